This is an optimization exercise on Yosys and OpenROAD, whose aim is small area, not a production implementation.
In this exercise RTL edits were held to simulation tests only and were not proved equivalent to the original.
Runs are listed by start time; runs that overlapped did not see each other's results, and the first one shown may already differ from the original design.
Not every run is shown, and edits may drop behaviour that the tests do not exercise.
Power is estimated from default activity; no workload was simulated.

### flow/design.v
module tlb
(
    input  wire                      clk,
    input  wire [               18:0] s0_vppn    ,
    input  wire                       s0_va_bit12,
    input  wire [                9:0] s0_asid    ,
    output wire                       s0_found   ,
    output wire [$clog2(16)-1:0] s0_index   ,  
    output wire [               19:0] s0_ppn     ,
    output wire [                5:0] s0_ps      ,
    output wire [                1:0] s0_plv     ,
    output wire [                1:0] s0_mat     ,
    output wire                       s0_d       ,
    output wire                       s0_v       ,
    input  wire [               18:0] s1_vppn    ,
    input  wire                       s1_va_bit12,
    input  wire [                9:0] s1_asid    ,
    output wire                       s1_found   ,
    output wire [$clog2(16)-1:0] s1_index   ,
    output wire [               19:0] s1_ppn     ,
    output wire [                5:0] s1_ps      ,
    output wire [                1:0] s1_plv     ,
    output wire [                1:0] s1_mat     ,
    output wire                       s1_d       ,
    output wire                       s1_v       ,
    input  wire                      invtlb_valid,
    input  wire [               4:0] invtlb_op   ,
    input  wire                       we     ,
    input  wire [$clog2(16)-1:0] w_index,
    input  wire                       w_e    ,
    input  wire [               18:0] w_vppn ,
    input  wire [                5:0] w_ps   ,
    input  wire [                9:0] w_asid ,
    input  wire                       w_g    ,
    input  wire [               19:0] w_ppn0 ,
    input  wire [                1:0] w_plv0 ,
    input  wire [                1:0] w_mat0 ,
    input  wire                       w_d0   ,
    input  wire                       w_v0   ,
    input  wire [               19:0] w_ppn1 ,
    input  wire [                1:0] w_plv1 ,
    input  wire [                1:0] w_mat1 ,
    input  wire                       w_d1   ,
    input  wire                       w_v1   ,
    input  wire [$clog2(16)-1:0] r_index,
    output wire                       r_e    ,
    output wire [               18:0] r_vppn ,
    output wire [                5:0] r_ps   ,
    output wire [                9:0] r_asid ,
    output wire                       r_g    ,
    output wire [               19:0] r_ppn0 ,
    output wire [                1:0] r_plv0 ,
    output wire [                1:0] r_mat0 ,
    output wire                       r_d0   ,
    output wire                       r_v0   ,
    output wire [               19:0] r_ppn1 ,
    output wire [                1:0] r_plv1 ,
    output wire [                1:0] r_mat1 ,
    output wire                       r_d1   ,
    output wire                       r_v1
);
reg  [16-1:0] tlb_e                     ;
reg  [16-1:0] tlb_ps2MB                 ;  
reg  [        5:0] tlb_ps       [16-1:0];
reg  [       18:0] tlb_vppn     [16-1:0];
reg  [        9:0] tlb_asid     [16-1:0];
reg                tlb_g        [16-1:0];
reg  [       19:0] tlb_ppn0     [16-1:0];
reg  [        1:0] tlb_plv0     [16-1:0];
reg  [        1:0] tlb_mat0     [16-1:0];
reg                tlb_d0       [16-1:0];
reg                tlb_v0       [16-1:0];
reg  [       19:0] tlb_ppn1     [16-1:0];
reg  [        1:0] tlb_plv1     [16-1:0];
reg  [        1:0] tlb_mat1     [16-1:0];
reg                tlb_d1       [16-1:0];
reg                tlb_v1       [16-1:0];
wire [       15:0] match0                    ;
wire [       15:0] match1                    ;
assign match0[ 0] = (s0_vppn[18:9]==tlb_vppn[ 0][18:9])
                 && (tlb_ps2MB[ 0] || s0_vppn[8:0]==tlb_vppn[ 0][8:0])
                 && ((s0_asid==tlb_asid[ 0]) || tlb_g[ 0])
                 && tlb_e[0];
assign match0[ 1] = (s0_vppn[18:9]==tlb_vppn[ 1][18:9])
                 && (tlb_ps2MB[ 1] || s0_vppn[8:0]==tlb_vppn[ 1][8:0])
                 && ((s0_asid==tlb_asid[ 1]) || tlb_g[ 1])
                 && tlb_e[1];
assign match0[ 2] = (s0_vppn[18:9]==tlb_vppn[ 2][18:9])
                 && (tlb_ps2MB[ 2] || s0_vppn[8:0]==tlb_vppn[ 2][8:0])
                 && ((s0_asid==tlb_asid[ 2]) || tlb_g[ 2])
                 && tlb_e[2];
assign match0[ 3] = (s0_vppn[18:9]==tlb_vppn[ 3][18:9])
                 && (tlb_ps2MB[ 3] || s0_vppn[8:0]==tlb_vppn[ 3][8:0])
                 && ((s0_asid==tlb_asid[ 3]) || tlb_g[ 3])
                 && tlb_e[3];
assign match0[ 4] = (s0_vppn[18:9]==tlb_vppn[ 4][18:9])
                 && (tlb_ps2MB[ 4] || s0_vppn[8:0]==tlb_vppn[ 4][8:0])
                 && ((s0_asid==tlb_asid[ 4]) || tlb_g[ 4])
                 && tlb_e[4];
assign match0[ 5] = (s0_vppn[18:9]==tlb_vppn[ 5][18:9])
                 && (tlb_ps2MB[ 5] || s0_vppn[8:0]==tlb_vppn[ 5][8:0])
                 && ((s0_asid==tlb_asid[ 5]) || tlb_g[ 5])
                 && tlb_e[5];
assign match0[ 6] = (s0_vppn[18:9]==tlb_vppn[ 6][18:9])
                 && (tlb_ps2MB[ 6] || s0_vppn[8:0]==tlb_vppn[ 6][8:0])
                 && ((s0_asid==tlb_asid[ 6]) || tlb_g[ 6])
                 && tlb_e[6];
assign match0[ 7] = (s0_vppn[18:9]==tlb_vppn[ 7][18:9])
                 && (tlb_ps2MB[ 7] || s0_vppn[8:0]==tlb_vppn[ 7][8:0])
                 && ((s0_asid==tlb_asid[ 7]) || tlb_g[ 7])
                 && tlb_e[7];
assign match0[ 8] = (s0_vppn[18:9]==tlb_vppn[ 8][18:9])
                 && (tlb_ps2MB[ 8] || s0_vppn[8:0]==tlb_vppn[ 8][8:0])
                 && ((s0_asid==tlb_asid[ 8]) || tlb_g[ 8])
                 && tlb_e[8];
assign match0[ 9] = (s0_vppn[18:9]==tlb_vppn[ 9][18:9])
                 && (tlb_ps2MB[ 9] || s0_vppn[8:0]==tlb_vppn[ 9][8:0])
                 && ((s0_asid==tlb_asid[ 9]) || tlb_g[ 9])
                 && tlb_e[9];
assign match0[10] = (s0_vppn[18:9]==tlb_vppn[10][18:9])
                 && (tlb_ps2MB[10] || s0_vppn[8:0]==tlb_vppn[10][8:0])
                 && ((s0_asid==tlb_asid[10]) || tlb_g[10])
                 && tlb_e[10];
assign match0[11] = (s0_vppn[18:9]==tlb_vppn[11][18:9])
                 && (tlb_ps2MB[11] || s0_vppn[8:0]==tlb_vppn[11][8:0])
                 && ((s0_asid==tlb_asid[11]) || tlb_g[11])
                 && tlb_e[11];
assign match0[12] = (s0_vppn[18:9]==tlb_vppn[12][18:9])
                 && (tlb_ps2MB[12] || s0_vppn[8:0]==tlb_vppn[12][8:0])
                 && ((s0_asid==tlb_asid[12]) || tlb_g[12])
                 && tlb_e[12];
assign match0[13] = (s0_vppn[18:9]==tlb_vppn[13][18:9])
                 && (tlb_ps2MB[13] || s0_vppn[8:0]==tlb_vppn[13][8:0])
                 && ((s0_asid==tlb_asid[13]) || tlb_g[13])
                 && tlb_e[13];
assign match0[14] = (s0_vppn[18:9]==tlb_vppn[14][18:9])
                 && (tlb_ps2MB[14] || s0_vppn[8:0]==tlb_vppn[14][8:0])
                 && ((s0_asid==tlb_asid[14]) || tlb_g[14])
                 && tlb_e[14];
assign match0[15] = (s0_vppn[18:9]==tlb_vppn[15][18:9])
                 && (tlb_ps2MB[15] || s0_vppn[8:0]==tlb_vppn[15][8:0])
                 && ((s0_asid==tlb_asid[15]) || tlb_g[15])
                 && tlb_e[15];
assign match1[ 0] = (s1_vppn[18:9]==tlb_vppn[ 0][18:9])
                 && (tlb_ps2MB[ 0] || s1_vppn[8:0]==tlb_vppn[ 0][8:0])
                 && ((s1_asid==tlb_asid[ 0]) || tlb_g[ 0])
                 && tlb_e[0];
assign match1[ 1] = (s1_vppn[18:9]==tlb_vppn[ 1][18:9])
                 && (tlb_ps2MB[ 1] || s1_vppn[8:0]==tlb_vppn[ 1][8:0])
                 && ((s1_asid==tlb_asid[ 1]) || tlb_g[ 1])
                 && tlb_e[1];
assign match1[ 2] = (s1_vppn[18:9]==tlb_vppn[ 2][18:9])
                 && (tlb_ps2MB[ 2] || s1_vppn[8:0]==tlb_vppn[ 2][8:0])
                 && ((s1_asid==tlb_asid[ 2]) || tlb_g[ 2])
                 && tlb_e[2];
assign match1[ 3] = (s1_vppn[18:9]==tlb_vppn[ 3][18:9])
                 && (tlb_ps2MB[ 3] || s1_vppn[8:0]==tlb_vppn[ 3][8:0])
                 && ((s1_asid==tlb_asid[ 3]) || tlb_g[ 3])
                 && tlb_e[3];
assign match1[ 4] = (s1_vppn[18:9]==tlb_vppn[ 4][18:9])
                 && (tlb_ps2MB[ 4] || s1_vppn[8:0]==tlb_vppn[ 4][8:0])
                 && ((s1_asid==tlb_asid[ 4]) || tlb_g[ 4])
                 && tlb_e[4];
assign match1[ 5] = (s1_vppn[18:9]==tlb_vppn[ 5][18:9])
                 && (tlb_ps2MB[ 5] || s1_vppn[8:0]==tlb_vppn[ 5][8:0])
                 && ((s1_asid==tlb_asid[ 5]) || tlb_g[ 5])
                 && tlb_e[5];
assign match1[ 6] = (s1_vppn[18:9]==tlb_vppn[ 6][18:9])
                 && (tlb_ps2MB[ 6] || s1_vppn[8:0]==tlb_vppn[ 6][8:0])
                 && ((s1_asid==tlb_asid[ 6]) || tlb_g[ 6])
                 && tlb_e[6];
assign match1[ 7] = (s1_vppn[18:9]==tlb_vppn[ 7][18:9])
                 && (tlb_ps2MB[ 7] || s1_vppn[8:0]==tlb_vppn[ 7][8:0])
                 && ((s1_asid==tlb_asid[ 7]) || tlb_g[ 7])
                 && tlb_e[7];
assign match1[ 8] = (s1_vppn[18:9]==tlb_vppn[ 8][18:9])
                 && (tlb_ps2MB[ 8] || s1_vppn[8:0]==tlb_vppn[ 8][8:0])
                 && ((s1_asid==tlb_asid[ 8]) || tlb_g[ 8])
                 && tlb_e[8];
assign match1[ 9] = (s1_vppn[18:9]==tlb_vppn[ 9][18:9])
                 && (tlb_ps2MB[ 9] || s1_vppn[8:0]==tlb_vppn[ 9][8:0])
                 && ((s1_asid==tlb_asid[ 9]) || tlb_g[ 9])
                 && tlb_e[9];
assign match1[10] = (s1_vppn[18:9]==tlb_vppn[10][18:9])
                 && (tlb_ps2MB[10] || s1_vppn[8:0]==tlb_vppn[10][8:0])
                 && ((s1_asid==tlb_asid[10]) || tlb_g[10])
                 && tlb_e[10];
assign match1[11] = (s1_vppn[18:9]==tlb_vppn[11][18:9])
                 && (tlb_ps2MB[11] || s1_vppn[8:0]==tlb_vppn[11][8:0])
                 && ((s1_asid==tlb_asid[11]) || tlb_g[11])
                 && tlb_e[11];
assign match1[12] = (s1_vppn[18:9]==tlb_vppn[12][18:9])
                 && (tlb_ps2MB[12] || s1_vppn[8:0]==tlb_vppn[12][8:0])
                 && ((s1_asid==tlb_asid[12]) || tlb_g[12])
                 && tlb_e[12];
assign match1[13] = (s1_vppn[18:9]==tlb_vppn[13][18:9])
                 && (tlb_ps2MB[13] || s1_vppn[8:0]==tlb_vppn[13][8:0])
                 && ((s1_asid==tlb_asid[13]) || tlb_g[13])
                 && tlb_e[13];
assign match1[14] = (s1_vppn[18:9]==tlb_vppn[14][18:9])
                 && (tlb_ps2MB[14] || s1_vppn[8:0]==tlb_vppn[14][8:0])
                 && ((s1_asid==tlb_asid[14]) || tlb_g[14])
                 && tlb_e[14];
assign match1[15] = (s1_vppn[18:9]==tlb_vppn[15][18:9])
                 && (tlb_ps2MB[15] || s1_vppn[8:0]==tlb_vppn[15][8:0])
                 && ((s1_asid==tlb_asid[15]) || tlb_g[15])
                 && tlb_e[15];
assign s0_found     = match0[ 0] | match0[ 1] | match0[ 2] | match0[ 3]
                    | match0[ 4] | match0[ 5] | match0[ 6] | match0[ 7]
                    | match0[ 8] | match0[ 9] | match0[10] | match0[11]
                    | match0[12] | match0[13] | match0[14] | match0[15];
assign s0_index     = s0_found ? (match0[ 0] ? 4'h0 : (match0[ 1] ? 4'h1 : (
                                  match0[ 2] ? 4'h2 : (match0[ 3] ? 4'h3 : (
                                  match0[ 4] ? 4'h4 : (match0[ 5] ? 4'h5 : (
                                  match0[ 6] ? 4'h6 : (match0[ 7] ? 4'h7 : (
                                  match0[ 8] ? 4'h8 : (match0[ 9] ? 4'h9 : (
                                  match0[10] ? 4'ha : (match0[11] ? 4'hb : (
                                  match0[12] ? 4'hc : (match0[13] ? 4'hd : (
                                  match0[14] ? 4'he : (match0[15] ? 4'hf : 4'hx
                                  )))))))))))))))) : 4'hx;
wire even_or_odd0 = tlb_ps2MB[s0_index] ? s0_vppn[8] : s0_va_bit12;
assign s0_ppn		= s0_found ? (even_or_odd0 ? tlb_ppn1[s0_index] : tlb_ppn0[s0_index])
 :
								 20'hxxx;
assign s0_ps        =   tlb_ps[s0_index]  ;
assign s0_plv       =   even_or_odd0 ? tlb_plv1[s0_index] : tlb_plv0[s0_index];
assign s0_mat       =   even_or_odd0 ? tlb_mat1[s0_index] : tlb_mat0[s0_index];
assign s0_d         =   even_or_odd0 ? tlb_d1[s0_index] : tlb_d0[s0_index];
assign s0_v         =   even_or_odd0 ? tlb_v1[s0_index] : tlb_v0[s0_index];
assign s1_found     = match1[ 0] | match1[ 1] | match1[ 2] | match1[ 3]
                    | match1[ 4] | match1[ 5] | match1[ 6] | match1[ 7]
                    | match1[ 8] | match1[ 9] | match1[10] | match1[11]
                    | match1[12] | match1[13] | match1[14] | match1[15];
assign s1_index     = s1_found ? (match1[ 0] ? 4'h0 : (match1[ 1] ? 4'h1 : (
                                  match1[ 2] ? 4'h2 : (match1[ 3] ? 4'h3 : (
                                  match1[ 4] ? 4'h4 : (match1[ 5] ? 4'h5 : (
                                  match1[ 6] ? 4'h6 : (match1[ 7] ? 4'h7 : (
                                  match1[ 8] ? 4'h8 : (match1[ 9] ? 4'h9 : (
                                  match1[10] ? 4'ha : (match1[11] ? 4'hb : (
                                  match1[12] ? 4'hc : (match1[13] ? 4'hd : (
                                  match1[14] ? 4'he : (match1[15] ? 4'hf : 4'hx
                                  )))))))))))))))) : 4'hx;
wire even_or_odd1 = tlb_ps2MB[s1_index] ? s1_vppn[8] : s1_va_bit12;
assign s1_ppn		= s1_found ? (even_or_odd1 ? tlb_ppn1[s1_index] : tlb_ppn0[s1_index])
 :
								 20'hxxx;
assign s1_ps        =   tlb_ps[s1_index]  ;
assign s1_plv       =   even_or_odd1 ? tlb_plv1[s1_index] : tlb_plv0[s1_index];
assign s1_mat       =   even_or_odd1 ? tlb_mat1[s1_index] : tlb_mat0[s1_index];
assign s1_d         =   even_or_odd1 ? tlb_d1[s1_index] : tlb_d0[s1_index];
assign s1_v         =   even_or_odd1 ? tlb_v1[s1_index] : tlb_v0[s1_index];
integer i;
always @(posedge clk) begin
    if(invtlb_valid) begin
        if(invtlb_op == 5'b00000||invtlb_op == 5'b00001) begin
            for(i = 0; i < 16; i = i+1) begin
                tlb_e[i] <= 1'b0;
            end
        end
        else if(invtlb_op == 5'b00010) begin
            for(i = 0; i < 16; i = i+1) begin
                if(tlb_g[i] == 1'b1) begin
                    tlb_e[i] <= 1'b0;
                end
            end
        end
        else if(invtlb_op == 5'b00011) begin
            for(i = 0; i < 16; i = i+1) begin
                if(tlb_g[i]==1'b0) begin
                    tlb_e[i] <= 1'b0;
                end
            end
        end
        else if(invtlb_op == 5'b00100) begin
            for(i = 0; i < 16; i = i+1) begin
                if(tlb_g[i]==1'b0 && tlb_asid[i]==s1_asid) begin
                    tlb_e[i] <= 1'b0;
                end
            end
        end
        else if(invtlb_op == 5'b00101) begin
            for(i = 0; i < 16; i = i+1) begin
                if(tlb_g[i]==1'b0 && tlb_asid[i]==s1_asid && tlb_vppn[i][18:9]==s1_vppn[18:9] && (tlb_ps2MB[i] || s1_vppn[8:0] == tlb_vppn[i][8:0])) begin
                    tlb_e[i] <= 1'b0;
                end
            end
        end
        else if(invtlb_op == 5'b00110) begin
            for(i = 0; i < 16; i = i+1) begin
                if((tlb_g[i]==1'b1 || tlb_asid[i]==s1_asid) && tlb_vppn[i][18:9]==s1_vppn[18:9] && (tlb_ps2MB[i] || s1_vppn[8:0] == tlb_vppn[i][8:0])) begin
                    tlb_e[i] <= 1'b0;
                end
            end
        end
    end
    if(we) begin
        tlb_e[w_index]       <= w_e                    ;
        tlb_ps[w_index]      <= w_ps                   ;
        tlb_ps2MB[w_index]   <= (w_ps == 6'h15) ? 1 : 0; 
        tlb_vppn[w_index]    <= w_vppn                 ;
        tlb_asid[w_index]    <= w_asid                 ;
        tlb_g[w_index]       <= w_g                    ;
        tlb_ppn0[w_index]    <= w_ppn0                 ;
        tlb_plv0[w_index]    <= w_plv0                 ;
        tlb_mat0[w_index]    <= w_mat0                 ;
        tlb_d0[w_index]      <= w_d0                   ;
        tlb_v0[w_index]      <= w_v0                   ;
        tlb_ppn1[w_index]    <= w_ppn1                 ;
        tlb_plv1[w_index]    <= w_plv1                 ;
        tlb_mat1[w_index]    <= w_mat1                 ;
        tlb_d1[w_index]      <= w_d1                   ;
        tlb_v1[w_index]      <= w_v1                   ;
    end
end
assign r_e      = tlb_e[r_index]   ;
assign r_vppn   = tlb_vppn[r_index];
assign r_ps     = tlb_ps[r_index]  ;
assign r_asid   = tlb_asid[r_index];
assign r_g      = tlb_g[r_index]   ;
assign r_ppn0   = tlb_ppn0[r_index];
assign r_plv0   = tlb_plv0[r_index];
assign r_mat0   = tlb_mat0[r_index];
assign r_d0     = tlb_d0[r_index]  ;
assign r_v0     = tlb_v0[r_index]  ;
assign r_ppn1   = tlb_ppn1[r_index];
assign r_plv1   = tlb_plv1[r_index];
assign r_mat1   = tlb_mat1[r_index];
assign r_d1     = tlb_d1[r_index]  ;
assign r_v1     = tlb_v1[r_index]  ;
endmodule
### flow/run.sh
#!/bin/bash
# synth_recipe.tcl (not shown) runs the flow's synth.tcl, then flattens the netlist and writes it again
# the make line also repeats each setting of config.mk as NAME=value (left out here)
make -C /OpenROAD-flow-scripts/flow DESIGN_CONFIG=/design/flow/config.mk WORK_HOME=/design/flow/orfs CLKGATE_MAP_FILE= SYNTH_SCRIPT=/design/flow/synth_recipe.tcl finish
### flow/config.mk
export PLATFORM = sky130hd
export DESIGN_NAME = tlb
export DESIGN_NICKNAME = tlb
export VERILOG_FILES = /design/flow/design.v
export SDC_FILE = /design/flow/constraint.sdc
export NUM_CORES = 4
export LEC_CHECK = 0
export CAP_MARGIN = 20
export CORE_MARGIN = 2
export CORE_UTILIZATION = 40
export SETUP_SLACK_MARGIN = 0.3
export SLEW_MARGIN = 20
### flow/constraint.sdc
create_clock -name core_clock -period 10.0 [get_ports {clk}]
set_input_delay 2.0000 -clock core_clock [delete_from_list [all_inputs] [get_ports {clk}]]
set_output_delay 2.0000 -clock core_clock [all_outputs]
set_load 0.01 [all_outputs]
==> run_results.csv, run 1 <==
group,metric,value,unit
run_status,outcome,"timing/DRC/antenna clean",
worst_setup_path,cp_top_family,"buffers and inverters",
yosys,netlist-cell-type-count,78,
route,vias,62400,
floorplanning,placeableCoreArea,212000,sq um
pwr,p_leak,36.7,nW
worst_setup_path,crit_arrival,7.73,ns
worst_setup_path,crit_path_end,"s1_ppn[7]",
worst_setup_path,crit_fanout,35,
yosys,ys.warnings.count,1,
route,drc,0,
global_routing,antenna_found_initial,34,
clocking,clock_latency,0.85,ns
worst_setup_path,path_buf_inv,7,
final_layout,fillers,18600,
route,dr.pass1.iters,6,
yosys,synth_top_cell_by_area,"edfxtp_1",
route,routedWlPerCell,34.1,microns
global_routing,grt_pass1_wl,465000,microns
sta,fin_hold_ws,0.537,ns
worst_setup_path,worstSetupPathType,"in -> out",
min_path,hp-class,"reg -> reg",
worst_setup_path,crit_slowest_cell,"nor4_1",
run,maxCapViolations,0,
yosys,synth-seq-cells,1440,
yosys,synth_edf_count,1424,
sta,max_freq,103,MHz
sta,relSlewSlack,21.3,%
sta,hold_violations,0,
sta,finalCriticalPeriod,9.73,ns
yosys,netlist_instances,6385,
place,portBuffers,327,
worst_setup_path,max_stage_delay,0.63,ns
clocking,clockBufferDepth,3,
yosys,synth_area_leaders,"edfxtp_1, mux4_2, mux2i_1",
global_routing,grtUsageTotal,30.1,%
yosys,syn-mean-instance-area,13.3,sq um
yosys,yosys-top-cells-count,"edfxtp_1, mux2i_1, xor2_1",
route,avgViaCountPerCell,6.36,
worst_setup_path,reg2reg_depth,9,
pwr,peakVddDrop,188,uV
worst_setup_path,crit_start,"s1_vppn[14]",
clocking,path_clk_slew,0.06,ns
place,pre_cts_slack,-0.369,ns
yosys,yosysSeqAreaShare,50.6,%
yosys,synth_most_common_cell,"edfxtp_1",
route,routed_wl,334000,microns
yosys,syn-num-nets,6554,
final_layout,area_growth_syn_to_layout,18.3,%
sta,setup_ws,0.268,ns
sta,period_share,97.3,%
route,drt_iter0_markers,8336,
floorplanning,die_area,216000,sq um
route,final_antenna_net_count,0,
worst_setup_path,worst_ep_required_time,8.00,ns
sta,finClkSkew,0.0325,ns
yosys,synthArstFlopShare,0,%
clocking,cts_root_buffer,"clkbuf_16",
worst_setup_path,worst-r2r-setup-slack,6.73,ns
worst_setup_path,cp-start-kind,"primary input",
place,post-place-cells,9470,
worst_setup_path,path_cells,"dlygate4sd2_1 > buf_4 > xor2_1 > nor4_1 > nand4_1 > nor4b_4 > buf_4 > a21oi_4 > o41a_1 > a41oi_4 > buf_12 > buf_12 > buf_12 > mux2i_1 > o22ai_1 > a211oi_1 > mux2i_1 > clkdlybuf4s50_1",
worst_setup_path,end_kind,"output pin",
pwr,power,14.7,mW
sta,final-max-slew-violation-count,0,
floorplanning,io_pins,328,
worst_setup_path,path_common_cell,"buf_12",
worst_setup_path,path_depth,18,
sta,rsz0062_at_grt,"yes",
place,globalplace.congestion,1.03,
final_layout,finalNetCount,7003,
clocking,numCtsBuffers,165,
worst_setup_path,r2r_end,"tlb_e[15]",
global_routing,grt_pass1_vias,60900,
yosys,synth_top_area_share,50.2,%
sta,setup_violations,0,
final_layout,drive_above_1_share,19.8,%
yosys,synth_ff_type,"edfxtp_1",
floorplanning,num_rows,169,
global_routing,grt_max_degree,90,
clocking,htreeDepth,4,
floorplanning,die_x,465,microns
worst_setup_path,r2r_start,"tlb_asid[15][4]",
sta,tightest_slew,1.17,ns
global_routing,gr-total-overflow,0,
clocking,clkSinkCount,1440,
clocking,cts_tree,"done",
final_layout,instances_no_fill,9815,
pwr,powerDensity,146,nW/um^2
floorplanning,die_h,465,microns
place,hpwl,220000,microns
yosys,netlist_area,85100,sq um
floorplanning,start_util,40.2,%
-- worst register-to-register path: stages, from the launching register on --
cell and delay [ns]:
edfxtp_1 0.46, xor2_1 0.18, nor4_1 0.60, a41oi_1 0.51, nor3_1 0.58, a21oi_1 0.17
a21oi_1 0.16, o21ai_0 0.16, o211ai_1 0.18, o21ai_0 0.11
-- kinds of logic (layout without fill, tap and decap cells) --
group	count (synthesis)	count (layout)	share of synthesized area [%]
AOI/OAI and AO/OA	759	759	5.70
xor gates and xnor gates	930	930	9.57
DFF	1440	1440	50.6
adders and majority gates	4	4	0.0588
muxes	1471	1471	24.0
and+or+nand+nor	1263	1263	7.25
buffers and inverters	518	1107	2.76
other	0	20	0
-- flip-flops by register name, summed over array words and instances (netlist names), 32 cells and up --
| name | count |
|---|---|
| tlb_ppn1 | 320 |
| tlb_mat0 | 32 |
| tlb_ps | 96 |
| tlb_plv1 | 32 |
| tlb_plv0 | 32 |
| tlb_mat1 | 32 |
| tlb_asid | 160 |
| tlb_ppn0 | 320 |
| tlb_vppn | 304 |
-- cell usage in the layout, fill, tap and decap left out, types with 28 or more instances in the layout --
cell | Yosys | routed
edfxtp_1 | 1424 | 1424
mux2_2 | 101 | 101
nand4_1 | 86 | 86
clkbuf_16 | 0 | 166
nand3_1 | 50 | 49
a21oi_1 | 73 | 72
mux2i_1 | 923 | 910
xor2_1 | 590 | 590
a211oi_1 | 117 | 116
clkinv_1 | 1 | 37
nor3_1 | 101 | 93
o21ai_0 | 306 | 301
buf_12 | 0 | 86
mux4_2 | 445 | 445
o22ai_1 | 66 | 66
xnor2_1 | 340 | 339
nor4_1 | 150 | 130
nor2_1 | 123 | 108
and3_1 | 95 | 95
buf_4 | 20 | 350
nand2_1 | 551 | 546
a41oi_1 | 53 | 29
clkbuf_1 | 229 | 28
clkdlybuf4s50_1 | 0 | 306
-- how the worst min path moves through the flow --
stage / from / endpoint / slack, ns / depth (start not counted)
6_report: tlb_e[6] / tlb_e[6] / 0.54 / 2
5_1_grt: tlb_e[6] / tlb_e[6] / 0.55 / 2
4_1_cts: tlb_e[6] / tlb_e[6] / 0.52 / 2
3_5_place_dp: tlb_e[6] / tlb_e[6] / 0.51 / 2
3_3_place_gp: tlb_e[6] / tlb_e[6] / 0.49 / 2
2_1_floorplan: tlb_e[4] / tlb_e[4] / 0.46 / 2
-- through the flow --
stage | cell area, sq um | TNS, ns | utilization, %
finish | 101000 | 0 | 47.5
global placement | 94300 | -1.44 | 44.5
detailed placement | 94300 | -1.05 | 44.5
CTS | 100000 | 0 | 47.2
floorplan | 85100 | 0 | -
global route | 101000 | 0 | 47.5
-- what timing repair did --
action                                  in CTS  in global routing
endpoints found under the setup margin      49                 49
endpoints found under the hold margin        0                  0
buffers inserted                             6                 10
hold buffers                                 0                  0
resized for setup                           50                 66
cloned                                       0                  1
pin swaps                                    5                 10
-- per-layer routing --
layer  vias to the layer above  share of wire [%]  track usage, %
li1                      25700                  -               -
met1                     32300                 41            41.9
met2                      3782                 44            45.1
met3                       644                 10            6.54
met4                        18                4.6            13.3
met5                         -              0.034               0
-- report_power, final --
part	total (mW)	leakage (nW)	switching (mW)	internal, mW
combinational	1.51	21.0	0.860	0.651
clock	6.29	2.70	2.67	3.61
sequential	6.91	13.0	0.134	6.78
-- area by class of cell --
type                    count  area, sq um  area share, %
clock buffers             193         4230           4.21
diodes                     20         50.0         0.0497
flip-flops and latches   1440        43100           42.8
inverters                  25          104          0.103
clock inverters           114         1340           1.33
repair buffers            775         7850           7.80
multi-input cells        4427        40500           40.2
well taps                2821         3530           3.51
==> inputs of run 2 (changes only) <==
==> flow/design.v (replaced) <==
module tlb
(
    input  wire                      clk,
    input  wire [               18:0] s0_vppn    ,
    input  wire                       s0_va_bit12,
    input  wire [                9:0] s0_asid    ,
    output wire                       s0_found   ,
    output wire [$clog2(16)-1:0] s0_index   ,
    output wire [               19:0] s0_ppn     ,
    output wire [                5:0] s0_ps      ,
    output wire [                1:0] s0_plv     ,
    output wire [                1:0] s0_mat     ,
    output wire                       s0_d       ,
    output wire                       s0_v       ,
    input  wire [               18:0] s1_vppn    ,
    input  wire                       s1_va_bit12,
    input  wire [                9:0] s1_asid    ,
    output wire                       s1_found   ,
    output wire [$clog2(16)-1:0] s1_index   ,
    output wire [               19:0] s1_ppn     ,
    output wire [                5:0] s1_ps      ,
    output wire [                1:0] s1_plv     ,
    output wire [                1:0] s1_mat     ,
    output wire                       s1_d       ,
    output wire                       s1_v       ,
    input  wire                      invtlb_valid,
    input  wire [               4:0] invtlb_op   ,
    input  wire                       we     ,
    input  wire [$clog2(16)-1:0] w_index,
    input  wire                       w_e    ,
    input  wire [               18:0] w_vppn ,
    input  wire [                5:0] w_ps   ,
    input  wire [                9:0] w_asid ,
    input  wire                       w_g    ,
    input  wire [               19:0] w_ppn0 ,
    input  wire [                1:0] w_plv0 ,
    input  wire [                1:0] w_mat0 ,
    input  wire                       w_d0   ,
    input  wire                       w_v0   ,
    input  wire [               19:0] w_ppn1 ,
    input  wire [                1:0] w_plv1 ,
    input  wire [                1:0] w_mat1 ,
    input  wire                       w_d1   ,
    input  wire                       w_v1   ,
    input  wire [$clog2(16)-1:0] r_index,
    output wire                       r_e    ,
    output wire [               18:0] r_vppn ,
    output wire [                5:0] r_ps   ,
    output wire [                9:0] r_asid ,
    output wire                       r_g    ,
    output wire [               19:0] r_ppn0 ,
    output wire [                1:0] r_plv0 ,
    output wire [                1:0] r_mat0 ,
    output wire                       r_d0   ,
    output wire                       r_v0   ,
    output wire [               19:0] r_ppn1 ,
    output wire [                1:0] r_plv1 ,
    output wire [                1:0] r_mat1 ,
    output wire                       r_d1   ,
    output wire                       r_v1
);
localparam PD = 26;
localparam W  = 19 + 6 + 10 + 1 + 2*PD;  
reg  [15:0]  tlb_e;
reg  [W-1:0] ent [0:15];
wire [W-1:0] w_word = {w_vppn, w_ps, w_asid, w_g,
                       w_ppn0, w_plv0, w_mat0, w_d0, w_v0,
                       w_ppn1, w_plv1, w_mat1, w_d1, w_v1};
wire [18:0] e_vppn [0:15];
wire [ 5:0] e_ps   [0:15];
wire [ 9:0] e_asid [0:15];
wire [15:0] e_g;
wire [15:0] e_huge;
wire [PD-1:0] e_pd0 [0:15];
wire [PD-1:0] e_pd1 [0:15];
genvar gi;
generate
for (gi = 0; gi < 16; gi = gi + 1) begin : fld
    assign e_vppn[gi] = ent[gi][W-1 -: 19];
    assign e_ps[gi]   = ent[gi][W-20 -: 6];
    assign e_asid[gi] = ent[gi][W-26 -: 10];
    assign e_g[gi]    = ent[gi][2*PD];
    assign e_pd0[gi]  = ent[gi][2*PD-1 -: PD];
    assign e_pd1[gi]  = ent[gi][PD-1:0];
    assign e_huge[gi] = (e_ps[gi] == 6'd21);
end
endgenerate
wire [15:0] va0, va1, as0, as1;
generate
for (gi = 0; gi < 16; gi = gi + 1) begin : cmp
    assign va0[gi] = (s0_vppn[18:9] == e_vppn[gi][18:9])
                  && (e_huge[gi] || s0_vppn[8:0] == e_vppn[gi][8:0]);
    assign va1[gi] = (s1_vppn[18:9] == e_vppn[gi][18:9])
                  && (e_huge[gi] || s1_vppn[8:0] == e_vppn[gi][8:0]);
    assign as0[gi] = (s0_asid == e_asid[gi]);
    assign as1[gi] = (s1_asid == e_asid[gi]);
end
endgenerate
wire [15:0] m0 = tlb_e & va0 & (e_g | as0);
wire [15:0] m1 = tlb_e & va1 & (e_g | as1);
wire [15:0] f0 = m0 & ~(m0 - 16'd1) ;
wire [15:0] f1 = m1 & ~(m1 - 16'd1) ;
assign s0_found = |m0;
assign s1_found = |m1;
reg [3:0]    s0_idx_r, s1_idx_r;
reg [5:0]    s0_ps_r, s1_ps_r;
reg [PD-1:0] s0_pd0, s0_pd1, s1_pd0, s1_pd1;
integer k;
always @(*) begin
    s0_idx_r = 4'd0; s1_idx_r = 4'd0;
    s0_ps_r = 6'd0; s1_ps_r = 6'd0;
    s0_pd0 = {PD{1'b0}}; s0_pd1 = {PD{1'b0}};
    s1_pd0 = {PD{1'b0}}; s1_pd1 = {PD{1'b0}};
    for (k = 0; k < 16; k = k + 1) begin
        s0_idx_r = s0_idx_r | ({4{f0[k]}} & k[3:0]);
        s1_idx_r = s1_idx_r | ({4{f1[k]}} & k[3:0]);
        s0_ps_r  = s0_ps_r  | ({6{f0[k]}} & e_ps[k]);
        s1_ps_r  = s1_ps_r  | ({6{f1[k]}} & e_ps[k]);
        s0_pd0   = s0_pd0   | ({PD{f0[k]}} & e_pd0[k]);
        s0_pd1   = s0_pd1   | ({PD{f0[k]}} & e_pd1[k]);
        s1_pd0   = s1_pd0   | ({PD{f1[k]}} & e_pd0[k]);
        s1_pd1   = s1_pd1   | ({PD{f1[k]}} & e_pd1[k]);
    end
end
wire odd0 = (s0_ps_r == 6'd21) ? s0_vppn[8] : s0_va_bit12;
wire odd1 = (s1_ps_r == 6'd21) ? s1_vppn[8] : s1_va_bit12;
wire [PD-1:0] s0_pd = odd0 ? s0_pd1 : s0_pd0;
wire [PD-1:0] s1_pd = odd1 ? s1_pd1 : s1_pd0;
assign s0_index = s0_idx_r;
assign s0_ps    = s0_ps_r;
assign {s0_ppn, s0_plv, s0_mat, s0_d, s0_v} = s0_pd;
assign s1_index = s1_idx_r;
assign s1_ps    = s1_ps_r;
assign {s1_ppn, s1_plv, s1_mat, s1_d, s1_v} = s1_pd;
wire [W-1:0] r_word = ent[r_index];
wire r_e_r = tlb_e[r_index];
assign r_e = r_e_r;
assign {r_vppn, r_ps, r_asid, r_g,
        r_ppn0, r_plv0, r_mat0, r_d0, r_v0,
        r_ppn1, r_plv1, r_mat1, r_d1, r_v1} = r_word;
wire [15:0] inv_sel =
      (invtlb_op == 5'd0 || invtlb_op == 5'd1) ? 16'hffff
    : (invtlb_op == 5'd2) ? e_g
    : (invtlb_op == 5'd3) ? ~e_g
    : (invtlb_op == 5'd4) ? (~e_g & as1)
    : (invtlb_op == 5'd5) ? (~e_g & as1 & va1)
    : (invtlb_op == 5'd6) ? ((e_g | as1) & va1)
    : 16'h0000;
wire [15:0] w_oh = 16'd1 << w_index;
integer j;
always @(posedge clk) begin
    for (j = 0; j < 16; j = j + 1) begin
        if (we && w_oh[j]) begin
            tlb_e[j] <= w_e;
            ent[j]   <= w_word;
        end else if (invtlb_valid && inv_sel[j]) begin
            tlb_e[j] <= 1'b0;
        end
    end
end
endmodule
==> run 2 against run 1 <==
Effect of this change: synthesized cell count decreased by 3.9%; via count increased by 8.9%; critical endpoint is now s0_ppn[7]; first-iteration DRC count increased by 75%; hold slack improved by 0.29 ns; utilization increased by 0.22 points; sequential share of layout area increased by 4.9 points; final cell count decreased by 7.0%; total power decreased by 4.4%; global-route usage increased by 11 points; largest cell class unchanged; non-clock buffer count decreased by 59; sequential cell count decreased by 16; maximum frequency increased by 1.3%.
==> run_results.csv, run 2 <==
group,metric,value,unit
yosys,synth_edf_count,1424,
sta,finalSetupTns,0,ns
final_layout,fin_area,89700,sq um
global_routing,grt_pass1_vias,64900,
yosys,syn-mean-instance-area,12.3,sq um
yosys,syn-num-nets,6298,
worst_setup_path,worst_ep_required_time,8.00,ns
yosys,yosys.area_share.simple,9.81,%
clocking,cts_tree,"done",
final_layout,finalNetCount,6656,
route,dr.pass1.iters,14,
sta,tightest_slew,1.29,ns
yosys,netlist_instances,6133,
final_layout,area_growth_syn_to_layout,18.5,%
worst_setup_path,worstSetupPathType,"in -> out",
floorplanning,num_rows,159,
yosys,ys.warnings.count,2,
place,place_area,84300,sq um
floorplanning,placeableCoreArea,188000,sq um
floorplanning,die_area,193000,sq um
floorplanning,io_pins,328,
yosys,synth_top_family_by_area,"compound AO/OA/AOI/OAI gates",
sta,finalCriticalPeriod,9.61,ns
worst_setup_path,crit_fanout,23,
final_layout,final_common_cell,"edfxtp_1",
route,avgViaCountPerCell,7.45,
sta,final-max-slew-violation-count,0,
yosys,synth_top_area_share,56.5,%
sta,relSlewSlack,14.2,%
run,maxCapViolations,0,
clocking,clkSinkCount,1424,
yosys,synth_top_cell_by_area,"edfxtp_1",
worst_setup_path,reg2reg_depth,9,
route,routedWlPerCell,44.5,microns
sta,hold_violations,0,
yosys,synthXorXnorAreaFrac,10.7,%
run_status,outcome,"timing/DRC/antenna clean",
pwr,powerDensity,157,nW/um^2
route,vias,68000,
final_layout,regMostFlops,"ent",
yosys,synth_area_leaders,"edfxtp_1, a22oi_1, xor2_1",
global_routing,grt_max_degree,91,
yosys,synthArstFlopShare,0,%
global_routing,gr-total-overflow,0,
min_path,hold_start,"ent[1][52]",
sta,setup_violations,0,
place,portBuffers,327,
min_path,whs_path_depth,3,
sta,rsz0062_at_grt,"yes",
clocking,clock_latency,0.83,ns
floorplanning,die_x,439,microns
yosys,yosysSeqAreaShare,56.5,%
clocking,clockBufferDepth,3,
sta,max_freq,104,MHz
clocking,htreeDepth,4,
pwr,power,14.1,mW
place,hpwl,244000,microns
final_layout,drive_above_1_share,12.0,%
worst_setup_path,worst-r2r-setup-slack,6.45,ns
worst_setup_path,crit_start,"s0_vppn[6]",
worst_setup_path,crit_arrival,7.61,ns
final_layout,largest_register_ffs,1408,
clocking,numCtsBuffers,159,
pwr,p_leak,28.5,nW
yosys,synthAdderAreaFrac,0,%
yosys,synth_compound_area_share,18.5,%
yosys,synth_most_common_cell,"edfxtp_1",
clocking,path_clk_slew,0.06,ns
global_routing,antenna_found_initial,32,
final_layout,post-route-util,47.7,%
route,drc,0,
floorplanning,die_h,439,microns
clocking,cts_root_buffer,"clkbuf_16",
yosys,yosys-top-cells-count,"edfxtp_1, a22oi_1, xor2_1",
worst_setup_path,end_kind,"output pin",
route,routed_wl,407000,microns
final_layout,fillers,16700,
place,globalplace.congestion,1.03,
sta,finClkSkew,0.0291,ns
worst_setup_path,cp-start-kind,"primary input",
yosys,netlist-cell-type-count,93,
final_layout,top_regs,"ent: 1408 flops, tlb_e: 16 flops",
yosys,synth_ff_type,"edfxtp_1",
route,final_antenna_net_count,0,
global_routing,grt_pass1_wl,546000,microns
global_routing,grtUsageTotal,40.9,%
pwr,peakVddDrop,139,uV
route,drt_iter0_markers,14600,
sta,period_share,96.1,%
yosys,synthMuxAreaShare,1.15,%
yosys,netlist_area,75700,sq um
floorplanning,start_util,40.3,%
yosys,synth-seq-cells,1424,
worst_setup_path,r2r_start,"ent[2][68]",
min_path,hp-class,"reg -> reg",
final_layout,layout_common_cells,"edfxtp_1, a22oi_1, xor2_1",
==> run 2: path summary, 6_finish.rpt <==
| check | end |
|---|---|
| max | s0_ppn[7] |
| min | tlb_e[1] |
| max reg2reg | tlb_e[2] |
| min reg2reg | tlb_e[1] |
==> run 2: final cells by class <==
class / count / area, sq um / area share [%]
Timing Repair Buffer: 716 / 7420 / 8.27
Sequential cell: 1424 / 42800 / 47.7
Clock buffer: 182 / 4130 / 4.60
Inverter: 32 / 120 / 0.134
Antenna cell: 24 / 60.1 / 0.0669
Clock inverter: 100 / 1070 / 1.19
Multi-Input combinational cell: 4158 / 31000 / 34.6
Tap cell: 2495 / 3120 / 3.48
==> run 2: routing by layer <==
layer  track usage [%]  routed length (microns)
met1              51.0                   141000
met2              59.0                   169000
met3              13.4                    58800
met4              30.3                    37900
met5            0.0744                      114
==> run 2: kinds of logic (layout without fill, tap and decap cells) <==
family,Yosys count,in the layout
compound gates,1810,1810
flops,1424,1424
simple gates,1356,1356
xor+xnor,928,928
buf+inv,551,1030
mux,64,64
other cells,0,24
==> run 2: critical path, stage by stage <==
cell and delay, ns:
clkdlybuf4s50_1 0.59, buf_4 0.30, xor2_1 0.17, nor3_1 0.08, a31oi_1 0.74, nor3_1 0.11
buf_4 0.21, or4_1 0.41, buf_4 0.24, or3_1 0.43, o32a_1 0.40, a311oi_1 0.29
nand4b_1 0.21, mux2i_4 0.25, buf_12 0.26, mux2_1 0.37, clkdlybuf4s50_1 0.49
==> run 2: what timing repair did <==
item,4_1_cts,5_1_grt
setup endpoints to repair,40,52
buffers inserted,0,5
cloned,0,0
gates resized for setup,2,26
pin swaps,0,4
hold buffers,0,0
==> run 2: metrics by stage <==
step,cells,worst slack (ns),hold WS (ns)
finish,9131,0.391,0.828
global route,9118,0.304,0.848
CTS,9102,0.312,0.824
detailed placement,8820,0.229,0.808
global placement,8820,0.305,0.799
floorplan,6133,0.675,0.724
==> run 2: power breakdown <==
group / total (mW) / switching [mW] / internal [mW]
logic: 1.21 / 0.766 / 0.442
registers: 6.85 / 0.141 / 6.71
clock network: 6.01 / 2.59 / 3.41
==> inputs of run 3 (changes only) <==
--- a/flow/design.v
+++ b/flow/design.v
@@ -60,81 +60,74 @@
     output wire                       r_v1
 );
 localparam PD = 26;
-localparam W  = 19 + 6 + 10 + 1 + 2*PD;  
-reg  [15:0]  tlb_e;
-reg  [W-1:0] ent [0:15];
+localparam W  = 88;
+reg  [15:0]     tlb_e;
+reg  [16*W-1:0] ent;
 wire [W-1:0] w_word = {w_vppn, w_ps, w_asid, w_g,
                        w_ppn0, w_plv0, w_mat0, w_d0, w_v0,
                        w_ppn1, w_plv1, w_mat1, w_d1, w_v1};
-wire [18:0] e_vppn [0:15];
-wire [ 5:0] e_ps   [0:15];
-wire [ 9:0] e_asid [0:15];
-wire [15:0] e_g;
-wire [15:0] e_huge;
-wire [PD-1:0] e_pd0 [0:15];
-wire [PD-1:0] e_pd1 [0:15];
-genvar gi;
-generate
-for (gi = 0; gi < 16; gi = gi + 1) begin : fld
-    assign e_vppn[gi] = ent[gi][W-1 -: 19];
-    assign e_ps[gi]   = ent[gi][W-20 -: 6];
-    assign e_asid[gi] = ent[gi][W-26 -: 10];
-    assign e_g[gi]    = ent[gi][2*PD];
-    assign e_pd0[gi]  = ent[gi][2*PD-1 -: PD];
-    assign e_pd1[gi]  = ent[gi][PD-1:0];
-    assign e_huge[gi] = (e_ps[gi] == 6'd21);
-end
-endgenerate
-wire [15:0] va0, va1, as0, as1;
+wire [15:0] e_g, e_huge, va0, va1, as0, as1, m0, m1;
+genvar gi, gb;
 generate
 for (gi = 0; gi < 16; gi = gi + 1) begin : cmp
-    assign va0[gi] = (s0_vppn[18:9] == e_vppn[gi][18:9])
-                  && (e_huge[gi] || s0_vppn[8:0] == e_vppn[gi][8:0]);
-    assign va1[gi] = (s1_vppn[18:9] == e_vppn[gi][18:9])
-                  && (e_huge[gi] || s1_vppn[8:0] == e_vppn[gi][8:0]);
-    assign as0[gi] = (s0_asid == e_asid[gi]);
-    assign as1[gi] = (s1_asid == e_asid[gi]);
-end
-endgenerate
-wire [15:0] m0 = tlb_e & va0 & (e_g | as0);
-wire [15:0] m1 = tlb_e & va1 & (e_g | as1);
-wire [15:0] f0 = m0 & ~(m0 - 16'd1) ;
-wire [15:0] f1 = m1 & ~(m1 - 16'd1) ;
-assign s0_found = |m0;
-assign s1_found = |m1;
-reg [3:0]    s0_idx_r, s1_idx_r;
-reg [5:0]    s0_ps_r, s1_ps_r;
-reg [PD-1:0] s0_pd0, s0_pd1, s1_pd0, s1_pd1;
-integer k;
-always @(*) begin
-    s0_idx_r = 4'd0; s1_idx_r = 4'd0;
-    s0_ps_r = 6'd0; s1_ps_r = 6'd0;
-    s0_pd0 = {PD{1'b0}}; s0_pd1 = {PD{1'b0}};
-    s1_pd0 = {PD{1'b0}}; s1_pd1 = {PD{1'b0}};
-    for (k = 0; k < 16; k = k + 1) begin
-        s0_idx_r = s0_idx_r | ({4{f0[k]}} & k[3:0]);
-        s1_idx_r = s1_idx_r | ({4{f1[k]}} & k[3:0]);
-        s0_ps_r  = s0_ps_r  | ({6{f0[k]}} & e_ps[k]);
-        s1_ps_r  = s1_ps_r  | ({6{f1[k]}} & e_ps[k]);
-        s0_pd0   = s0_pd0   | ({PD{f0[k]}} & e_pd0[k]);
-        s0_pd1   = s0_pd1   | ({PD{f0[k]}} & e_pd1[k]);
-        s1_pd0   = s1_pd0   | ({PD{f1[k]}} & e_pd0[k]);
-        s1_pd1   = s1_pd1   | ({PD{f1[k]}} & e_pd1[k]);
-    end
-end
-wire odd0 = (s0_ps_r == 6'd21) ? s0_vppn[8] : s0_va_bit12;
-wire odd1 = (s1_ps_r == 6'd21) ? s1_vppn[8] : s1_va_bit12;
-wire [PD-1:0] s0_pd = odd0 ? s0_pd1 : s0_pd0;
-wire [PD-1:0] s1_pd = odd1 ? s1_pd1 : s1_pd0;
-assign s0_index = s0_idx_r;
-assign s0_ps    = s0_ps_r;
+    wire [W-1:0] q = ent[gi*W +: W];
+    assign e_g[gi]    = q[2*PD];
+    assign e_huge[gi] = (q[68:63] == 6'd21);
+    tlb_cmp c0 (.sv(s0_vppn), .sa(s0_asid), .ev(q[87:69]), .ea(q[62:53]),
+                .huge(e_huge[gi]), .g(e_g[gi]), .e(tlb_e[gi]),
+                .match(m0[gi]), .va(va0[gi]), .as(as0[gi]));
+    tlb_cmp c1 (.sv(s1_vppn), .sa(s1_asid), .ev(q[87:69]), .ea(q[62:53]),
+                .huge(e_huge[gi]), .g(e_g[gi]), .e(tlb_e[gi]),
+                .match(m1[gi]), .va(va1[gi]), .as(as1[gi]));
+end
+endgenerate
+wire [15:0] f0, f1, g00, g01, g10, g11;
+wire [31:0] sel0, sel1;  
+genvar gk;
+generate
+for (gk = 0; gk < 16; gk = gk + 1) begin : il
+    assign sel0[2*gk] = g00[gk]; assign sel0[2*gk+1] = g01[gk];
+    assign sel1[2*gk] = g10[gk]; assign sel1[2*gk+1] = g11[gk];
+end
+endgenerate
+tlb_prio p0 (.m(m0), .huge(e_huge), .v8(s0_vppn[8]), .b12(s0_va_bit12),
+             .f(f0), .g0(g00), .g1(g01), .found(s0_found), .index(s0_index));
+tlb_prio p1 (.m(m1), .huge(e_huge), .v8(s1_vppn[8]), .b12(s1_va_bit12),
+             .f(f1), .g0(g10), .g1(g11), .found(s1_found), .index(s1_index));
+wire [PD-1:0] s0_pd, s1_pd;
+generate
+for (gb = 0; gb < PD; gb = gb + 1) begin : spd
+    wire [31:0] col;
+    for (gi = 0; gi < 16; gi = gi + 1) begin : c
+        assign col[2*gi]   = ent[gi*W + PD + gb];  
+        assign col[2*gi+1] = ent[gi*W + gb];       
+    end
+    tlb_mux32 u0 (.s(sel0), .d(col), .y(s0_pd[gb]));
+    tlb_mux32 u1 (.s(sel1), .d(col), .y(s1_pd[gb]));
+end
+for (gb = 0; gb < 6; gb = gb + 1) begin : sps
+    wire [15:0] col;
+    for (gi = 0; gi < 16; gi = gi + 1) begin : c
+        assign col[gi] = ent[gi*W + 63 + gb];
+    end
+    tlb_mux16 u0 (.s(f0), .d(col), .y(s0_ps[gb]));
+    tlb_mux16 u1 (.s(f1), .d(col), .y(s1_ps[gb]));
+end
+endgenerate
 assign {s0_ppn, s0_plv, s0_mat, s0_d, s0_v} = s0_pd;
-assign s1_index = s1_idx_r;
-assign s1_ps    = s1_ps_r;
 assign {s1_ppn, s1_plv, s1_mat, s1_d, s1_v} = s1_pd;
-wire [W-1:0] r_word = ent[r_index];
-wire r_e_r = tlb_e[r_index];
-assign r_e = r_e_r;
+wire [15:0] r_oh = 16'd1 << r_index;
+wire [W-1:0] r_word;
+generate
+for (gb = 0; gb < W; gb = gb + 1) begin : rd
+    wire [15:0] col;
+    for (gi = 0; gi < 16; gi = gi + 1) begin : c
+        assign col[gi] = ent[gi*W + gb];
+    end
+    tlb_mux16 u (.s(r_oh), .d(col), .y(r_word[gb]));
+end
+endgenerate
+tlb_mux16 u_re (.s(r_oh), .d(tlb_e), .y(r_e));
 assign {r_vppn, r_ps, r_asid, r_g,
         r_ppn0, r_plv0, r_mat0, r_d0, r_v0,
         r_ppn1, r_plv1, r_mat1, r_d1, r_v1} = r_word;
@@ -146,16 +139,112 @@
     : (invtlb_op == 5'd5) ? (~e_g & as1 & va1)
     : (invtlb_op == 5'd6) ? ((e_g | as1) & va1)
     : 16'h0000;
-wire [15:0] w_oh = 16'd1 << w_index;
 integer j;
 always @(posedge clk) begin
     for (j = 0; j < 16; j = j + 1) begin
-        if (we && w_oh[j]) begin
-            tlb_e[j] <= w_e;
-            ent[j]   <= w_word;
+        if (we && w_index == j) begin
+            tlb_e[j]       <= w_e;
+            ent[j*W +: W]  <= w_word;
         end else if (invtlb_valid && inv_sel[j]) begin
             tlb_e[j] <= 1'b0;
         end
     end
 end
 endmodule
+module tlb_cmp (
+    input  wire [18:0] sv,
+    input  wire [ 9:0] sa,
+    input  wire [18:0] ev,
+    input  wire [ 9:0] ea,
+    input  wire        huge,
+    input  wire        g,
+    input  wire        e,
+    output wire        match,
+    output wire        va,
+    output wire        as
+);
+    assign va    = (sv[18:9] == ev[18:9]) && (huge || sv[8:0] == ev[8:0]);
+    assign as    = (sa == ea);
+    assign match = e && va && (g || as);
+endmodule
+module tlb_prio (
+    input  wire [15:0] m,
+    input  wire [15:0] huge,
+    input  wire        v8,
+    input  wire        b12,
+    output wire [15:0] f,
+    output wire [15:0] g0,
+    output wire [15:0] g1,
+    output wire        found,
+    output reg  [ 3:0] index
+);
+    assign f = m & ~(m - 16'd1);
+    wire [15:0] odd = (huge & {16{v8}}) | (~huge & {16{b12}});
+    assign g1 = f & odd;
+    assign g0 = f & ~odd;
+    assign found = |m;
+    integer k;
+    always @(*) begin
+        index = 4'd0;
+        for (k = 0; k < 16; k = k + 1)
+            index = index | ({4{f[k]}} & k[3:0]);
+    end
+endmodule
+module tlb_mux16 (
+    input  wire [15:0] s,
+    input  wire [15:0] d,
+    output wire        y
+);
+    wire [5:0] n;
+    genvar i;
+    generate
+    for (i = 0; i < 5; i = i + 1) begin : a
+        tlb_aoi222 u (.a1(s[3*i]), .a2(d[3*i]), .b1(s[3*i+1]), .b2(d[3*i+1]),
+                      .c1(s[3*i+2]), .c2(d[3*i+2]), .y(n[i]));
+    end
+    endgenerate
+    tlb_nand2 u5 (.a(s[15]), .b(d[15]), .y(n[5]));
+    wire p0, p1;
+    tlb_nand3 u6 (.a(n[0]), .b(n[1]), .c(n[2]), .y(p0));
+    tlb_nand3 u7 (.a(n[3]), .b(n[4]), .c(n[5]), .y(p1));
+    tlb_or2   u8 (.a(p0), .b(p1), .y(y));
+endmodule
+module tlb_mux32 (
+    input  wire [31:0] s,
+    input  wire [31:0] d,
+    output wire        y
+);
+    wire [11:0] n;
+    genvar i;
+    generate
+    for (i = 0; i < 10; i = i + 1) begin : a
+        tlb_aoi222 u (.a1(s[3*i]), .a2(d[3*i]), .b1(s[3*i+1]), .b2(d[3*i+1]),
+                      .c1(s[3*i+2]), .c2(d[3*i+2]), .y(n[i]));
+    end
+    endgenerate
+    tlb_nand2 u10 (.a(s[30]), .b(d[30]), .y(n[10]));
+    tlb_nand2 u11 (.a(s[31]), .b(d[31]), .y(n[11]));
+    wire p0, p1, p2;
+    tlb_nand4 u12 (.a(n[0]), .b(n[1]), .c(n[2]),  .d(n[3]),  .y(p0));
+    tlb_nand4 u13 (.a(n[4]), .b(n[5]), .c(n[6]),  .d(n[7]),  .y(p1));
+    tlb_nand4 u14 (.a(n[8]), .b(n[9]), .c(n[10]), .d(n[11]), .y(p2));
+    tlb_or3   u15 (.a(p0), .b(p1), .c(p2), .y(y));
+endmodule
+module tlb_aoi222 (input wire a1, a2, b1, b2, c1, c2, output wire y);
+    assign y = ~((a1 & a2) | (b1 & b2) | (c1 & c2));
+endmodule
+module tlb_nand2 (input wire a, b, output wire y);
+    assign y = ~(a & b);
+endmodule
+module tlb_nand3 (input wire a, b, c, output wire y);
+    assign y = ~(a & b & c);
+endmodule
+module tlb_nand4 (input wire a, b, c, d, output wire y);
+    assign y = ~(a & b & c & d);
+endmodule
+module tlb_or2 (input wire a, b, output wire y);
+    assign y = a | b;
+endmodule
+module tlb_or3 (input wire a, b, c, output wire y);
+    assign y = a | b | c;
+endmodule
--- a/flow/config.mk
+++ b/flow/config.mk
@@ -10,3 +10,5 @@
 export CORE_UTILIZATION = 40
 export SETUP_SLACK_MARGIN = 0.3
 export SLEW_MARGIN = 20
+export SYNTH_HIERARCHICAL = 1
+export SYNTH_MINIMUM_KEEP_SIZE = 0
==> run 3 against run 2 <==
Effect of this change: largest power group unchanged; clock skew grew 0.015 ns; clock power shrank 1%; first-iteration DRC count grew 11%; synthesized cell count shrank 18%; sequential share of layout area grew 2.0 points; setup slack lost 0.14 ns; combinational power shrank 11%; utilization grew 0.68 points; die area shrank 5.5%; design area shrank 3.9%; count of clock-buffer cells in the layout grew 11.
==> run_results.csv, run 3 <==
group,metric,value,unit
worst_setup_path,path_depth,13,
pwr,power,13.8,mW
floorplanning,io_pins,328,
yosys,netlist_instances,5018,
final_layout,final_common_cell,"edfxtp_1",
route,avgViaCountPerCell,7.31,
floorplanning,placeableCoreArea,178000,sq um
route,routedWlPerCell,38.3,microns
final_layout,drive_above_1_share,13.4,%
yosys,syn-mean-instance-area,14.2,sq um
worst_setup_path,crit_fanout,26,
floorplanning,start_util,40.1,%
sta,setup_violations,0,
worst_setup_path,worst_ep_required_time,8.00,ns
floorplanning,die_area,182000,sq um
global_routing,antenna_found_initial,16,
place,hpwl,202000,microns
sta,relSlewSlack,12.5,%
pwr,peakVddDrop,202,uV
floorplanning,num_rows,155,
run_status,outcome,"timing/DRC/antenna clean",
pwr,powerDensity,160,nW/um^2
worst_setup_path,cp_top_family,"simple AND/OR/NAND/NOR gates",
route,drt_iter0_markers,16200,
final_layout,instances_no_fill,8260,
worst_setup_path,worstSetupPathType,"in -> out",
worst_setup_path,crit_arrival,7.75,ns
min_path,hp-class,"reg -> reg",
route,vias,60400,
global_routing,gr-total-overflow,0,
worst_setup_path,reg2reg_depth,8,
sta,rsz0062_at_grt,"no",
clocking,numCtsBuffers,160,
global_routing,grtUsageTotal,33.4,%
sta,final-max-slew-violation-count,0,
clocking,cts_tree,"done",
clocking,clock_latency,0.83,ns
worst_setup_path,cp-start-kind,"primary input",
sta,tightest_slew,1.31,ns
clocking,clkSinkCount,1424,
yosys,netlist_area,71500,sq um
clocking,cts_root_buffer,"clkbuf_16",
floorplanning,die_h,427,microns
route,final_antenna_net_count,0,
clocking,htreeDepth,4,
global_routing,grt_pass1_vias,57400,
worst_setup_path,max_stage_delay,0.73,ns
worst_setup_path,path_buf_inv,3,
clocking,path_clk_slew,0.06,ns
sta,finalCriticalPeriod,9.75,ns
route,drc,0,
route,routed_wl,316000,microns
route,dr.pass1.iters,19,
place,portBuffers,327,
sta,finalSetupTns,0,ns
global_routing,grt_max_degree,91,
pwr,p_leak,28.0,nW
global_routing,grt_pass1_wl,433000,microns
worst_setup_path,path_common_cell,"clkdlybuf4s50_1",
final_layout,layout_common_cells,"edfxtp_1, a222oi_1, xor2_1",
worst_setup_path,path_cells,"clkdlybuf4s50_1 > xor2_1 > nor4_1 > a41oi_1 > a2111oi_2 > buf_4 > nor3_1 > and2_1 > and3_2 > a222oi_1 > nand4_1 > or3_1 > clkdlybuf4s50_1",
sta,period_share,97.5,%
final_layout,largest_register_ffs,1408,
run,maxCapViolations,0,
sta,max_freq,103,MHz
final_layout,top_regs,"ent: 1408 flops, tlb_e: 16 flops",
sta,hold_violations,0,
min_path,whs_path_depth,3,
worst_setup_path,end_kind,"output pin",
sta,finClkSkew,0.0444,ns
place,globalplace.congestion,1.03,
clocking,clockBufferDepth,3,
yosys,syn-num-nets,5183,
final_layout,finalNetCount,5925,
yosys,ys.warnings.count,8,
floorplanning,die_x,427,microns
final_layout,area_growth_syn_to_layout,20.6,%
place,post-place-cells,7947,
final_layout,regMostFlops,"ent",
worst_setup_path,crit_slowest_cell,"nor4_1",
==> run 3: power by group <==
group / leakage [nW] / internal, mW / switching, mW
logic: 12.6 / 0.407 / 0.674
clock network: 2.52 / 3.35 / 2.58
registers: 12.9 / 6.70 / 0.104
==> run 3: timing repair <==
item                       in CTS  in global routing
setup buffers                   0                  5
resized for setup               0                  7
hold buffers                    0                  0
setup endpoints to repair       0                 23
==> run 3: final timing paths <==
| check | startpoint | end | slack (ns) |
|---|---|---|---|
| hold reg to reg | ent[404] | tlb_e[4] | 0.91 |
| setup reg to reg | ent[1036] | tlb_e[11] | 6.74 |
| setup / recovery | s0_vppn[7] | s0_ppn[12] | 0.25 |
| hold / removal | ent[404] | tlb_e[4] | 0.91 |
==> run 3: metal layers <==
layer  wire [microns]  global-route usage (%)  vias to the layer above  share of wire (%)
li1                 -                       -                    23700                  -
met2           138000                    50.4                     5726                 44
met4            25800                    22.8                        6                8.2
met5               43                       0                        -              0.014
met1           108000                    40.9                    29600                 34
met3            44300                    10.5                     1317                 14
==> run 3: layout make-up <==
class                   count  area (sq um)
diodes                     17          42.5
clock buffers             193          4190
clock inverters            97          1030
fillers                 15500         91800
inverters                 127           477
multi-input cells        3438         28800
flip-flops and latches   1424         42800
well taps                2355          2950
repair buffers            609          5910
==> run 3: worst reg2reg max path, stage by stage (launching register included) <==
cell,delay (ns)
edfxtp_1,0.44
nand4bb_1,0.26
nor3b_2,0.98
a41oi_1,0.42
nor2_1,0.36
inv_1,0.07
a21oi_1,0.14
a221o_1,0.17
a311o_1,0.17
==> run 3: stage by stage <==
stage	cell area (sq um)	hold WS (ns)	utilization, %	setup slack (ns)
CTS	86000	0.906	48.3	0.415
floorplan	71500	0.817	-	0.577
detailed placement	80700	0.887	45.3	0.450
global route	86200	0.971	48.4	0.317
global placement	80600	0.873	45.3	0.430
finish	86200	0.913	48.4	0.252
==> inputs of run 4 (changes only) <==
--- a/flow/design.v
+++ b/flow/design.v
@@ -66,21 +66,25 @@
 wire [W-1:0] w_word = {w_vppn, w_ps, w_asid, w_g,
                        w_ppn0, w_plv0, w_mat0, w_d0, w_v0,
                        w_ppn1, w_plv1, w_mat1, w_d1, w_v1};
-wire [15:0] e_g, e_huge, va0, va1, as0, as1, m0, m1;
+wire [15:0] e_g, e_huge, m0, m1, lo_ok1, hi_ne1, as_ne1;
 genvar gi, gb;
 generate
 for (gi = 0; gi < 16; gi = gi + 1) begin : cmp
     wire [W-1:0] q = ent[gi*W +: W];
+    wire huge_n = ~(q[68:63] == 6'd21);
+    wire g_n    = ~q[2*PD];
     assign e_g[gi]    = q[2*PD];
-    assign e_huge[gi] = (q[68:63] == 6'd21);
+    assign e_huge[gi] = ~huge_n;
     tlb_cmp c0 (.sv(s0_vppn), .sa(s0_asid), .ev(q[87:69]), .ea(q[62:53]),
-                .huge(e_huge[gi]), .g(e_g[gi]), .e(tlb_e[gi]),
-                .match(m0[gi]), .va(va0[gi]), .as(as0[gi]));
+                .huge_n(huge_n), .g_n(g_n), .e(tlb_e[gi]),
+                .match(m0[gi]), .lo_ok(), .hi_ne(), .as_ne());
     tlb_cmp c1 (.sv(s1_vppn), .sa(s1_asid), .ev(q[87:69]), .ea(q[62:53]),
-                .huge(e_huge[gi]), .g(e_g[gi]), .e(tlb_e[gi]),
-                .match(m1[gi]), .va(va1[gi]), .as(as1[gi]));
-end
-endgenerate
+                .huge_n(huge_n), .g_n(g_n), .e(tlb_e[gi]),
+                .match(m1[gi]), .lo_ok(lo_ok1[gi]), .hi_ne(hi_ne1[gi]), .as_ne(as_ne1[gi]));
+end
+endgenerate
+wire [15:0] va1 = lo_ok1 & ~hi_ne1;
+wire [15:0] as1 = ~as_ne1;
 wire [15:0] f0, f1, g00, g01, g10, g11;
 wire [31:0] sel0, sel1;  
 genvar gk;
@@ -156,16 +160,43 @@
     input  wire [ 9:0] sa,
     input  wire [18:0] ev,
     input  wire [ 9:0] ea,
-    input  wire        huge,
-    input  wire        g,
+    input  wire        huge_n,
+    input  wire        g_n,
     input  wire        e,
     output wire        match,
-    output wire        va,
-    output wire        as
-);
-    assign va    = (sv[18:9] == ev[18:9]) && (huge || sv[8:0] == ev[8:0]);
-    assign as    = (sa == ea);
-    assign match = e && va && (g || as);
+    output wire        lo_ok,    
+    output wire        hi_ne,    
+    output wire        as_ne     
+);
+    wire [18:0] qv;
+    wire [ 9:0] qa;
+    genvar i;
+    generate
+    for (i = 0; i < 19; i = i + 1) begin : xv
+        tlb_xnor2 u (.a(sv[i]), .b(ev[i]), .y(qv[i]));
+    end
+    for (i = 0; i < 10; i = i + 1) begin : xa
+        tlb_xnor2 u (.a(sa[i]), .b(ea[i]), .y(qa[i]));
+    end
+    endgenerate
+    wire h1, h2, h3, l1, l2, l3, a1, a2, a3, lo_ne, z;
+    tlb_nand4 uh1 (.a(qv[18]), .b(qv[17]), .c(qv[16]), .d(qv[15]), .y(h1));
+    tlb_nand4 uh2 (.a(qv[14]), .b(qv[13]), .c(qv[12]), .d(qv[11]), .y(h2));
+    tlb_nand2 uh3 (.a(qv[10]), .b(qv[9]), .y(h3));
+    tlb_nand3 ul1 (.a(qv[8]), .b(qv[7]), .c(qv[6]), .y(l1));
+    tlb_nand3 ul2 (.a(qv[5]), .b(qv[4]), .c(qv[3]), .y(l2));
+    tlb_nand3 ul3 (.a(qv[2]), .b(qv[1]), .c(qv[0]), .y(l3));
+    tlb_nand4 ua1 (.a(qa[9]), .b(qa[8]), .c(qa[7]), .d(qa[6]), .y(a1));
+    tlb_nand4 ua2 (.a(qa[5]), .b(qa[4]), .c(qa[3]), .d(qa[2]), .y(a2));
+    tlb_nand2 ua3 (.a(qa[1]), .b(qa[0]), .y(a3));
+    tlb_or3   uhn (.a(h1), .b(h2), .c(h3), .y(hi_ne));
+    tlb_or3   uln (.a(l1), .b(l2), .c(l3), .y(lo_ne));
+    tlb_or3   uan (.a(a1), .b(a2), .c(a3), .y(as_ne));
+    wire as_ok;
+    tlb_nand2 ulo (.a(lo_ne), .b(huge_n), .y(lo_ok));
+    tlb_nand2 uao (.a(as_ne), .b(g_n), .y(as_ok));
+    tlb_nand3 uz  (.a(e), .b(lo_ok), .c(as_ok), .y(z));
+    tlb_nor2  um  (.a(z), .b(hi_ne), .y(match));
 endmodule
 module tlb_prio (
     input  wire [15:0] m,
@@ -242,6 +273,12 @@
 module tlb_nand4 (input wire a, b, c, d, output wire y);
     assign y = ~(a & b & c & d);
 endmodule
+module tlb_xnor2 (input wire a, b, output wire y);
+    assign y = ~(a ^ b);
+endmodule
+module tlb_nor2 (input wire a, b, output wire y);
+    assign y = ~(a | b);
+endmodule
 module tlb_or2 (input wire a, b, output wire y);
     assign y = a | b;
 endmodule
==> flow/flow/run.sh (new file) <==
#!/bin/bash
set -euo pipefail
export POST_SYNTH_TCL=$PWD/flow/downsize.tcl
bash standard.sh \
  BUFFER_PORTS_ARGS="-buffer_cell sky130_fd_sc_hd__buf_1" \
  CTS_ARGS="-sink_clustering_enable -repair_clock_nets -dont_use_dummy_load -buf_list sky130_fd_sc_hd__clkbuf_8" \
  finish > standard.log 2>&1
==> flow/flow/downsize.tcl (new file) <==
# Set every combinational cell from synthesis to the smallest drive of its
# own type; timing repair later sizes up only what the paths need.
set db [ord::get_db]
set block [ord::get_db_block]
set dont_use {}
if { [info exists ::env(DONT_USE_CELLS)] } { set dont_use $::env(DONT_USE_CELLS) }
set n 0
foreach inst [$block getInsts] {
  set mname [[$inst getMaster] getName]
  if { ![regexp {^(sky130_fd_sc_hd__)(.*)_([0-9]+)$} $mname -> pre base drv] } { continue }
  if { [regexp {^(df|edf|sdf|sedf|dl|tap|fill|decap|conb|lpflow|probe)} $base] } { continue }
  foreach d {0 1 2} {
    if { $d >= $drv } { break }
    set cand "${pre}${base}_$d"
    if { [lsearch -exact $dont_use $cand] >= 0 } { continue }
    set cm [$db findMaster $cand]
    if { $cm != "NULL" } {
      $inst swapMaster $cm
      incr n
      break
    }
  }
}
puts "downsize: $n instances set to a smaller drive"
==> flow/standard.sh (new file) <==
#!/bin/bash
# synth_recipe.tcl (not shown) runs the flow's synth.tcl, then flattens the netlist and writes it again
# the make line also repeats each setting of config.mk as NAME=value (left out here)
make -C /OpenROAD-flow-scripts/flow DESIGN_CONFIG=/design/flow/config.mk WORK_HOME=/design/flow/orfs CLKGATE_MAP_FILE= SYNTH_SCRIPT=/design/flow/synth_recipe.tcl "${@:-finish}"
--- a/flow/config.mk
+++ b/flow/config.mk
@@ -7,8 +7,8 @@
 export LEC_CHECK = 0
 export CAP_MARGIN = 20
 export CORE_MARGIN = 2
-export CORE_UTILIZATION = 40
-export SETUP_SLACK_MARGIN = 0.3
+export CORE_UTILIZATION = 45
+export SETUP_SLACK_MARGIN = 0.1
 export SLEW_MARGIN = 20
 export SYNTH_HIERARCHICAL = 1
 export SYNTH_MINIMUM_KEEP_SIZE = 0
removed: flow/run.sh
==> run 4 against run 3 <==
Effect of this change: utilization rose by 2.8 points; combinational power fell by about 10%; wire length fell by 0.62%; hold slack got worse by 0.23 ns; largest power group unchanged; maximum frequency rose by 4.4%; via count fell by 0.21%; synthesized cell count rose by 1.1%.
==> run_results.csv, run 4 <==
group,metric,value,unit
yosys,synthArstFlopShare,0,%
route,wl_met1,111000,microns
final_layout,drive_above_1_share,9.33,%
route,vias,60300,
final_layout,layout_common_cells,"edfxtp_1, a222oi_1, xnor2_1",
global_routing,grt_pass1_vias,57600,
yosys,netlist_area,70300,sq um
global_routing,antenna_found_initial,34,
route,route.met3.wl,48600,microns
route,routedWlPerCell,39.8,microns
final_layout,top_regs,"ent: 1408 flops, tlb_e: 16 flops",
final_layout,finalNetCount,5988,
sta,period_share,93.4,%
global_routing,gr-total-overflow,0,
worst_setup_path,worst_ep_required_time,8.00,ns
yosys,netlist_instances,5075,
worst_setup_path,worst-r2r-setup-slack,7.26,ns
sta,rsz0062_at_grt,"no",
final_layout,largest_register_ffs,1408,
sta,max_freq,107,MHz
floorplanning,start_util,45.2,%
sta,setup_violations,0,
sta,final-max-slew-violation-count,0,
final_layout,fillers,13400,
place,hpwl,196000,microns
pwr,peakVddDrop,116,uV
final_layout,regMostFlops,"ent",
yosys,synth_top_area_share,60.6,%
yosys,synth_ff_type,"edfxtp_1",
sta,finClkSkew,0.0793,ns
route,routed_wl,314000,microns
worst_setup_path,cp-start-kind,"primary input",
clocking,clockBufferDepth,3,
clocking,htreeDepth,4,
place,globalplace.congestion,1.01,
global_routing,grt_pass1_wl,427000,microns
pwr,power,12.0,mW
final_layout,area_growth_syn_to_layout,13.3,%
clocking,cts_root_buffer,"clkbuf_8",
global_routing,grt_max_degree,90,
yosys,synth_area_leaders,"edfxtp_1, a222oi_1, xnor2_1",
place,portBuffers,327,
worst_setup_path,crit_start,"s1_asid[2]",
floorplanning,die_area,159000,sq um
yosys,syn-num-nets,5240,
route,drt_iter0_markers,15900,
yosys,syn-mean-instance-area,13.9,sq um
sta,finalCriticalPeriod,9.34,ns
run_status,outcome,"timing/DRC/antenna clean",
route,dr.pass1.iters,17,
place,place_area,76300,sq um
worst_setup_path,reg2reg_depth,7,
yosys,synth_edf_count,1424,
final_layout,final_common_cell,"edfxtp_1",
clocking,cts_tree,"done",
yosys,ys.warnings.count,8,
worst_setup_path,crit_arrival,7.34,ns
final_layout,post-route-util,51.2,%
global_routing,grtUsageTotal,38.0,%
worst_setup_path,crit_path_end,"s1_mat[0]",
worst_setup_path,worstSetupPathType,"in -> out",
yosys,synth-seq-cells,1424,
worst_setup_path,path_cells,"buf_1 > xnor2_1 > nand4_1 > or3_1 > nand2_1 > nand3_1 > nor2_1 > or4_1 > nor2_1 > nand3_1 > inv_1 > and2_2 > a222oi_1 > nand4_1 > or3_1 > buf_1",
clocking,clkSinkCount,1424,
worst_setup_path,r2r_end,"tlb_e[15]",
yosys,ys_chip_area,70500,sq um
route,drc,0,
yosys,yosysSeqAreaShare,60.6,%
sta,hold_violations,0,
yosys,netlist-cell-type-count,46,
clocking,cts_resized,0,
floorplanning,die_h,399,microns
run,maxCapViolations,0,
sta,finalSetupTns,0,ns
worst_setup_path,end_kind,"output pin",
clocking,post-cts-setup-buffer-count,0,
floorplanning,io_pins,328,
yosys,synth_top_cell_by_area,"edfxtp_1",
route,wl_met2,134000,microns
floorplanning,num_rows,145,
clocking,path_clk_slew,0.06,ns
yosys,yosys-top-cells-count,"edfxtp_1, a222oi_1, xnor2_1",
worst_setup_path,crit_fanout,26,
place,post-place-cells,7643,
worst_setup_path,crit_slowest_cell,"buf_1",
clocking,hold_buffers,0,
pwr,p_leak,24.1,nW
clocking,clock_latency,0.99,ns
yosys,synth_most_common_cell,"edfxtp_1",
final_layout,fin_area,79700,sq um
worst_setup_path,r2r_start,"ent[1386]",
clocking,numCtsBuffers,233,
worst_setup_path,max_stage_delay,0.72,ns
route,avgViaCountPerCell,7.62,
floorplanning,placeableCoreArea,156000,sq um
route,highest_layer,"met5",
floorplanning,die_x,399,microns
pwr,powerDensity,150,nW/um^2
route,final_antenna_net_count,0,
min_path,hp-class,"reg -> reg",
final_layout,instances_no_fill,7906,
sta,relSlewSlack,15.1,%
sta,tightest_slew,1.27,ns
## run 4: cell count changes in the layout (fill, tap and decap cells not counted), sizes merged, moves of 98 or more
cell / previous run / this run
clkdlybuf4s50: 325 / 0
xor2: 800 / 0
or3: 52 / 151
xnor2: 128 / 930
nand4: 192 / 290
nor4: 165 / 15
nand2: 221 / 352
buf: 282 / 531
## run 4: power by group
part	total, mW	switching, mW	internal [mW]	leakage (nW)
logic	0.972	0.641	0.332	9.52
registers	6.81	0.105	6.71	12.9
clock network	4.19	2.16	2.03	1.68
total	12.0	2.91	9.07	24.1
## run 4: cell families (layout without fill, tap and decap cells)
| kind of cell | count (synthesis) | in the layout | synth area share [%] |
|---|---|---|---|
| AO/OA/AOI/OAI | 1115 | 1115 | 15.4 |
| other | 0 | 27 | 0 |
| AND/OR/NAND/NOR | 1501 | 1501 | 11.5 |
| multiplexers | 32 | 32 | 0.454 |
| XOR/XNOR | 930 | 930 | 11.5 |
| buffers and inverters | 73 | 819 | 0.450 |
| flip-flops | 1424 | 1424 | 60.6 |
## run 4: area by class of cell
type / count / area (sq um) / area share (%)
Sequential cell: 1424 / 42800 / 53.7
Multi-Input combinational cell: 3578 / 27900 / 35.0
Clock buffer: 233 / 3210 / 4.02
Antenna cell: 27 / 67.6 / 0.0848
Inverter: 53 / 199 / 0.250
Timing Repair Buffer: 533 / 2990 / 3.75
Tap cell: 2058 / 2570 / 3.23
## run 4: per-stage QoR
stage	hold slack, ns	setup slack (ns)
finish	0.680	0.664
global route	0.703	0.589
CTS	0.661	0.961
detailed placement	0.664	1.00
global placement	0.667	1.08
floorplan	0.625	0.542
## run 4: routing by layer
metal / track usage, % / up-vias
met4: 21.2 / 26
met5: 0.817 / -
li1: - / 23700
met3: 13.1 / 1234
met2: 55.9 / 5819
met1: 48.9 / 29500
## run 4: worst min path at each step
| stage | depth (start not counted) | slack (ns) | from | endpoint |
|---|---|---|---|---|
| after floorplan | 1 | 0.62 | ent[52] | tlb_e[0] |
| after global placement | 1 | 0.67 | ent[580] | tlb_e[6] |
| after detailed placement | 1 | 0.66 | ent[580] | tlb_e[6] |
| after CTS | 1 | 0.66 | ent[140] | tlb_e[1] |
| after global routing | 1 | 0.70 | ent[140] | tlb_e[1] |
| final | 1 | 0.68 | ent[140] | tlb_e[1] |
## run 4: modules after synthesis (local to each module, per instance), excerpt
module | cell area, sq um | flops+latches | cells inside
tlb | 44300 | 1424 | 1674
tlb_prio | 748 | 0 | 110
tlb_aoi222 | 10.0 | 0 | 1
tlb_xnor2 | 8.76 | 0 | 1
tlb_nand4 | 6.26 | 0 | 1
tlb_or2 | 6.26 | 0 | 1
tlb_or3 | 6.26 | 0 | 1
tlb_nand3 | 5.00 | 0 | 1
tlb_nand2 | 3.75 | 0 | 1
tlb_nor2 | 3.75 | 0 | 1
## run 4: worst max-delay path, delay by kind of cell
| family | cells | cell delay (ns) |
|---|---|---|
| and+or+nand+nor | 11 | 3.42 |
| AOI/OAI and AO/OA | 1 | 0.51 |
| xor gates and xnor gates | 1 | 0.20 |
| buffers and inverters | 3 | 1.14 |
==> inputs of run 5 (changes only) <==
==> flow/flow/run.sh (replaced) <==
#!/bin/bash
set -euo pipefail
export POST_SYNTH_TCL=$PWD/flow/downsize.tcl
bash standard.sh \
  BUFFER_PORTS_ARGS="-buffer_cell sky130_fd_sc_hd__buf_1" \
  CTS_ARGS="-sink_clustering_enable -repair_clock_nets -dont_use_dummy_load -buf_list sky130_fd_sc_hd__clkbuf_4" \
  finish > standard.log 2>&1
--- a/flow/config.mk
+++ b/flow/config.mk
@@ -7,7 +7,8 @@
 export LEC_CHECK = 0
 export CAP_MARGIN = 20
 export CORE_MARGIN = 2
-export CORE_UTILIZATION = 45
+export CORE_UTILIZATION = 35
+export PLACE_DENSITY = 0.45
 export SETUP_SLACK_MARGIN = 0.1
 export SLEW_MARGIN = 20
 export SYNTH_HIERARCHICAL = 1
==> run 5 against run 4 <==
Effect of this change: utilization fell by 11 points; maximum frequency increased by 2.3%; clock power decreased by 3%; non-clock buffer count up 33; register-to-register slack worse by 0.43 ns; clock skew increased by 0.0053 ns; critical path depth is 1 higher; combinational power grew 0.9%; largest cell class unchanged; sequential share of layout area is 0.54 points lower; sequential power about the same; wire length increased by 9.1%; global-route usage fell by 5.8 points.
==> run_results.csv, run 5 <==
group,metric,value,unit
run_status,outcome,"timing/DRC/antenna clean",
clocking,cts_resized,0,
yosys,netlist_instances,5075,
sta,tightest_slew,1.24,ns
worst_setup_path,max_stage_delay,0.99,ns
final_layout,drive_above_1_share,12.4,%
route,routed_wl,343000,microns
pwr,p_clk_share,34.2,%
route,dr.pass1.iters,15,
floorplanning,die_h,452,microns
min_path,hp-class,"reg -> reg",
worst_setup_path,crit_slowest_cell,"nor2b_4",
route,routedWlPerCell,39.4,microns
floorplanning,start_util,35.2,%
run,maxCapViolations,0,
yosys,syn-mean-instance-area,13.9,sq um
worst_setup_path,cp-start-kind,"primary input",
global_routing,grt_pass1_vias,58500,
yosys,netlist_area,70300,sq um
final_layout,layout_common_cells,"edfxtp_1, a222oi_1, xnor2_1",
final_layout,fillers,18800,
worst_setup_path,path_cells,"buf_1 > buf_4 > xnor2_1 > nand4_1 > or3_1 > nand2_1 > nand3_1 > nor2_1 > or4_1 > nor2_1 > nand3b_1 > nor2b_4 > buf_4 > a222oi_1 > nand4_1 > or3_1 > buf_1",
yosys,synth-seq-cells,1424,
sta,finalSetupTns,0,ns
floorplanning,die_x,452,microns
worst_setup_path,worstSetupPathType,"in -> out",
sta,setup_violations,0,
final_layout,regArea,42800,sq um
clocking,htreeDepth,5,
worst_setup_path,end_kind,"output pin",
pwr,peakVddDrop,108,uV
final_layout,largest_register_ffs,1408,
yosys,synthArstFlopShare,0,%
yosys,synth_ff_type,"edfxtp_1",
yosys,synth_edf_count,1424,
pwr,pwr-share-seq,57.5,%
worst_setup_path,worst_ep_required_time,8.00,ns
yosys,synth_top_cell_by_area,"edfxtp_1",
sta,rsz0062_at_grt,"no",
sta,final-max-slew-violation-count,0,
pwr,powerDensity,147,nW/um^2
floorplanning,io_pins,328,
sta,hold_violations,0,
clocking,post-cts-setup-buffer-count,0,
pwr,internal_power,8.84,mW
global_routing,grt_max_degree,90,
place,portBuffers,327,
place,globalplace.congestion,0.956,
pwr,p_sw,3.00,mW
clocking,numCtsBuffers,401,
sta,finalCriticalPeriod,9.13,ns
place,hpwl,222000,microns
clocking,clock_latency,1.41,ns
clocking,cts_root_buffer,"clkbuf_4",
yosys,yosys-top-cells-count,"edfxtp_1, a222oi_1, xnor2_1",
final_layout,top_regs,"ent: 1408 flops, tlb_e: 16 flops",
sta,relSlewSlack,17.2,%
final_layout,multi_input_area,27900,sq um
clocking,clockBufferDepth,4,
floorplanning,placeableCoreArea,200000,sq um
floorplanning,num_rows,164,
yosys,netlist-cell-type-count,46,
sta,period_share,91.3,%
clocking,path_clk_slew,0.04,ns
pwr,switching_share,25.3,%
sta,finClkSkew,0.0846,ns
worst_setup_path,crit_fanout,19,
final_layout,area_growth_syn_to_layout,14.5,%
yosys,synth_most_common_cell,"edfxtp_1",
route,vias,60100,
final_layout,finalNetCount,6189,
final_layout,post-route-util,40.3,%
route,avgViaCountPerCell,6.91,
yosys,yosysSeqAreaShare,60.6,%
global_routing,antenna_found_initial,30,
floorplanning,die_area,205000,sq um
sta,max_freq,110,MHz
route,final_antenna_net_count,0,
yosys,synth_area_leaders,"edfxtp_1, a222oi_1, xnor2_1",
worst_setup_path,crit_arrival,7.13,ns
pwr,combinationalPowerShare,8.3,%
route,drt_iter0_markers,13300,
yosys,synth_top_area_share,60.6,%
clocking,clkSinkCount,1424,
global_routing,grtUsageTotal,32.2,%
yosys,syn-num-nets,5240,
pwr,p_leak,24.5,nW
clocking,cts_tree,"done",
global_routing,grt_pass1_wl,462000,microns
yosys,ys.warnings.count,8,
route,drc,0,
clocking,hold_buffers,0,
final_layout,final_common_cell,"edfxtp_1",
global_routing,gr-total-overflow,0,
final_layout,regMostFlops,"ent",
yosys,ys_chip_area,70500,sq um
[run 5: changes by cell type in the layout (fill, tap and decap cells not counted), sizes merged]
cell,before,now
clkbuf,235,403
diode,27,18
buf,531,564
[run 5: modules after synthesis, one instance, submodules excluded, excerpt]
module,cells inside,area (sq um)
tlb,1674,44300
tlb_prio,110,748
tlb_aoi222,1,10.0
tlb_xnor2,1,8.76
tlb_nand4,1,6.26
tlb_or2,1,6.26
tlb_or3,1,6.26
tlb_nand3,1,5.00
tlb_nand2,1,3.75
tlb_nor2,1,3.75
[run 5: metal layers]
layer  up-vias  share of wire [%]  wire length [microns]  global-route usage [%]
li1      24200                  -                      -                       -
met1     29900                 36                 124000                    39.9
met2      4942                 45                 155000                    50.0
met3      1115                 11                  38300                    7.65
met4        10                7.4                  25300                    21.6
met5         -              0.020                     69                       0
[run 5: through the flow]
stage               total power [mW]  cell area, sq um  instances  setup WS, ns  hold WS (ns)
finish                          11.8             80500       8696         0.874         0.686
floorplan                       7.38             70300       5075         0.542         0.625
CTS                             12.0             80400       8675          1.08         0.695
global route                    12.3             80500       8688         0.810         0.723
detailed placement              7.90             77300       8274          1.11         0.681
global placement                7.90             77300       8272          1.13         0.667
[run 5: cell type report]
| cell class | count | area share [%] |
|---|---|---|
| multi-input combinational | 3578 | 34.6 |
| antenna | 18 | 0.0560 |
| inverter | 53 | 0.247 |
| clock buffer | 401 | 3.74 |
| sequential | 1424 | 53.1 |
| tap | 2656 | 4.13 |
| timing repair buffer | 566 | 4.05 |
[run 5: worst paths after layout]
path / slack (ns) / to / cells after the start / startpoint
setup / recovery: 0.87 / s0_plv[0] / 17 / s0_asid[5]
hold / removal: 0.69 / tlb_e[10] / 1 / ent[932]
setup reg to reg: 6.83 / tlb_e[15] / 7 / ent[1386]
hold reg to reg: 0.69 / tlb_e[10] / 1 / ent[932]
[run 5: power groups by stage]
stage / sequential (mW) / combinational, mW / clock [mW]
after floorplan: 6.91 / 0.477 / 0
after global placement: 6.93 / 0.970 / 0
after detailed placement: 6.93 / 0.973 / 0
after CTS: 6.81 / 0.976 / 4.18
after global routing: 6.82 / 1.04 / 4.43
final: 6.81 / 0.981 / 4.05
[run 5: kinds of logic after synthesis]
kind of cell,synth area share [%]
compound gates,15.4
xor+xnor,11.5
buf+inv,0.450
simple gates,11.5
mux,0.454
flops,60.6
[run 5: worst max-delay path: cells and delay by family]
| kind | cells | cell delay, ns |
|---|---|---|
| simple gates | 11 | 3.64 |
| buf+inv | 4 | 1.15 |
| compound gates | 1 | 0.13 |
| xor+xnor | 1 | 0.09 |
==> inputs of run 6 (changes only) <==
--- a/flow/design.v
+++ b/flow/design.v
@@ -143,12 +143,25 @@
     : (invtlb_op == 5'd5) ? (~e_g & as1 & va1)
     : (invtlb_op == 5'd6) ? ((e_g | as1) & va1)
     : 16'h0000;
+wire [16*W-1:0] ent_d;
+generate
+for (gi = 0; gi < 16; gi = gi + 1) begin : wr
+    wire en   = we & (w_index == gi);
+    wire en_n = ~en;
+    for (gb = 0; gb < W; gb = gb + 1) begin : b
+        tlb_a22o h (.a1(en), .a2(w_word[gb]), .b1(en_n), .b2(ent[gi*W + gb]),
+                    .y(ent_d[gi*W + gb]));
+    end
+end
+endgenerate
+always @(posedge clk) begin
+    ent <= ent_d;
+end
 integer j;
 always @(posedge clk) begin
     for (j = 0; j < 16; j = j + 1) begin
         if (we && w_index == j) begin
-            tlb_e[j]       <= w_e;
-            ent[j*W +: W]  <= w_word;
+            tlb_e[j] <= w_e;
         end else if (invtlb_valid && inv_sel[j]) begin
             tlb_e[j] <= 1'b0;
         end
@@ -273,6 +286,9 @@
 module tlb_nand4 (input wire a, b, c, d, output wire y);
     assign y = ~(a & b & c & d);
 endmodule
+module tlb_a22o (input wire a1, a2, b1, b2, output wire y);
+    assign y = (a1 & a2) | (b1 & b2);
+endmodule
 module tlb_xnor2 (input wire a, b, output wire y);
     assign y = ~(a ^ b);
 endmodule
==> flow/flow/run.sh (replaced) <==
#!/bin/bash
set -euo pipefail
export POST_SYNTH_TCL=$PWD/flow/downsize.tcl
bash standard.sh \
  BUFFER_PORTS_ARGS="-buffer_cell sky130_fd_sc_hd__buf_1" \
  CTS_ARGS="-sink_clustering_enable -sink_clustering_size 22 -sink_clustering_max_diameter 100 -repair_clock_nets -dont_use_dummy_load -buf_list sky130_fd_sc_hd__clkbuf_16" \
  finish > standard.log 2>&1
--- a/flow/config.mk
+++ b/flow/config.mk
@@ -5,11 +5,11 @@
 export SDC_FILE = /design/flow/constraint.sdc
 export NUM_CORES = 4
 export LEC_CHECK = 0
-export CAP_MARGIN = 20
+export CAP_MARGIN = 5
 export CORE_MARGIN = 2
 export CORE_UTILIZATION = 35
 export PLACE_DENSITY = 0.45
 export SETUP_SLACK_MARGIN = 0.1
-export SLEW_MARGIN = 20
+export SLEW_MARGIN = 5
 export SYNTH_HIERARCHICAL = 1
 export SYNTH_MINIMUM_KEEP_SIZE = 0
==> run 6 against run 5 <==
Effect of this change: clock skew up 0.0082 ns; sequential power increased by 26%; clock power shrank 13%; count of clock-buffer cells in the layout fell by 320; hold slack lost 0.15 ns; total power increased by 28%; final cell count increased by 13%; wire length rose by 21%; global-route usage increased by 7.3 points; maximum frequency decreased by 1.1%; sequential share of layout area down 16 points; area after synthesis down 2.4%; largest cell class is now multi-input combinational cells.
==> run_results.csv, run 6 <==
group,metric,value,unit
run_status,outcome,"timing/DRC/antenna clean",
worst_setup_path,max_stage_delay,1.06,ns
sta,fin_hold_ws,0.532,ns
place,globalplace.congestion,1.03,
global_routing,grtUsageTotal,39.4,%
worst_setup_path,crit_fanout,16,
worst_setup_path,crit_path_end,"s1_ppn[0]",
sta,relSlewSlack,5.37,%
worst_setup_path,r2r_start,"ent[947]",
yosys,synth_area_leaders,"dfxtp_1, a22o_1, a222oi_1",
final_layout,multi_input_area,40200,sq um
clocking,numCtsBuffers,81,
global_routing,grt_pass1_wl,561000,microns
route,drt_iter0_markers,17100,
yosys,synth_top_area_share,40.9,%
clocking,post-cts-setup-buffer-count,0,
yosys,synth_ff_type,"dfxtp_1",
pwr,p_leak,29.1,nW
worst_setup_path,crit_slowest_cell,"nor2_4",
yosys,yosysSeqAreaShare,41.6,%
sta,setup_ws,0.777,ns
yosys,syn-num-nets,6667,
yosys,yosys-top-cells-count,"a22o_1, dfxtp_1, a222oi_1",
worst_setup_path,end_kind,"output pin",
sta,max_freq,108,MHz
final_layout,regMostFlops,"ent",
worst_setup_path,path_cells,"buf_1 > xnor2_1 > nand4_1 > or3_1 > nand2_1 > nand3_1 > nor2_1 > or4_1 > nor2_1 > nand3_1 > nor2_4 > buf_4 > a222oi_1 > nand4_1 > or3_1 > buf_1",
sta,setup_violations,0,
final_layout,largest_register_ffs,1408,
yosys,netlist_instances,6502,
sta,final-max-slew-violation-count,0,
clocking,cts_tree,"done",
floorplanning,io_pins,328,
run,maxCapViolations,0,
worst_setup_path,reg2reg_depth,7,
pwr,powerDensity,194,nW/um^2
global_routing,antenna_found_initial,39,
route,dr.pass1.iters,19,
sta,finalCriticalPeriod,9.22,ns
final_layout,fillers,19100,
route,final_antenna_net_count,0,
worst_setup_path,r2r_end,"tlb_e[10]",
yosys,ys_chip_area,68800,sq um
sta,rsz0062_at_grt,"no",
min_path,hold_start,"ent[1361]",
yosys,netlist_area,68600,sq um
floorplanning,die_area,200000,sq um
clocking,clkSinkCount,1424,
sta,finClkSkew,0.0928,ns
sta,hold_violations,0,
route,avgViaCountPerCell,7.49,
worst_setup_path,cp-start-kind,"primary input",
final_layout,area_growth_syn_to_layout,13.8,%
clocking,clockBufferDepth,3,
yosys,synth-seq-cells,1424,
global_routing,grt_pass1_vias,67700,
sta,tightest_slew,1.42,ns
yosys,netlist-cell-type-count,46,
clocking,cts_resized,0,
route,routedWlPerCell,42.3,microns
final_layout,drive_above_1_share,6.37,%
worst_setup_path,cp_top_family,"simple AND/OR/NAND/NOR gates",
final_layout,finalNetCount,7310,
final_layout,regArea,28700,sq um
worst_setup_path,worst_ep_required_time,8.00,ns
yosys,synth_top_cell_by_area,"dfxtp_1",
floorplanning,num_rows,162,
global_routing,gr-total-overflow,0,
clocking,path_clk_slew,0.09,ns
place,hpwl,258000,microns
place,pre_cts_slack,1.03,ns
sta,period_share,92.2,%
min_path,hp-class,"reg -> reg",
worst_setup_path,crit_start,"s1_asid[5]",
yosys,synth_edf_count,16,
clocking,htreeDepth,3,
worst_setup_path,worst-r2r-setup-slack,7.24,ns
yosys,ys.warnings.count,8,
worst_setup_path,worstSetupPathType,"in -> out",
yosys,syn-mean-instance-area,10.6,sq um
clocking,cts_root_buffer,"clkbuf_16",
global_routing,grt_max_degree,90,
floorplanning,die_h,447,microns
worst_setup_path,path_buf_inv,3,
floorplanning,placeableCoreArea,195000,sq um
place,portBuffers,327,
pwr,peakVddDrop,125,uV
route,vias,73400,
worst_setup_path,crit_arrival,7.22,ns
yosys,synthArstFlopShare,0,%
worst_setup_path,path_depth,16,
route,drc,0,
clocking,hold_buffers,0,
route,routed_wl,415000,microns
floorplanning,die_x,447,microns
floorplanning,start_util,35.2,%
final_layout,layout_common_cells,"a22o_1, dfxtp_1, a222oi_1",
clocking,clock_latency,0.77,ns
sta,finalSetupTns,0,ns
final_layout,top_regs,"ent: 1408 flops, tlb_e: 16 flops",
-- run 6: power by group --
part | switching, mW | internal [mW]
Clock | 2.09 | 1.45
Sequential | 1.63 | 6.92
Combinational | 1.41 | 1.67
-- run 6: cell families after synthesis --
logic type	share of synthesized area, %
flops	41.6
mux	0.465
compound gates	33.7
simple gates	11.9
buf+inv	0.549
xor+xnor	11.8
-- run 6: worst min-delay path by stage --
stage	to	cells past startpoint
2_1_floorplan	ent[1082]	1
3_3_place_gp	ent[442]	1
3_5_place_dp	ent[126]	1
4_1_cts	ent[1106]	1
5_1_grt	ent[1343]	1
6_report	ent[1361]	1
-- run 6: worst reg2reg max path: stages (launching register included) --
cell	delay, ns
dfxtp_1	0.48
nor4bb_1	0.53
nand3b_1	0.40
nand2_1	0.18
nor2b_1	0.44
o2bb2ai_1	0.11
o21ai_0	0.15
a221o_1	0.19
-- run 6: routing by layer --
layer	vias up	wire length [microns]	GRT usage (%)
met1	36600	163000	51.4
met3	1408	53600	13.5
li1	29300	-	-
met4	18	27500	22.3
met2	6109	170000	56.4
met5	-	425	1.22
-- run 6: metrics by stage --
step                      instances  area (sq um)  power (mW)  util (%)
after global placement         9686         76000        11.6      39.0
after CTS                      9767         78000        15.1      40.0
final                          9801         78100        15.2      40.1
after global routing           9781         78000        15.7      40.1
after floorplan                6502         68600        10.2         -
after detailed placement       9686         76000        11.6      39.0
-- run 6: Yosys stat by module, one instance, submodules excluded, excerpt --
module | flip-flops and latches | cells inside | times used | cell area (sq um)
tlb_nor2 | 0 | 1 | 32 | 3.75
tlb_or3 | 0 | 1 | 148 | 6.26
tlb_nand4 | 0 | 1 | 284 | 6.26
tlb_aoi222 | 0 | 1 | 1025 | 10.0
tlb_a22o | 0 | 1 | 1408 | 8.76
tlb_nand3 | 0 | 1 | 330 | 5.00
tlb_nand2 | 0 | 1 | 333 | 3.75
tlb_xnor2 | 0 | 1 | 928 | 8.76
tlb_prio | 0 | 110 | 2 | 748
tlb | 1424 | 1693 | 1 | 30300
tlb_or2 | 0 | 1 | 101 | 6.26
-- run 6: area by class of cell --
type / count / share of cell area [%]
timing repair buffer: 580 / 4.42
sequential: 1424 / 36.7
antenna: 34 / 0.109
inverter: 69 / 0.422
multi-input combinational: 4989 / 51.5
clock buffer: 81 / 2.60
tap: 2624 / 4.21
==> inputs of run 7 (changes only) <==
--- a/flow/config.mk
+++ b/flow/config.mk
@@ -6,9 +6,11 @@
 export NUM_CORES = 4
 export LEC_CHECK = 0
 export CAP_MARGIN = 5
+export CELL_PAD_IN_SITES_DETAIL_PLACEMENT = 1
+export CELL_PAD_IN_SITES_GLOBAL_PLACEMENT = 1
 export CORE_MARGIN = 2
 export CORE_UTILIZATION = 35
-export PLACE_DENSITY = 0.45
+export PLACE_DENSITY = 0.5
 export SETUP_SLACK_MARGIN = 0.1
 export SLEW_MARGIN = 5
 export SYNTH_HIERARCHICAL = 1
==> run 7 against run 6 <==
Effect of this change: area after synthesis did not move; hold slack improved by 0.0078 ns; setup slack got worse by 0.77 ns; wire length rose by 6.8%; design area rose by 0.50%; clock skew rose by 0.018 ns; sequential power rose by 0.9%; via count rose by 1.8%; combinational power rose by 2%; non-clock buffer count rose by 21; first-iteration DRC count fell by 13%; count of clock-buffer cells in the layout rose by 5; critical path type unchanged; highest routed layer unchanged.
==> run_results.csv, run 7 <==
group,metric,value,unit
route,vias,74700,
yosys,synth-seq-cells,1424,
final_layout,finalNetCount,7336,
worst_setup_path,crit_fanout,17,
global_routing,grt_max_degree,90,
clocking,clock_latency,0.81,ns
worst_setup_path,crit_arrival,7.99,ns
sta,tightest_slew,1.36,ns
floorplanning,start_util,35.2,%
min_path,hp-class,"reg -> reg",
place,portBuffers,327,
floorplanning,placeableCoreArea,195000,sq um
worst_setup_path,worstSetupPathType,"in -> out",
yosys,synth_compound_area_share,33.7,%
yosys,synthXorXnorAreaFrac,11.8,%
yosys,synthAdderAreaFrac,0,%
clocking,clockBufferDepth,3,
route,drc,0,
route,avgViaCountPerCell,7.61,
place,hpwl,279000,microns
final_layout,largest_register_ffs,1408,
pwr,power,15.5,mW
final_layout,top_regs,"ent: 1408 flops, tlb_e: 16 flops",
floorplanning,num_rows,162,
floorplanning,die_area,200000,sq um
final_layout,regMostFlops,"ent",
sta,finalCriticalPeriod,9.99,ns
sta,finalSetupTns,0,ns
sta,hold_violations,0,
worst_setup_path,cp-start-kind,"primary input",
global_routing,antenna_found_initial,38,
sta,setup_violations,0,
clocking,path_clk_slew,0.09,ns
run,maxCapViolations,0,
yosys,synth_top_area_share,40.9,%
sta,relSlewSlack,9.48,%
sta,final-max-slew-violation-count,0,
yosys,synthArstFlopShare,0,%
route,routed_wl,443000,microns
place,globalplace.congestion,0.987,
floorplanning,io_pins,328,
sta,rsz0062_at_grt,"no",
worst_setup_path,end_kind,"output pin",
floorplanning,die_x,447,microns
route,dr.pass1.iters,14,
clocking,post-cts-setup-buffer-count,0,
yosys,synthMuxAreaShare,0.465,%
clocking,cts_root_buffer,"clkbuf_16",
global_routing,grt_pass1_wl,603000,microns
sta,finClkSkew,0.111,ns
yosys,syn-num-nets,6667,
yosys,ys_chip_area,68800,sq um
yosys,ys.warnings.count,8,
yosys,synth_top_cell_by_area,"dfxtp_1",
clocking,cts_tree,"done",
yosys,yosys.area_share.simple,11.9,%
yosys,yosys-top-cells-count,"a22o_1, dfxtp_1, a222oi_1",
yosys,netlist_instances,6502,
clocking,hold_buffers,0,
final_layout,area_growth_syn_to_layout,14.3,%
run_status,outcome,"timing/DRC/antenna clean",
global_routing,grtUsageTotal,42.4,%
sta,period_share,99.9,%
worst_setup_path,max_stage_delay,0.88,ns
worst_setup_path,worst_ep_required_time,8.00,ns
global_routing,gr-total-overflow,0,
yosys,yosysSeqAreaShare,41.6,%
yosys,syn-mean-instance-area,10.6,sq um
yosys,netlist-cell-type-count,46,
floorplanning,die_h,447,microns
yosys,synth_edf_count,16,
route,final_antenna_net_count,0,
global_routing,grt_pass1_vias,72100,
yosys,synth_top_family_by_area,"compound AO/OA/AOI/OAI gates",
yosys,synth_area_leaders,"dfxtp_1, a22o_1, a222oi_1",
yosys,netlist_area,68600,sq um
sta,max_freq,100,MHz
worst_setup_path,path_cells,"buf_1 > buf_4 > xnor2_1 > nand4_1 > or3_1 > nor2_1 > or4_1 > nor4_1 > buf_4 > and3_2 > buf_12 > a222oi_1 > nand4_1 > or3_1 > buf_1",
final_layout,layout_common_cells,"a22o_1, dfxtp_1, a222oi_1",
final_layout,drive_above_1_share,6.70,%
pwr,powerDensity,197,nW/um^2
route,drt_iter0_markers,14900,
pwr,peakVddDrop,142,uV
route,routedWlPerCell,45.1,microns
worst_setup_path,crit_slowest_cell,"a222oi_1",
clocking,htreeDepth,3,
clocking,numCtsBuffers,86,
sta,setup_ws,0.00580,ns
clocking,cts_resized,0,
yosys,synth_ff_type,"dfxtp_1",
clocking,clkSinkCount,1424,
place,pre_cts_slack,0.303,ns
pwr,p_leak,29.3,nW
run 7: cell count changes in the layout (fill, tap and decap cells not counted), sizes merged:
| cell | change |
|---|---|
| buf | +21 |
| clkbuf | +5 |
| diode | -10 |
run 7: where the power goes:
part / internal (mW) / leakage (nW) / switching (mW)
Combinational: 1.67 / 16.3 / 1.46
Clock: 1.53 / 1.06 / 2.16
Sequential: 6.92 / 11.9 / 1.71
run 7: cells by family after synthesis:
group,Yosys count
AO/OA/AOI/OAI,2515
buffers and inverters,89
multiplexers,32
XOR/XNOR,930
AND/OR/NAND/NOR,1512
flip-flops,1424
run 7: final cells by class:
type,count,area [sq um]
inverter,69,329
tap,2624,3280
multi-input combinational,4989,40200
fill,21600,116000
antenna,24,60.1
sequential,1424,28700
timing repair buffer,601,3740
clock buffer,86,2150
run 7: per-module statistics from Yosys, one instance, submodules excluded, a selection:
module | flip-flops and latches | cell area (sq um) | copies in the design
tlb_nor2 | 0 | 3.75 | 32
tlb_or3 | 0 | 6.26 | 148
tlb_aoi222 | 0 | 10.0 | 1025
tlb_xnor2 | 0 | 8.76 | 928
tlb | 1424 | 30300 | 1
tlb_prio | 0 | 748 | 2
tlb_nand4 | 0 | 6.26 | 284
tlb_or2 | 0 | 6.26 | 101
tlb_nand2 | 0 | 3.75 | 333
run 7: critical path, delay by kind of cell:
family / cells / cell delay (ns)
xor gates and xnor gates: 1 / 0.14
AOI/OAI and AO/OA: 1 / 0.88
and+or+nand+nor: 8 / 3.30
buffers and inverters: 5 / 1.59
run 7: through the flow:
stage | cells | cell area, sq um | util (%) | hold slack [ns]
after floorplan | 6502 | 68600 | - | 0.482
after global placement | 9707 | 76200 | 39.1 | 0.498
after detailed placement | 9707 | 76200 | 39.1 | 0.508
after CTS | 9793 | 78400 | 40.2 | 0.531
after global routing | 9801 | 78400 | 40.3 | 0.551
final | 9817 | 78500 | 40.3 | 0.540
run 7: path summary, 6_finish.rpt:
check	start	to	slack, ns	cells past startpoint
worst max register to register	ent[1404]	tlb_e[15]	7.04	7
worst min-delay path	ent[811]	ent[811]	0.54	1
worst min register to register	ent[811]	ent[811]	0.54	1
worst max-delay path	s1_vppn[18]	s1_ppn[14]	0.006	15
run 7: per-layer routing:
layer | share of wire (%) | global-route usage [%]
met4 | 7.7 | 28.6
met2 | 41 | 60.6
met3 | 12 | 11.0
met5 | 0.039 | 0.635
met1 | 40 | 55.6
==> inputs of run 8 (changes only) <==
--- a/flow/design.v
+++ b/flow/design.v
@@ -66,7 +66,7 @@
 wire [W-1:0] w_word = {w_vppn, w_ps, w_asid, w_g,
                        w_ppn0, w_plv0, w_mat0, w_d0, w_v0,
                        w_ppn1, w_plv1, w_mat1, w_d1, w_v1};
-wire [15:0] e_g, e_huge, m0, m1, lo_ok1, hi_ne1, as_ne1;
+wire [15:0] e_g, e_huge, m0_n, m1_n, lo_ok1, hi_eq1, as_eq1;
 genvar gi, gb;
 generate
 for (gi = 0; gi < 16; gi = gi + 1) begin : cmp
@@ -77,14 +77,14 @@
     assign e_huge[gi] = ~huge_n;
     tlb_cmp c0 (.sv(s0_vppn), .sa(s0_asid), .ev(q[87:69]), .ea(q[62:53]),
                 .huge_n(huge_n), .g_n(g_n), .e(tlb_e[gi]),
-                .match(m0[gi]), .lo_ok(), .hi_ne(), .as_ne());
+                .match_n(m0_n[gi]), .lo_ok(), .hi_eq(), .as_eq());
     tlb_cmp c1 (.sv(s1_vppn), .sa(s1_asid), .ev(q[87:69]), .ea(q[62:53]),
                 .huge_n(huge_n), .g_n(g_n), .e(tlb_e[gi]),
-                .match(m1[gi]), .lo_ok(lo_ok1[gi]), .hi_ne(hi_ne1[gi]), .as_ne(as_ne1[gi]));
+                .match_n(m1_n[gi]), .lo_ok(lo_ok1[gi]), .hi_eq(hi_eq1[gi]), .as_eq(as_eq1[gi]));
 end
 endgenerate
-wire [15:0] va1 = lo_ok1 & ~hi_ne1;
-wire [15:0] as1 = ~as_ne1;
+wire [15:0] va1 = lo_ok1 & hi_eq1;
+wire [15:0] as1 = as_eq1;
 wire [15:0] f0, f1, g00, g01, g10, g11;
 wire [31:0] sel0, sel1;  
 genvar gk;
@@ -94,9 +94,9 @@
     assign sel1[2*gk] = g10[gk]; assign sel1[2*gk+1] = g11[gk];
 end
 endgenerate
-tlb_prio p0 (.m(m0), .huge(e_huge), .v8(s0_vppn[8]), .b12(s0_va_bit12),
+tlb_prio p0 (.m_n(m0_n), .huge(e_huge), .v8(s0_vppn[8]), .b12(s0_va_bit12),
              .f(f0), .g0(g00), .g1(g01), .found(s0_found), .index(s0_index));
-tlb_prio p1 (.m(m1), .huge(e_huge), .v8(s1_vppn[8]), .b12(s1_va_bit12),
+tlb_prio p1 (.m_n(m1_n), .huge(e_huge), .v8(s1_vppn[8]), .b12(s1_va_bit12),
              .f(f1), .g0(g10), .g1(g11), .found(s1_found), .index(s1_index));
 wire [PD-1:0] s0_pd, s1_pd;
 generate
@@ -176,10 +176,10 @@
     input  wire        huge_n,
     input  wire        g_n,
     input  wire        e,
-    output wire        match,
+    output wire        match_n,
     output wire        lo_ok,    
-    output wire        hi_ne,    
-    output wire        as_ne     
+    output wire        hi_eq,    
+    output wire        as_eq     
 );
     wire [18:0] qv;
     wire [ 9:0] qa;
@@ -192,7 +192,7 @@
         tlb_xnor2 u (.a(sa[i]), .b(ea[i]), .y(qa[i]));
     end
     endgenerate
-    wire h1, h2, h3, l1, l2, l3, a1, a2, a3, lo_ne, z;
+    wire h1, h2, h3, l1, l2, l3, a1, a2, a3, as_ok;
     tlb_nand4 uh1 (.a(qv[18]), .b(qv[17]), .c(qv[16]), .d(qv[15]), .y(h1));
     tlb_nand4 uh2 (.a(qv[14]), .b(qv[13]), .c(qv[12]), .d(qv[11]), .y(h2));
     tlb_nand2 uh3 (.a(qv[10]), .b(qv[9]), .y(h3));
@@ -202,17 +202,14 @@
     tlb_nand4 ua1 (.a(qa[9]), .b(qa[8]), .c(qa[7]), .d(qa[6]), .y(a1));
     tlb_nand4 ua2 (.a(qa[5]), .b(qa[4]), .c(qa[3]), .d(qa[2]), .y(a2));
     tlb_nand2 ua3 (.a(qa[1]), .b(qa[0]), .y(a3));
-    tlb_or3   uhn (.a(h1), .b(h2), .c(h3), .y(hi_ne));
-    tlb_or3   uln (.a(l1), .b(l2), .c(l3), .y(lo_ne));
-    tlb_or3   uan (.a(a1), .b(a2), .c(a3), .y(as_ne));
-    wire as_ok;
-    tlb_nand2 ulo (.a(lo_ne), .b(huge_n), .y(lo_ok));
-    tlb_nand2 uao (.a(as_ne), .b(g_n), .y(as_ok));
-    tlb_nand3 uz  (.a(e), .b(lo_ok), .c(as_ok), .y(z));
-    tlb_nor2  um  (.a(z), .b(hi_ne), .y(match));
+    tlb_nor3  uhe (.a(h1), .b(h2), .c(h3), .y(hi_eq));
+    tlb_nor3  uae (.a(a1), .b(a2), .c(a3), .y(as_eq));
+    tlb_o31ai ulo (.a1(l1), .a2(l2), .a3(l3), .b1(huge_n), .y(lo_ok));
+    tlb_o31ai uao (.a1(a1), .a2(a2), .a3(a3), .b1(g_n), .y(as_ok));
+    tlb_nand4 um  (.a(e), .b(hi_eq), .c(lo_ok), .d(as_ok), .y(match_n));
 endmodule
 module tlb_prio (
-    input  wire [15:0] m,
+    input  wire [15:0] m_n,
     input  wire [15:0] huge,
     input  wire        v8,
     input  wire        b12,
@@ -222,6 +219,7 @@
     output wire        found,
     output reg  [ 3:0] index
 );
+    wire [15:0] m = ~m_n;
     assign f = m & ~(m - 16'd1);
     wire [15:0] odd = (huge & {16{v8}}) | (~huge & {16{b12}});
     assign g1 = f & odd;
@@ -248,10 +246,9 @@
     end
     endgenerate
     tlb_nand2 u5 (.a(s[15]), .b(d[15]), .y(n[5]));
-    wire p0, p1;
-    tlb_nand3 u6 (.a(n[0]), .b(n[1]), .c(n[2]), .y(p0));
-    tlb_nand3 u7 (.a(n[3]), .b(n[4]), .c(n[5]), .y(p1));
-    tlb_or2   u8 (.a(p0), .b(p1), .y(y));
+    wire t;
+    tlb_and3  u6 (.a(n[0]), .b(n[1]), .c(n[2]), .y(t));
+    tlb_nand4 u7 (.a(t), .b(n[3]), .c(n[4]), .d(n[5]), .y(y));
 endmodule
 module tlb_mux32 (
     input  wire [31:0] s,
@@ -295,6 +292,15 @@
 module tlb_nor2 (input wire a, b, output wire y);
     assign y = ~(a | b);
 endmodule
+module tlb_and3 (input wire a, b, c, output wire y);
+    assign y = a & b & c;
+endmodule
+module tlb_nor3 (input wire a, b, c, output wire y);
+    assign y = ~(a | b | c);
+endmodule
+module tlb_o31ai (input wire a1, a2, a3, b1, output wire y);
+    assign y = ~((a1 | a2 | a3) & b1);
+endmodule
 module tlb_or2 (input wire a, b, output wire y);
     assign y = a | b;
 endmodule
--- a/flow/config.mk
+++ b/flow/config.mk
@@ -6,11 +6,9 @@
 export NUM_CORES = 4
 export LEC_CHECK = 0
 export CAP_MARGIN = 5
-export CELL_PAD_IN_SITES_DETAIL_PLACEMENT = 1
-export CELL_PAD_IN_SITES_GLOBAL_PLACEMENT = 1
 export CORE_MARGIN = 2
 export CORE_UTILIZATION = 35
-export PLACE_DENSITY = 0.5
+export PLACE_DENSITY = 0.45
 export SETUP_SLACK_MARGIN = 0.1
 export SLEW_MARGIN = 5
 export SYNTH_HIERARCHICAL = 1
==> run 8 against run 7 <==
Effect of this change: still clean; die area shrank 0.78%; final cell count shrank 3.0%; non-clock buffer count shrank 20; sequential power shrank 1%; largest power group unchanged; design area shrank 1.6%; global-route usage shrank 3.8 points; critical endpoint is now s0_ppn[5]; sequential share of layout area grew 0.60 points; count of clock-buffer cells in the layout shrank 7; total power shrank 2.2%; synthesized cell count shrank 2.6%; critical path depth is the same.
==> run_results.csv, run 8 <==
group,metric,value,unit
run_status,outcome,"timing/DRC/antenna clean",
place,portBuffers,327,
pwr,pwr-share-seq,56.4,%
final_layout,regMostFlops,"ent",
clocking,post-cts-setup-buffer-count,0,
final_layout,largest_register_ffs,1408,
final_layout,top_regs,"ent: 1408 flops, tlb_e: 16 flops",
worst_setup_path,r2r_start,"ent[951]",
sta,finalSetupTns,0,ns
route,routedWlPerCell,42.3,microns
pwr,p_clk_share,23.0,%
clocking,path_clk_slew,0.04,ns
floorplanning,placeableCoreArea,193000,sq um
sta,setup_violations,0,
place,globalplace.congestion,0.950,
sta,finalCriticalPeriod,9.84,ns
global_routing,grt_pass1_vias,67300,
min_path,hold_start,"ent[1003]",
place,hpwl,252000,microns
final_layout,area_growth_syn_to_layout,13.4,%
global_routing,antenna_found_initial,28,
global_routing,grt_max_degree,90,
clocking,cts_resized,0,
clocking,hold_buffers,0,
floorplanning,num_rows,161,
final_layout,layout_common_cells,"a22o_1, dfxtp_1, a222oi_1",
sta,max_freq,102,MHz
worst_setup_path,crit_start,"s0_asid[3]",
sta,tightest_slew,1.39,ns
pwr,p_leak,28.0,nW
route,routed_wl,403000,microns
clocking,htreeDepth,3,
worst_setup_path,worstSetupPathType,"in -> out",
yosys,ys.warnings.count,8,
sta,fin_hold_ws,0.525,ns
worst_setup_path,end_kind,"output pin",
clocking,cts_root_buffer,"clkbuf_16",
route,vias,71900,
sta,final-max-slew-violation-count,0,
clocking,numCtsBuffers,79,
worst_setup_path,crit_fanout,16,
final_layout,finalNetCount,7140,
pwr,switching_share,33.9,%
floorplanning,die_area,198000,sq um
clocking,clockBufferDepth,3,
pwr,power,15.1,mW
route,drc,0,
pwr,peakVddDrop,127,uV
route,avgViaCountPerCell,7.55,
global_routing,gr-total-overflow,0,
place,pre_cts_slack,0.685,ns
route,drt_iter0_markers,15500,
clocking,clock_latency,0.78,ns
yosys,netlist_instances,6333,
floorplanning,io_pins,328,
run,maxCapViolations,0,
sta,setup_ws,0.161,ns
clocking,clkSinkCount,1424,
route,final_antenna_net_count,0,
route,dr.pass1.iters,17,
pwr,powerDensity,196,nW/um^2
floorplanning,die_x,445,microns
worst_setup_path,cp-start-kind,"primary input",
yosys,syn-mean-instance-area,10.7,sq um
global_routing,grt_pass1_wl,549000,microns
worst_setup_path,worst_ep_required_time,8.00,ns
worst_setup_path,crit_arrival,7.84,ns
sta,relSlewSlack,6.79,%
pwr,p_sw,5.12,mW
min_path,hp-class,"reg -> reg",
floorplanning,start_util,35.3,%
sta,period_share,98.4,%
pwr,internal_power,10.0,mW
global_routing,grtUsageTotal,38.6,%
clocking,cts_tree,"done",
sta,rsz0062_at_grt,"no",
final_layout,drive_above_1_share,6.45,%
floorplanning,die_h,445,microns
yosys,syn-num-nets,6498,
sta,hold_violations,0,
sta,finClkSkew,0.0872,ns
pwr,combinationalPowerShare,20.6,%
yosys,netlist_area,68100,sq um
[run 8: cell types whose count changed in the layout (fill, tap and decap cells not counted), moves of 17 or more]
cell	change
and2_0	+25
and3_1	+105
nand2_1	-60
nand3_1	-234
nand4_1	+129
nor2_1	-31
nor3_1	+53
o22ai_1	+17
o31ai_1	+64
or2_0	-100
or3_1	-91
[run 8: final timing paths]
path,end,slack [ns],cells after the start
max,s0_ppn[5],0.16,15
min,ent[1003],0.53,1
max reg2reg,tlb_e[10],7.00,7
min reg2reg,ent[1003],0.53,1
[run 8: power by group through the flow]
stage	Combinational [mW]	Clock (mW)	Sequential [mW]
6_report	3.11	3.48	8.53
5_1_grt	3.33	3.69	8.67
4_1_cts	3.07	3.51	8.44
3_5_place_dp	3.06	0	8.56
3_3_place_gp	3.01	0	8.58
2_1_floorplan	2.18	0	8.08
[run 8: layout make-up]
cell class / instances / area (sq um)
diodes: 21 / 52.6
inverters: 62 / 275
multi-input cells: 4827 / 39700
fillers: 18900 / 116000
clock buffers: 79 / 1980
repair buffers: 581 / 3400
flip-flops and latches: 1424 / 28700
well taps: 2526 / 3160
[run 8: per-layer routing]
layer / part of all wire [%] / up-vias / GRT usage [%]
li1: - / 29000 / -
met1: 38 / 35800 / 48.8
met2: 42 / 5695 / 57.6
met3: 11 / 1367 / 9.72
met4: 8.1 / 18 / 26.1
met5: 0.038 / - / 0.220
[run 8: stage by stage]
step	cell area [sq um]	cells	util, %
final	77200	9520	40.0
after global routing	77200	9511	40.0
after CTS	77100	9499	40.0
after detailed placement	75200	9420	39.0
after global placement	75200	9420	39.0
after floorplan	68100	6333	-
[run 8: worst max-delay path, cell delays in order]
cell	delay, ns
buf_1	0.61
xnor2_1	0.19
nand4_1	0.26
o31ai_1	1.05
nand4_1	0.49
nand4_1	0.58
or3_1	0.31
nor3_1	0.08
buf_4	0.21
and2_2	0.47
buf_4	0.38
a222oi_1	0.31
nand4_1	0.13
or3_1	0.55
buf_1	0.19
==> inputs of run 9 (changes only) <==
--- a/flow/config.mk
+++ b/flow/config.mk
@@ -7,8 +7,8 @@
 export LEC_CHECK = 0
 export CAP_MARGIN = 5
 export CORE_MARGIN = 2
-export CORE_UTILIZATION = 35
-export PLACE_DENSITY = 0.45
+export CORE_UTILIZATION = 45
+export PLACE_DENSITY = 0.55
 export SETUP_SLACK_MARGIN = 0.1
 export SLEW_MARGIN = 5
 export SYNTH_HIERARCHICAL = 1
==> run 9 against run 8 <==
Effect of this change: now fails the layout checks on capacitance limit, slew limit, setup timing; clock power decreased by 3%; count of clock-buffer cells in the layout decreased by 3; combinational power hardly changed; maximum frequency decreased by 1.9%; sequential share of layout area rose by 0.43 points; critical path depth is 1 lower; global-route usage rose by 9.0 points; total power down 0.69%; sequential power about the same; utilization rose by 11 points; setup slack got worse by 0.19 ns; wire length down 3.6%; critical path type unchanged; largest cell class unchanged; largest power group unchanged; highest routed layer unchanged.
==> run_results.csv, run 9 <==
group,metric,value,unit
floorplanning,num_rows,142,
min_path,whs_path_depth,1,
yosys,syn-mean-instance-area,10.7,sq um
worst_setup_path,worst_ep_required_time,8.00,ns
worst_setup_path,worst-r2r-setup-slack,7.01,ns
final_layout,fillers,13900,
global_routing,grt_pass1_wl,528000,microns
floorplanning,placeableCoreArea,150000,sq um
place,pre_cts_slack,0.596,ns
clocking,htreeDepth,3,
clocking,cts_root_buffer,"clkbuf_16",
min_path,hp-class,"reg -> reg",
run,maxCapViolations,4,
worst_setup_path,worstSetupPathType,"in -> out",
global_routing,grt_pass1_vias,67000,
route,final_antenna_net_count,0,
sta,setup_ws,-0.0300,ns
final_layout,largest_register_ffs,1408,
clocking,numCtsBuffers,76,
sta,max_freq,99.7,MHz
floorplanning,die_x,393,microns
pwr,powerDensity,197,nW/um^2
run_status,outcome,"complete, but fails checks",
yosys,syn-num-nets,6498,
pwr,power,15.0,mW
worst_setup_path,crit_arrival,8.03,ns
yosys,netlist_instances,6333,
route,routedWlPerCell,43.1,microns
clocking,clkSinkCount,1424,
worst_setup_path,reg2reg_depth,7,
place,portBuffers,327,
run_status,so_faults,"capacitance limit, slew limit, setup timing",
floorplanning,die_h,393,microns
sta,relSlewSlack,-2.82,%
final_layout,drive_above_1_share,6.31,%
yosys,netlist_area,68100,sq um
global_routing,antenna_found_initial,29,
sta,final-max-slew-violation-count,55,
clocking,post-cts-setup-buffer-count,0,
final_layout,finalNetCount,7128,
final_layout,regMostFlops,"ent",
worst_setup_path,r2r_end,"tlb_e[15]",
floorplanning,start_util,45.4,%
clocking,clockBufferDepth,3,
worst_setup_path,r2r_start,"ent[1391]",
floorplanning,die_area,154000,sq um
min_path,hold_start,"ent[632]",
route,drc,0,
pwr,p_leak,27.9,nW
global_routing,gr-total-overflow,0,
route,dr.pass1.iters,20,
clocking,clock_latency,0.75,ns
pwr,peakVddDrop,138,uV
worst_setup_path,crit_fanout,26,
global_routing,grtUsageTotal,47.6,%
route,avgViaCountPerCell,8.24,
final_layout,layout_common_cells,"a22o_1, dfxtp_1, a222oi_1",
final_layout,fin_area,76300,sq um
route,vias,74200,
sta,rsz0062_at_grt,"no",
worst_setup_path,end_kind,"output pin",
place,hpwl,235000,microns
clocking,path_clk_slew,0.09,ns
sta,finalCriticalPeriod,10.03,ns
place,place_area,74300,sq um
sta,finClkSkew,0.0935,ns
sta,period_share,100,%
sta,setup_violations,1,
clocking,cts_tree,"done",
floorplanning,io_pins,328,
worst_setup_path,cp-start-kind,"primary input",
min_path,whs_endpoint,"ent[632]",
sta,hold_violations,0,
final_layout,area_growth_syn_to_layout,12.1,%
final_layout,top_regs,"ent: 1408 flops, tlb_e: 16 flops",
global_routing,grt_max_degree,90,
sta,tightest_slew,1.54,ns
yosys,ys.warnings.count,8,
clocking,hold_buffers,0,
route,routed_wl,388000,microns
route,drt_iter0_markers,18200,
place,globalplace.congestion,1.02,
## run 9: cell type report
class / instances / area (sq um) / share of cell area, %
Clock buffer: 76 / 1900 / 2.49
Inverter: 62 / 273 / 0.357
Multi-Input combinational cell: 4827 / 39700 / 52.0
Antenna cell: 26 / 65.1 / 0.0853
Timing Repair Buffer: 572 / 3220 / 4.22
Sequential cell: 1424 / 28700 / 37.6
Tap cell: 2016 / 2520 / 3.31
## run 9: report_power, final
| part | switching [mW] | internal, mW | leakage [nW] |
|---|---|---|---|
| registers | 1.60 | 6.91 | 11.9 |
| clock network | 2.01 | 1.36 | 0.937 |
| logic | 1.45 | 1.67 | 15.1 |
## run 9: how the worst max path moves through the flow
stage	from	end	cells after the start
finish	s1_asid[7]	s1_ppn[11]	14
global route	s1_asid[7]	s1_ppn[11]	14
CTS	s1_vppn[5]	s1_ppn[4]	14
detailed placement	s1_vppn[5]	s1_ppn[4]	14
global placement	s1_vppn[5]	s1_ppn[4]	14
floorplan	r_index[2]	r_asid[0]	5
## run 9: through the flow
step / instances / hold slack (ns) / TNS (ns) / util [%]
4_1_cts: 8975 / 0.531 / 0 / 50.8
3_5_place_dp: 8899 / 0.504 / 0 / 49.5
3_3_place_gp: 8899 / 0.497 / 0 / 49.5
2_1_floorplan: 6333 / 0.482 / 0 / -
5_1_grt: 8983 / 0.545 / 0 / 50.9
6_report: 9003 / 0.532 / -0.0300 / 50.9
## run 9: routing by layer
metal | track usage, % | vias up | wire length (microns)
met2 | 65.2 | 7371 | 152000
met4 | 32.5 | 15 | 33500
met3 | 19.5 | 1805 | 61400
met1 | 60.3 | 36100 | 141000
li1 | - | 28900 | -
met5 | 0.319 | - | 206
## run 9: timing repair
item | 4_1_cts | 5_1_grt
setup endpoints to repair | 0 | 1
resized for setup | 0 | 3
hold endpoints to repair | 0 | 0
## run 9: critical path, cell delays in order
cell	delay, ns
buf_1	0.57
buf_4	0.30
xnor2_1	0.13
nand4_1	0.27
o31ai_1	1.06
nand4_1	0.63
nand2_1	0.35
nor3_1	0.10
and3_1	0.37
and2_2	0.71
a222oi_1	0.56
nand4_1	0.13
or3_1	0.59
buf_1	0.21

[separate check: timing with driven ports]
Ports are ideal in the flow. The routed layouts listed here were re-timed in OpenROAD. Step 1 assumes that a clkbuf_16 drives the clock port and a buf_2 every other input. Step 2, shift: input delay + t, output delay - t, t = (earliest + latest rising clock arrival at the registers) / 2. This alone moves slack from input paths to output paths. Slacks: ideal / step 1 / step 2; pairs: ideal / step 1.
run | shift t [ns] | setup slack, ns | latest minus earliest clock arrival (ns) | worst data-port slew with drivers (ns)
run 1 | 0.926 | 0.268 / 0.243 / 0.243 | 0.063 / 0.063 | 0.20
run 2 | 0.915 | 0.391 / 0.369 / 0.369 | 0.040 / 0.039 | 0.24
run 3 | 0.904 | 0.252 / 0.221 / 0.221 | 0.067 / 0.067 | 0.19
run 4 | 1.039 | 0.664 / 0.630 / 0.630 | 0.140 / 0.140 | 0.21
run 5 | 1.449 | 0.874 / 0.852 / 0.852 | 0.186 / 0.186 | 0.25
run 6 | 0.825 | 0.777 / 0.748 / 0.748 | 0.115 / 0.115 | 0.20
run 7 | 0.848 | 0.006 / -0.033 / -0.033 | 0.120 / 0.120 | 0.20
run 8 | 0.831 | 0.161 / 0.135 / 0.135 | 0.092 / 0.092 | 0.18
run 9 | 0.794 | -0.030 / -0.056 / -0.056 | 0.100 / 0.100 | 0.23
With both steps, setup timing fails in run 7, where it was met with ideal ports. For run 7, which loses most, drivers alone change the setup slack by -0.039 ns; drivers and shift together by -0.039 ns.
